Source: an optimization exercise on an open RTL-to-GDS flow (aim: small area). Production flows keep margins and buffers that such runs may drop.
At most, simulation tests tie the RTL to the original design; equivalence was not proved.
Order is by start time. A run may have started before the one above it ended, and the first run may already hold edits.
Not every run is shown, and edits may drop behaviour that the tests do not exercise.
The RTL of runs 3 to 6 was laid out without a check of its function.
The clock cells of runs 7 and 8 come from the design's own scripts or RTL, not from TritonCTS.
The clock port is modelled as an ideal driver, which makes a skipped or thinned clock tree look cheaper than it is; a real chip needs a root buffer or a tree.
Power is estimated from default activity; no workload was simulated.

==> design/flow/design.v <==
module	beep(clk,rst_n,key,beep_out);
	input	clk,rst_n;
	input	[3:0]key;
	output	reg	beep_out;
	reg	[15:0]cnt;
	reg	[15:0]frep;
	always@(posedge clk,negedge	rst_n)
		begin
			if(!rst_n)
				cnt<=16'd0;
			else
				if(cnt==frep)
					cnt<=16'd0;
				else
					cnt<=cnt+1'b1;
		end
	always@(posedge	clk,negedge	rst_n)
		begin
			if(!rst_n)
				beep_out<=1'b1;
			else
				begin
					if(cnt==frep)
						beep_out<=~beep_out;
					else
						beep_out<=beep_out;
				end
		end
	always@(*)
   begin
	 case(key)
	   4'b1110:frep=16'd47774; 
		4'b1101:frep=16'd42568; 
		4'b1011:frep=16'd37919; 
		4'b0111:frep=16'd35791; 
	 default:frep=16'b0;
	 endcase
	end
endmodule
module	counter(key,clk,rst_n,data);
	input	clk,rst_n;
	input	[3:0]key;
	output	reg[23:0]data;
	parameter	T1s=200;
	localparam	CW=$clog2(T1s);
	reg	[CW-1:0]cnt;
	reg	[3:0]miao_l,miao_h,fen_l,fen_h,shi_l,shi_h;
	reg	stop;
	always@(posedge	clk,negedge	rst_n)
		begin
			if(!rst_n)
				stop<=1'b0;
			else
				begin
					if(key[0]==1'b0)
						stop<=~stop;
					else
						stop<=stop;
				end
		end
	always@(posedge clk,negedge rst_n)
		begin
			if(!rst_n)
				begin
					cnt<={CW{1'b0}};
				end
			else
				begin
					if(stop)
						cnt<=cnt;
					else
						begin
							if(cnt==T1s-1'b1)
								begin
									cnt<={CW{1'b0}};
								end
							else
								begin
									cnt<=cnt+1'b1;
								end
						end
				end
		end
	wire	flag;
	assign	flag=(cnt==T1s-1'b1)?1'b1:1'b0;
	always@(posedge	clk,negedge	rst_n)
		begin
			if(!rst_n)
			begin
				data[3:0]<=4'd0;
				miao_l<=4'd0;
			end
			else
				begin
					if(miao_l==4'd10)
						miao_l<=4'd0;
					else
						begin
							if(flag||(key[2]==1'b0))
								miao_l<=miao_l+1'b1;
							else
								data[3:0]<=miao_l;
						end
				end
		end
	always@(posedge	clk,negedge	rst_n)
		begin
			if(!rst_n)
				begin
					data[7:4]<=4'd0;
					miao_h<=4'd0;
				end
			else
				begin
					if(miao_h==4'd6)
						miao_h<=4'd0;
					else
						begin
							if(miao_l==4'd10)
								miao_h<=miao_h+1'b1;
							else
								data[7:4]<=miao_h;
						end
				end
		end
	always@(posedge	clk,negedge	rst_n)
		begin
			if(!rst_n)
				begin
					data[11:8]<=4'd0;
					fen_l<=4'd0;
				end
			else
				begin
					if(fen_l==4'd10)
						fen_l<=4'd0;
					else
						begin
							if(miao_h==4'd6||key[3]==1'b0)
								fen_l<=fen_l+1'b1;
							else
								data[11:8]<=fen_l;
						end
				end
		end
	always@(posedge	clk,negedge	rst_n)
		begin
			if(!rst_n)
				begin
					data[15:12]<=4'd0;
					fen_h<=4'd0;
				end
			else
				begin
					if(fen_h==4'd6)
						fen_h<=4'd0;
					else
						begin
							if(fen_l==4'd10)
								fen_h<=fen_h+1'b1;
							else
								data[15:12]<=fen_h;
						end
				end
		end
	always@(posedge	clk,negedge	rst_n)
		begin
			if(!rst_n)
				begin
					data[19:16]<=4'd0;
					shi_l<=4'd0;
				end
			else
				begin
					if((shi_h==1'b0||shi_h==1'b1)&&shi_l==10||(shi_h==2'd2&&shi_l==3'd4))
						shi_l<=4'd0;
					else
						begin
							if(fen_h==4'd6||key[1]==1'b0)
								shi_l<=shi_l+1'b1;
							else
								data[19:16]<=shi_l;
						end
				end
		end
	always@(posedge	clk,negedge	rst_n)
		begin
			if(!rst_n)
				begin
					data[23:20]<=4'd0;
					shi_h<=4'd0;
				end
			else
				begin
					if(shi_h==2'd2&&shi_l==3'd4)
						shi_h<=4'd0;
					else
						if((shi_h==1'b0||shi_h==1'b1)&&shi_l==10||(shi_h==2'd2&&shi_l==3'd4))
							shi_h<=shi_h+1'b1;
						else
							data[23:20]<=shi_h;
				end
		end
endmodule
module	display(data,clk,rst_n,sel,seg);
	input	[23:0]data;
	input	clk,rst_n;
	output	reg[2:0]sel;
	output	reg[7:0]seg;
	parameter	T1ms=5;
	localparam	CW=$clog2(T1ms);
	reg	[CW-1:0]cnt;
	always@(posedge	clk,negedge	rst_n)
		begin
			if(!rst_n)
				cnt<={CW{1'b0}};
			else
				begin
					if(cnt==T1ms-1'b1)
						cnt<={CW{1'b0}};
					else
						cnt<=cnt+1'b1;
				end
		end
	wire	flag;
	assign	flag=(cnt==T1ms-1'b1)?1'b1:1'b0;
	reg	[2:0]state;
	reg	[3:0]show_data;
	always@(posedge	clk,negedge	rst_n)
		begin
			if(!rst_n)
				begin
					sel<=3'd7;
					state<=3'd0;
				end
			else
				begin
					case(state)
						3'd0	:begin
									if(flag)
										state<=3'd1;
									else
										begin
											show_data<=data[23:20];
											sel<=3'd0;
											state<=3'd0;
										end
								end
						3'd1	:begin
									if(flag)
										state<=3'd2;
									else
										begin
											show_data<=data[19:16];
											sel<=3'd1;
											state<=3'd1;
										end
								end
						3'd2	:begin
									if(flag)
										state<=3'd3;
									else
										begin
											show_data<=data[15:12];
											sel<=3'd2;
											state<=3'd2;
										end
								end
						3'd3	:begin
									if(flag)
										state<=3'd4;
									else
										begin
											show_data<=data[11:8];
											sel<=3'd3;
											state<=3'd3;
										end
								end
						3'd4	:begin
									if(flag)
										state<=3'd5;
									else
										begin
											show_data<=data[7:4];
											sel<=3'd4;
											state<=3'd4;
										end
								end
						3'd5	:begin
									if(flag)
										state<=3'd0;
									else
										begin
											show_data<=data[3:0];
											sel<=3'd5;
											state<=3'd5;
										end
								end
						default	:state<=3'd0;
					endcase
				end
		end
	always@(*)
	  begin
	      if(!rst_n)
			  begin
			    seg=8'b1111_1111;
			  end
			else
			  begin
			    case(show_data)
				     0: seg=8'b1100_0000;
                 1: seg=8'b1111_1001;
					  2: seg=8'b1010_0100;
					  3: seg=8'b1011_0000;
					  4: seg=8'b1001_1001;
					  5: seg=8'b1001_0010;
					  6: seg=8'b1000_0010;
					  7: seg=8'b1111_1000;
					  8: seg=8'b1000_0000;
					  9: seg=8'b1001_0000;
					  default :seg=8'b0000_0000;
				 endcase
			  end
	  end
endmodule
module	key_module(clk,rst_n,key,key_out);
	input	clk,rst_n;
	input	[3:0]key;
	output	reg[3:0]	key_out;
	parameter	T20ms=40;
	localparam	CW=$clog2(T20ms+1);
	reg	[CW-1:0]cnt;
	localparam	key_in=4'b1111;
	reg	key_press;
	always@(posedge	clk,negedge	rst_n)
		begin
			if(!rst_n)
				key_press<=1'b0;
			else
				if(key_in^key)
					key_press<=1'b1;
				else
					key_press<=1'b0;
		end
	always@(posedge	clk,negedge	rst_n)
		begin
			if(!rst_n)
				begin
					cnt<={CW{1'b0}};
					key_out<=4'b1111;
				end
			else
				begin
					if(cnt==T20ms)
					begin
						cnt<={CW{1'b0}};
						if(key_press)
							key_out<=key;
						else
							key_out<=4'b1111;
					end
					else
						begin
							cnt<=cnt+1'b1;
							key_out<=4'b1111;
						end
				end
		end
endmodule
module	shizhong(clk,key,rst_n,seg,sel,beep_out);
	input	clk,rst_n;
	input	[3:0]key;
	output	[7:0]seg;
	output	[2:0]sel;
	output	beep_out;
	wire	[3:0]key_l;
	wire	[23:0]data;
	counter	counter(
		.clk(clk),
		.rst_n(rst_n),
		.key(key_l),
		.data(data)
	);
	display	display(
		.data(data),
		.clk(clk),
		.rst_n(rst_n),
		.sel(sel),
		.seg(seg)
	);
	key_module	key_module(
		.clk(clk),
		.rst_n(rst_n),
		.key(key),
		.key_out(key_l)
	);
	beep	beep(
		.clk(clk),
		.rst_n(rst_n),
		.key(key),
		.beep_out(beep_out)
	);
endmodule
==> design/flow/run.sh <==
#!/bin/bash
# synth_recipe.tcl (not shown) runs the flow's synth.tcl, then flattens the netlist and writes it again
# the make line also repeats each setting of config.mk as NAME=value (left out here)
make -C /OpenROAD-flow-scripts/flow DESIGN_CONFIG=/design/flow/config.mk WORK_HOME=/design/flow/orfs CLKGATE_MAP_FILE= SYNTH_SCRIPT=/design/flow/synth_recipe.tcl finish
==> design/flow/config.mk <==
export PLATFORM = sky130hd
export DESIGN_NAME = shizhong
export DESIGN_NICKNAME = shizhong
export VERILOG_FILES = /design/flow/design.v
export SDC_FILE = /design/flow/constraint.sdc
export NUM_CORES = 4
export LEC_CHECK = 0
export CAP_MARGIN = 20
export CORE_MARGIN = 2
export CORE_UTILIZATION = 40
export SLEW_MARGIN = 20
==> design/flow/constraint.sdc <==
create_clock -name core_clock -period 10.0 [get_ports {clk}]
set_input_delay 2.0000 -clock core_clock [delete_from_list [all_inputs] [get_ports {clk}]]
set_output_delay 2.0000 -clock core_clock [all_outputs]
set_load 0.01 [all_outputs]
==> results of run 1 <==
## sequential cells by signal, summed over array words and instances, names as in the netlist, 3 cells and up, named ones only
register and count:
counter.shi_l 4, display.show_data 4, display.state 3, counter.miao_h 4
counter.fen_h 4, counter.cnt 8, display.sel 3, counter.fen_l 4
counter.miao_l 4, key_module.key_out 4, key_module.cnt 6, counter.shi_h 4
display.cnt 3, counter.data 24, beep.cnt 16
## worst max-delay path by stage
stage	startpoint	end	slack, ns	cells after the start
4_1_cts	rst_n	seg[3]	4.12	4
3_5_place_dp	rst_n	seg[3]	4.13	4
2_1_floorplan	rst_n	seg[0]	5.91	1
3_3_place_gp	rst_n	seg[0]	4.19	4
6_report	rst_n	seg[3]	4.23	4
5_1_grt	rst_n	seg[7]	3.95	4
## routing by layer
| metal | global-route usage, % | wire, um | vias up |
|---|---|---|---|
| met5 | 0 | 0 | - |
| met4 | 4.67 | 133 | 0 |
| met3 | 3.18 | 189 | 9 |
| met2 | 21.7 | 4510 | 21 |
| met1 | 21.9 | 5210 | 1866 |
| li1 | - | - | 1938 |
## cell usage after synthesis (7+ instances only)
cell type	number	area (um^2)
xnor2_1	25	219
mux2_2	18	203
o21ai_0	36	180
clkbuf_1	13	48.8
dfxtp_1	8	160
dfstp_2	8	210
nor3_1	7	35.0
nand2b_1	25	156
a21oi_1	25	125
nand2_1	40	150
nand3_1	17	85.1
mux2i_1	9	90.1
nor2_1	57	214
dfrtp_1	86	2150
ha_1	18	225
xor2_1	16	140
a21o_1	9	67.6
inv_1	28	105
## layout by cell type (no fill, tap or decap), drive strengths merged, types with 7 or more instances in the layout
master	netlist	routed
a21o	9	9
a21oi	25	25
a31oi	7	7
clkbuf	13	13
clkdlybuf4s50	0	16
dfrtp	86	86
dfstp	8	8
dfxtp	8	8
ha	18	18
inv	28	28
mux2	18	18
mux2i	9	9
nand2	40	40
nand2b	25	25
nand3	17	17
nor2	57	57
nor3	7	7
o21ai	38	38
xnor2	25	25
xor2	16	16
## per-stage QoR
stage | cells | worst slack, ns | power (W) | hold WS, ns | utilization [%]
finish | 747 | 4.23 | 0.000865 | 0.433 | 44.4
global route | 747 | 3.95 | 0.000911 | 0.462 | 44.4
CTS | 747 | 4.12 | 0.000878 | 0.436 | 44.3
detailed placement | 731 | 4.13 | 0.000555 | 0.422 | 42.4
global placement | 731 | 4.19 | 0.000552 | 0.423 | 42.4
floorplan | 558 | 5.91 | 0.000528 | 0.390 | -
## power breakdown
group | internal [W] | switching [W] | total [W] | leakage, nW
registers | 0.000449 | 0.0000185 | 0.000468 | 1.30
clock network | 0.000175 | 0.000144 | 0.000318 | 0.133
logic | 0.0000382 | 0.0000402 | 0.0000784 | 1.23
total | 0.000662 | 0.000202 | 0.000865 | 2.67
## cell families (layout without fill, tap and decap cells)
family                   after synthesis  in the layout  share of synthesized area [%]
AND/OR/NAND/NOR                      190            190                           17.5
AO/OA/AOI/OAI                        120            120                           13.9
flip-flops                           106            106                           47.6
buffers and inverters                 55             64                           4.76
XOR/XNOR                              41             41                           6.47
multiplexers                          28             28                           5.68
adder cells (fa/ha/maj)               18             18                           4.06
## critical path: stages
cell,delay (ns)
buf_4,0.38
buf_4,0.72
nand2b_1,0.11
clkdlybuf4s50_1,0.50
## cell type report
type,count,area share [%]
timing repair buffer,20,3.12
inverter,28,1.73
tap,180,3.70
sequential,106,43.4
clock inverter,3,0.247
clock buffer,13,4.11
multi-input combinational,397,43.7
==> impl_metrics.py, run 1 <==
metrics = {
    "global_routing": {
        "grt_max_degree": 68,
        "grt_pass1_wl_um": 17700,
        "grt_usage_pct": 14.8,
        "gr-total-overflow": 0,
        "antenna_found_initial": 0,
        "grt_pass1_vias": 3675,
    },
    "setup_path": {
        "worstPathRequired_ns": 8.00,
        "reg2reg_slack_ns": 7.20,
        "crit_type": "in2out",
        "worstReg2RegStart": "display.state[1]",
        "crit_fanout": 67,
        "worst_setup_path_end_kind": "output pin",
        "r2r_cells": 8,
        "worstPathArrival_ns": 3.77,
        "cp-start-kind": "input pin",
    },
    "placement": {
        "gp_congestion": 0.841,
        "io_buffers": 17,
        "placed_area_um2": 5810,
        "dp_hpwl_um": 6950,
    },
    "yosys": {
        "ys_seq_area_share_pct": 47.6,
        "synth.distinct_cells": 67,
        "synth_seq_cells": 106,
        "syn-instance-count": 558,
        "avgSynthCellArea_um2": 9.95,
        "async_flop_share_pct": 88.7,
        "syn-num-nets": 582,
        "synth_flop_cell": "dfrtp_1",
        "yosys_warnings": 4,
        "syn_area_um2": 5550,
        "synth_edf_count": 4,
    },
    "layout": {
        "final_area_um2": 6090,
        "num-fill-cells": 1304,
        "syn_to_final_growth_pct": 9.67,
        "nets": 586,
        "diodes": 0,
        "multi_input_area_um2": 2660,
        "drive_gt1_share_pct": 10.2,
        "seqCellArea_um2": 2640,
    },
    "drt": {
        "num_vias": 3834,
        "wl_um": 10000,
        "remaining_drc_errors": 0,
        "ant_nets": 0,
        "viasPerCell": 5.13,
        "wl_per_cell_um": 13.4,
        "drtIter0Drc": 311,
        "dr.pass1.iters": 4,
    },
    "power_and_ir_drop": {
        "leakagePower_nw": 2.67,
        "ir_drop_mv": 0.0740,
        "p_per_area_nw_per_um2": 142,
    },
    "cts": {
        "htree_levels": 3,
        "clk_latency_ns": 0.34,
        "ctsRootBufferMaster": "clkbuf_16",
        "hold_buffers": 0,
        "ctsResizeCount": 0,
        "clock_tree.buffer_depth": 2,
        "clkTransAtPathRegs_ns": 0.06,
        "cts_tree": "done",
        "numCtsBuffers": 9,
        "cts_sinks": 106,
        "postCtsSetupBuffers": 0,
    },
    "floorplanning": {
        "start_util_pct": 40.5,
        "die_area_um2": 14800,
        "ios": 18,
        "core_um2": 13700,
        "die_y_um": 122,
        "rows": 43,
        "die_w_um": 122,
    },
    "timing": {
        "max_freq_mhz": 173,
        "setup_viol": 0,
        "fin_tns_setup_ns": 0,
        "slew_headroom_pct": 39.0,
        "period_needed_ns": 5.77,
        "worst_pin_slew_ns": 0.908,
        "post-route-period-util_pct": 57.7,
        "rsz0062_at_grt": "false",
        "skew_ns": 0.00968,
        "report.final.slew_viol_count": 0,
        "hold_viol_final": 0,
    },
    "hold_path": {
        "min-delay-start": "counter.shi_h[3]",
        "hold_path_end": "counter.shi_h[3]",
        "holdCritPathClass": "reg2reg",
        "min_delay_path_depth": 0,
    },
    "status": {
        "status": "no timing/DRC/antenna violations",
    },
    "flow_run": {
        "max-cap-violations": 0,
    },
}
==> inputs of run 2 (changes only) <==
==> design/flow/design.v (replaced) <==
module beep(clk, rst_n, key, beep_out);
	input clk, rst_n;
	input [3:0] key;
	output reg beep_out;
	localparam [15:0] X  = 16'hd020;   
	localparam [15:0] T0 = 16'hdc20;   
	localparam [15:0] T1 = 16'hd164;   
	localparam [15:0] T2 = 16'hd133;   
	localparam [15:0] T3 = 16'h9130;   
	reg [15:0] s;
	reg [15:0] lim;
	always @(*)
		case (key)
			4'b1110: lim = T0;
			4'b1101: lim = T1;
			4'b1011: lim = T2;
			4'b0111: lim = T3;
			default: lim = X;
		endcase
	wire eq = (s == lim);
	wire f = s[15] ^ s[13] ^ s[11] ^ s[0] ^ ~|s[14:0];
	always @(posedge clk or negedge rst_n)
		if (!rst_n) begin
			s <= X;
			beep_out <= 1'b1;
		end else begin
			s <= eq ? X : {s[14:0], f};
			beep_out <= beep_out ^ eq;
		end
endmodule
module counter(clk, rst_n, kl, dhh, dhl, dfh, dfl, dmh, dml);
	input clk, rst_n;
	input [3:0] kl;
	output reg [1:0] dhh;
	output reg [3:0] dhl;
	output reg [2:0] dfh;
	output reg [3:0] dfl;
	output reg [2:0] dmh;
	output reg [3:0] dml;
	reg stop;
	reg [7:0] tc;    
	reg [3:0] ml, fl, hl;
	reg [2:0] mh, fh;
	reg [1:0] hh;
	wire flag   = tc[7] & tc[6] & tc[2] & tc[1] & tc[0];
	wire ovf_ml = ml[3] & ml[1];
	wire ovf_mh = mh[2] & mh[1];
	wire ovf_fl = fl[3] & fl[1];
	wire ovf_fh = fh[2] & fh[1];
	wire ovf_h  = hh[1] ? hl[2] : (hl[3] & hl[1]);
	wire st_ml  = flag | kl[2];
	wire st_mh  = ovf_ml;
	wire st_fl  = ovf_mh | kl[3];
	wire st_fh  = ovf_fl;
	wire st_hl  = ovf_fh | kl[1];
	always @(posedge clk or negedge rst_n)
		if (!rst_n) begin
			stop <= 1'b0;
			tc <= 8'd0;
			ml <= 4'd0; mh <= 3'd0; fl <= 4'd0; fh <= 3'd0; hl <= 4'd0; hh <= 2'd0;
			dhh <= 2'd0;
		end else begin
			stop <= stop ^ kl[0];
			if (!stop) tc <= flag ? 8'd0 : tc + 8'd1;
			if (ovf_ml) ml <= 4'd0; else if (st_ml) ml <= ml + 4'd1;
			if (ovf_mh) mh <= 3'd0; else if (st_mh) mh <= mh + 3'd1;
			if (ovf_fl) fl <= 4'd0; else if (st_fl) fl <= fl + 4'd1;
			if (ovf_fh) fh <= 3'd0; else if (st_fh) fh <= fh + 3'd1;
			if (ovf_h)  hl <= 4'd0; else if (st_hl) hl <= hl + 4'd1;
			if (ovf_h)  hh <= hh[1] ? 2'd0 : hh + 2'd1;
			else dhh <= hh;
		end
	always @(posedge clk) begin
		if (!ovf_ml && !st_ml) dml <= ml;
		if (!ovf_mh && !st_mh) dmh <= mh;
		if (!ovf_fl && !st_fl) dfl <= fl;
		if (!ovf_fh && !st_fh) dfh <= fh;
		if (!ovf_h  && !st_hl) dhl <= hl;
	end
endmodule
module display(clk, rst_n, dhh, dhl, dfh, dfl, dmh, dml, sel, seg);
	input clk, rst_n;
	input [1:0] dhh;
	input [3:0] dhl;
	input [2:0] dfh;
	input [3:0] dfl;
	input [2:0] dmh;
	input [3:0] dml;
	output reg [2:0] sel;
	output reg [7:0] seg;
	reg [2:0] dc;    
	reg [3:0] sd;    
	wire dc4 = dc[2];
	wire dc0 = ~(dc[2] | dc[1] | dc[0]);
	wire s5 = sel[2] & ~sel[1] & sel[0];
	wire [2:0] sel_n = dc0 ? (s5 ? 3'd0 : sel + 3'd1) : sel;
	reg [3:0] dsel;
	always @(*)
		case (sel_n)
			3'd0: dsel = {2'b00, dhh};
			3'd1: dsel = dhl;
			3'd2: dsel = {1'b0, dfh};
			3'd3: dsel = dfl;
			3'd4: dsel = {1'b0, dmh};
			default: dsel = dml;
		endcase
	always @(posedge clk or negedge rst_n)
		if (!rst_n) begin
			dc <= 3'd0;
			sel <= 3'd7;
		end else begin
			dc <= dc4 ? 3'd0 : dc + 3'd1;
			sel <= sel_n;
		end
	always @(posedge clk)
		if (!dc4) sd <= dsel;
	wire [3:0] v = sd;
	wire [6:0] s;
	assign s[0] = (v[2]&~v[1]&~v[0]) | (~v[3]&~v[2]&~v[1]&v[0]);
	assign s[1] = v[2] & (v[1] ^ v[0]);
	assign s[2] = ~v[2] & v[1] & ~v[0];
	assign s[3] = (v[2]&~v[1]&~v[0]) | (v[2]&v[1]&v[0]) | (~v[3]&~v[2]&~v[1]&v[0]);
	assign s[4] = v[0] | (v[2]&~v[1]);
	assign s[5] = (v[1]&v[0]) | (~v[2]&v[1]) | (~v[3]&~v[2]&v[0]);
	assign s[6] = (v[2]&v[1]&v[0]) | (~v[3]&~v[2]&~v[1]);
	always @(*)
		seg = {1'b1, s | {7{~rst_n}}};
endmodule
module key_module(clk, rst_n, key, kl);
	input clk, rst_n;
	input [3:0] key;
	output reg [3:0] kl;
	reg [5:0] kc;    
	reg kp;          
	wire k40 = kc[5] & kc[3];
	always @(posedge clk)
		kp <= ~&key;
	always @(posedge clk or negedge rst_n)
		if (!rst_n) begin
			kc <= 6'd0;
			kl <= 4'd0;
		end else begin
			kc <= k40 ? 6'd0 : kc + 6'd1;
			kl <= {4{k40 & kp}} & ~key;
		end
endmodule
module shizhong(clk, key, rst_n, seg, sel, beep_out);
	input clk, rst_n;
	input [3:0] key;
	output [7:0] seg;
	output [2:0] sel;
	output beep_out;
	wire [3:0] kl;
	wire [1:0] dhh;
	wire [3:0] dhl, dfl, dml;
	wire [2:0] dfh, dmh;
	key_module key_module(.clk(clk), .rst_n(rst_n), .key(key), .kl(kl));
	counter counter(.clk(clk), .rst_n(rst_n), .kl(kl),
		.dhh(dhh), .dhl(dhl), .dfh(dfh), .dfl(dfl), .dmh(dmh), .dml(dml));
	display display(.clk(clk), .rst_n(rst_n),
		.dhh(dhh), .dhl(dhl), .dfh(dfh), .dfl(dfl), .dmh(dmh), .dml(dml),
		.sel(sel), .seg(seg));
	beep beep(.clk(clk), .rst_n(rst_n), .key(key), .beep_out(beep_out));
endmodule
==> run 2 against run 1 <==
- still clean
- design area decreased by 26%
- critical path depth grew 1
- register-to-register slack improved by 0.08 ns
- via count shrank 34%
- area after synthesis fell by 28%
- first-iteration DRC count fell by 63%
==> impl_metrics.py, run 2 <==
metrics = {
    "yosys": {
        "synth_most_common_cell": "dfrtp_1",
        "avgSynthCellArea_um2": 11.2,
        "synth.distinct_cells": 56,
        "async_flop_share_pct": 73.6,
        "yosysTopAreaCell": "dfrtp_1",
        "synth_top_area_share_pct": 35.1,
        "syn_area_um2": 3990,
        "synthTopCellsByCount": "dfrtp_1, nor2_1, edfxtp_1, a21oi_1, nand2_1",
        "syn-instance-count": 355,
        "synth_edf_count": 22,
        "yosys_warnings": 4,
        "synth_flop_cell": "dfrtp_1",
        "synth_seq_cells": 87,
        "syn-num-nets": 371,
        "synth_area_leaders": "dfrtp_1, edfxtp_1, dfstp_2, xnor2_1, ha_1",
        "ys_seq_area_share_pct": 57.5,
    },
    "floorplanning": {
        "die_w_um": 104,
        "die_area_um2": 10800,
        "start_util_pct": 41.0,
        "die_y_um": 104,
        "core_um2": 9730,
        "ios": 18,
        "rows": 36,
    },
    "layout": {
        "top_register": "beep.s",
        "largest_reg_flops": 16,
        "layout_common_cells": "dfrtp_1, nor2_1, edfxtp_1, a21oi_1, nand2_1",
        "layout_top_registers": "beep.s (16), counter.tc (8), key_module.kc (6)",
        "layout_commonest_cell": "dfrtp_1",
        "nets": 384,
        "syn_to_final_growth_pct": 12.3,
        "final_area_um2": 4480,
        "drive_gt1_share_pct": 9.65,
        "diodes": 0,
    },
    "hold_path": {
        "holdCritPathClass": "reg2reg",
        "min-delay-start": "beep.s[3]",
    },
    "drt": {
        "wl_met1_um": 3220,
        "drtIter0Drc": 114,
        "met3_length_um": 265,
        "topRoutingLayerUsed": "met4",
        "ant_nets": 0,
        "dr_wl_met2_um": 2950,
        "dr.pass1.iters": 4,
        "wl_um": 6540,
        "num_vias": 2547,
        "remaining_drc_errors": 0,
        "wl_per_cell_um": 12.9,
        "viasPerCell": 5.03,
    },
    "timing": {
        "rsz0062_at_grt": "false",
        "worst_pin_slew_ns": 0.846,
        "max_freq_mhz": 177,
        "setup_viol": 0,
        "slew_headroom_pct": 43.6,
        "period_needed_ns": 5.65,
        "fin_tns_setup_ns": 0,
        "skew_ns": 0.00899,
        "post-route-period-util_pct": 56.5,
        "report.final.slew_viol_count": 0,
        "hold_viol_final": 0,
    },
    "cts": {
        "clk_latency_ns": 0.35,
        "htree_levels": 3,
        "ctsRootBufferMaster": "clkbuf_8",
        "ctsResizeCount": 0,
        "clkTransAtPathRegs_ns": 0.08,
        "hold_buffers": 0,
        "cts_tree": "done",
        "postCtsSetupBuffers": 0,
        "clock_tree.buffer_depth": 2,
        "cts_sinks": 87,
        "numCtsBuffers": 9,
    },
    "setup_path": {
        "worstPathRequired_ns": 8.00,
        "cp-start-kind": "input pin",
        "crit_family": "buffers and inverters",
        "cp.buffers_inverters": 3,
        "worst_setup_path_end_kind": "output pin",
        "cp-endpoint": "seg[3]",
        "crit_fanout": 70,
        "crit_path_start": "rst_n",
        "worstPathArrival_ns": 3.65,
        "r2r_cells": 5,
        "reg2reg_slack_ns": 7.28,
        "path_cells": "buf_2 > buf_4 > o21ai_0 > nand2b_1 > clkdlybuf4s50_1",
        "cp.depth": 5,
        "critical_path.max_stage_delay_ns": 0.64,
        "rr_endpoint": "display.sd[2]",
        "crit_type": "in2out",
        "slowest_stage": "buf_4",
        "worstReg2RegStart": "display.sel[0]",
    },
    "power_and_ir_drop": {
        "p_per_area_nw_per_um2": 161,
        "leakagePower_nw": 1.97,
        "ir_drop_mv": 0.0716,
    },
    "global_routing": {
        "grt_pass1_wl_um": 11600,
        "gr-total-overflow": 0,
        "antenna_found_initial": 0,
        "grt_pass1_vias": 2493,
        "grt_usage_pct": 13.2,
        "grt_max_degree": 71,
    },
    "placement": {
        "placed_area_um2": 4240,
        "gp_congestion": 0.790,
        "dp_hpwl_um": 4490,
        "io_buffers": 16,
    },
    "flow_run": {
        "max-cap-violations": 0,
    },
    "status": {
        "status": "no timing/DRC/antenna violations",
    },
}
[run 2: cell count changes after synthesis, sizes merged, moves of 11 or more]
cell    before  now
nor2b        6   17
o21ai       38   11
nand2b      25    3
dfrtp       86   56
nor2        57   33
mux2        18    4
nand2       40   21
inv         28   11
edfxtp       4   22
[run 2: per-stage QoR]
stage	setup slack, ns	std cells	hold slack [ns]	power (W)	utilization (%)
floorplan	5.63	355	0.420	0.000434	-
global placement	4.30	490	0.365	0.000451	43.6
detailed placement	4.26	490	0.366	0.000454	43.6
CTS	4.26	506	0.386	0.000730	46.0
global route	4.14	506	0.408	0.000756	46.0
finish	4.35	506	0.383	0.000721	46.0
[run 2: kinds of logic after synthesis]
group / Yosys count / synth area share [%]
XOR/XNOR: 23 / 5.05
flip-flops: 87 / 57.5
adder cells (fa/ha/maj): 10 / 3.14
other: 1 / 0.0940
AND/OR/NAND/NOR: 134 / 18.3
buffers and inverters: 26 / 2.95
AO/OA/AOI/OAI: 63 / 10.1
multiplexers: 11 / 2.89
[run 2: worst reg2reg max path, stage by stage, from the launching register on]
cell and delay, ns:
dfstp_2 0.70, ha_1 0.28, nor4b_1 0.61, o22ai_1 0.16, nor2_1 0.33, mux2_2 0.39
[run 2: layer usage]
metal | global-route usage, % | up-vias
met5 | 0 | -
met4 | 5.60 | 0
met3 | 3.40 | 12
met2 | 20.7 | 43
met1 | 17.6 | 1209
li1 | - | 1283
[run 2: final cells by class]
class | count | area [um^2]
multi-input cells | 242 | 1580
well taps | 133 | 166
clock buffers | 13 | 191
clock inverters | 3 | 45.0
fillers | 936 | 5250
inverters | 11 | 41.3
flip-flops and latches | 87 | 2290
repair buffers | 17 | 163
[run 2: worst min-delay path by stage]
stage,endpoint,slack (ns),cells after the start
CTS,beep.s[8],0.39,0
floorplan,counter.stop,0.42,1
detailed placement,beep.s[8],0.37,0
global placement,beep.s[8],0.36,0
finish,beep.s[4],0.38,0
global route,beep.s[10],0.41,0
[run 2: report_power, final]
| part | internal [W] | leakage, nW | switching (W) | total [W] |
|---|---|---|---|---|
| Clock | 0.000153 | 0.120 | 0.000122 | 0.000276 |
| Sequential | 0.000382 | 1.08 | 0.0000166 | 0.000398 |
| Combinational | 0.0000241 | 0.762 | 0.0000229 | 0.0000470 |
==> inputs of run 3 (changes only) <==
--- a/design/flow/design.v
+++ b/design/flow/design.v
@@ -29,18 +29,16 @@
 		end
 endmodule
-module counter(clk, rst_n, kl, dhh, dhl, dfh, dfl, dmh, dml);
+module counter(clk, rst_n, kl, dml, mh, lmh, fl, lfl, fh, lfh, hl, lhl, hh, lhh);
 	input clk, rst_n;
 	input [3:0] kl;
-	output reg [1:0] dhh;
-	output reg [3:0] dhl;
-	output reg [2:0] dfh;
-	output reg [3:0] dfl;
-	output reg [2:0] dmh;
 	output reg [3:0] dml;
+	output reg [2:0] mh, fh;
+	output reg [3:0] fl, hl;
+	output reg [1:0] hh;
+	output reg lmh, lfh, lhh;
+	output reg [1:0] lfl, lhl;
 	reg stop;
 	reg [7:0] tc;    
-	reg [3:0] ml, fl, hl;
-	reg [2:0] mh, fh;
-	reg [1:0] hh;
+	reg [3:0] ml;
 	wire flag   = tc[7] & tc[6] & tc[2] & tc[1] & tc[0];
 	wire ovf_ml = ml[3] & ml[1];
@@ -59,5 +57,5 @@
 			tc <= 8'd0;
 			ml <= 4'd0; mh <= 3'd0; fl <= 4'd0; fh <= 3'd0; hl <= 4'd0; hh <= 2'd0;
-			dhh <= 2'd0;
+			lhh <= 1'b0;
 		end else begin
 			stop <= stop ^ kl[0];
@@ -69,40 +67,41 @@
 			if (ovf_h)  hl <= 4'd0; else if (st_hl) hl <= hl + 4'd1;
 			if (ovf_h)  hh <= hh[1] ? 2'd0 : hh + 2'd1;
-			else dhh <= hh;
+			lhh <= ovf_h;
 		end
 	always @(posedge clk) begin
 		if (!ovf_ml && !st_ml) dml <= ml;
-		if (!ovf_mh && !st_mh) dmh <= mh;
-		if (!ovf_fl && !st_fl) dfl <= fl;
-		if (!ovf_fh && !st_fh) dfh <= fh;
-		if (!ovf_h  && !st_hl) dhl <= hl;
+		lmh <= ovf_mh | st_mh;
+		lfh <= ovf_fh | st_fh;
+		lfl <= (ovf_fl | st_fl) ? lfl + 2'd1 : 2'd0;
+		lhl <= (ovf_h  | st_hl) ? lhl + 2'd1 : 2'd0;
 	end
 endmodule
-module display(clk, rst_n, dhh, dhl, dfh, dfl, dmh, dml, sel, seg);
+module display(clk, rst_n, dml, mh, lmh, fl, lfl, fh, lfh, hl, lhl, hh, lhh, sel, seg);
 	input clk, rst_n;
-	input [1:0] dhh;
-	input [3:0] dhl;
-	input [2:0] dfh;
-	input [3:0] dfl;
-	input [2:0] dmh;
-	input [3:0] dml;
+	input [3:0] dml, fl, hl;
+	input [2:0] mh, fh;
+	input [1:0] hh, lfl, lhl;
+	input lmh, lfh, lhh;
 	output reg [2:0] sel;
-	output reg [7:0] seg;
-	reg [2:0] dc;    
+	output [7:0] seg;
+	reg [2:0] dc;
 	reg [3:0] sd;    
-	wire dc4 = dc[2];
-	wire dc0 = ~(dc[2] | dc[1] | dc[0]);
+	wire dc4 = dc[2] & ~dc[1];
+	wire dc0 = ~dc[2] & ~dc[0];
 	wire s5 = sel[2] & ~sel[1] & sel[0];
 	wire [2:0] sel_n = dc0 ? (s5 ? 3'd0 : sel + 3'd1) : sel;
-	reg [3:0] dsel;
+	reg [3:0] c, m;
+	reg [1:0] lag;
 	always @(*)
 		case (sel_n)
-			3'd0: dsel = {2'b00, dhh};
-			3'd1: dsel = dhl;
-			3'd2: dsel = {1'b0, dfh};
-			3'd3: dsel = dfl;
-			3'd4: dsel = {1'b0, dmh};
-			default: dsel = dml;
+			3'd0: begin c = {2'b00, hh}; lag = {1'b0, lhh}; m = 4'd3; end
+			3'd1: begin c = hl; lag = lhl; m = (hh == 2'd0) ? 4'd5 : 4'd11; end
+			3'd2: begin c = {1'b0, fh}; lag = {1'b0, lfh}; m = 4'd6; end
+			3'd3: begin c = fl; lag = lfl; m = 4'd11; end
+			3'd4: begin c = {1'b0, mh}; lag = {1'b0, lmh}; m = 4'd6; end
+			default: begin c = dml; lag = 2'd0; m = 4'd10; end
 		endcase
+	wire [4:0] diff = {1'b0, c} - {3'b000, lag};
+	wire [3:0] val = diff[4] ? diff[3:0] + m : diff[3:0];
 	always @(posedge clk or negedge rst_n)
 		if (!rst_n) begin
@@ -110,9 +109,9 @@
 			sel <= 3'd7;
 		end else begin
-			dc <= dc4 ? 3'd0 : dc + 3'd1;
+			dc <= {dc[1], dc[0], ~(dc[2] | dc[1])};
 			sel <= sel_n;
 		end
 	always @(posedge clk)
-		if (!dc4) sd <= dsel;
+		if (!dc4) sd <= val;
 	wire [3:0] v = sd;
 	wire [6:0] s;
@@ -124,6 +123,5 @@
 	assign s[5] = (v[1]&v[0]) | (~v[2]&v[1]) | (~v[3]&~v[2]&v[0]);
 	assign s[6] = (v[2]&v[1]&v[0]) | (~v[3]&~v[2]&~v[1]);
-	always @(*)
-		seg = {1'b1, s | {7{~rst_n}}};
+	assign seg = {1'b1, s | {7{~rst_n}}};
 endmodule
 module key_module(clk, rst_n, key, kl);
@@ -131,15 +129,15 @@
 	input [3:0] key;
 	output reg [3:0] kl;
-	reg [5:0] kc;    
+	reg [5:0] kc;
 	reg kp;          
-	wire k40 = kc[5] & kc[3];
+	wire k40 = kc[4] & kc[3] & ~kc[1] & ~kc[0];
 	always @(posedge clk)
 		kp <= ~&key;
 	always @(posedge clk or negedge rst_n)
 		if (!rst_n) begin
-			kc <= 6'd0;
+			kc <= 6'h02;
 			kl <= 4'd0;
 		end else begin
-			kc <= k40 ? 6'd0 : kc + 6'd1;
+			kc <= k40 ? 6'h02 : {kc[4:0], kc[5] ^ kc[0]};
 			kl <= {4{k40 & kp}} & ~key;
 		end
@@ -152,13 +150,15 @@
 	output beep_out;
 	wire [3:0] kl;
-	wire [1:0] dhh;
-	wire [3:0] dhl, dfl, dml;
-	wire [2:0] dfh, dmh;
+	wire [3:0] dml, fl, hl;
+	wire [2:0] mh, fh;
+	wire [1:0] hh, lfl, lhl;
+	wire lmh, lfh, lhh;
 	key_module key_module(.clk(clk), .rst_n(rst_n), .key(key), .kl(kl));
-	counter counter(.clk(clk), .rst_n(rst_n), .kl(kl),
-		.dhh(dhh), .dhl(dhl), .dfh(dfh), .dfl(dfl), .dmh(dmh), .dml(dml));
-	display display(.clk(clk), .rst_n(rst_n),
-		.dhh(dhh), .dhl(dhl), .dfh(dfh), .dfl(dfl), .dmh(dmh), .dml(dml),
-		.sel(sel), .seg(seg));
+	counter counter(.clk(clk), .rst_n(rst_n), .kl(kl), .dml(dml),
+		.mh(mh), .lmh(lmh), .fl(fl), .lfl(lfl), .fh(fh), .lfh(lfh),
+		.hl(hl), .lhl(lhl), .hh(hh), .lhh(lhh));
+	display display(.clk(clk), .rst_n(rst_n), .dml(dml),
+		.mh(mh), .lmh(lmh), .fl(fl), .lfl(lfl), .fh(fh), .lfh(lfh),
+		.hl(hl), .lhl(lhl), .hh(hh), .lhh(lhh), .sel(sel), .seg(seg));
 	beep beep(.clk(clk), .rst_n(rst_n), .key(key), .beep_out(beep_out));
 endmodule
==> design/flow/flow/run.sh (new file) <==
#!/bin/bash
# Standard layout, unchanged; full tool output goes to standard.log.
bash standard.sh > standard.log 2>&1
==> design/flow/standard.sh (new file) <==
#!/bin/bash
# synth_recipe.tcl (not shown) runs the flow's synth.tcl, then flattens the netlist and writes it again
# the make line also repeats each setting of config.mk as NAME=value (left out here)
make -C /OpenROAD-flow-scripts/flow DESIGN_CONFIG=/design/flow/config.mk WORK_HOME=/design/flow/orfs CLKGATE_MAP_FILE= SYNTH_SCRIPT=/design/flow/synth_recipe.tcl "${@:-finish}"
--- a/design/flow/config.mk
+++ b/design/flow/config.mk
@@ -6,4 +6,5 @@
 export NUM_CORES = 4
 export LEC_CHECK = 0
+export ABC_AREA = 1
 export CAP_MARGIN = 20
 export CORE_MARGIN = 2
removed: design/flow/run.sh
==> run 3 against run 2 <==
- still clean on timing, DRC and antenna
- clock skew decreased by 0.0017 ns
- sequential power increased by 3%
- sequential share of layout area decreased by 6.2 points
==> impl_metrics.py, run 3 <==
metrics = {
    "timing": {
        "fin_tns_setup_ns": 0,
        "hold_viol_final": 0,
        "setup_viol": 0,
        "skew_ns": 0.00733,
        "rsz0062_at_grt": "false",
        "max_freq_mhz": 180,
        "worst_pin_slew_ns": 0.846,
        "report.final.slew_viol_count": 0,
        "hold-worst-slack_ns": 0.371,
        "period_needed_ns": 5.55,
        "slew_headroom_pct": 43.6,
        "post-route-period-util_pct": 55.5,
    },
    "placement": {
        "gp_congestion": 0.826,
        "io_buffers": 16,
        "dp_hpwl_um": 5340,
        "dp_cells": 597,
    },
    "global_routing": {
        "gr-total-overflow": 0,
        "antenna_found_initial": 0,
        "grt_max_degree": 71,
        "grt_pass1_wl_um": 12300,
        "grt_usage_pct": 15.0,
        "grt_pass1_vias": 2678,
    },
    "yosys": {
        "muxShareOfSynthArea_pct": 0,
        "synth_edf_count": 8,
        "synth_area_leaders": "dfrtp_1, inv_1, nand2_1, edfxtp_1, dfstp_2",
        "syn_area_um2": 3900,
        "synth_top_family_by_area": "simple AND/OR/NAND/NOR gates",
        "ys_seq_area_share_pct": 50.5,
        "yosys.area_share.simple_pct": 25.5,
        "synthTopCellsByCount": "inv_1, nand2_1, dfrtp_1, nor2_1, nand3_1",
        "synth_fa_ha_area_share_pct": 5.20,
        "synth.distinct_cells": 41,
        "synth_flop_cell": "dfrtp_1",
        "syn-instance-count": 453,
        "synth_xor_area_share_pct": 2.47,
        "avgSynthCellArea_um2": 8.61,
        "synth_top_area_share_pct": 34.7,
        "synth_seq_cells": 78,
        "async_flop_share_pct": 80.8,
        "yosysTopAreaCell": "dfrtp_1",
        "syn-num-nets": 474,
        "synth_compound_area_share_pct": 7.25,
        "yosys_warnings": 4,
        "synth_most_common_cell": "inv_1",
    },
    "layout": {
        "top_register": "beep.s",
        "diodes": 0,
        "final_util_pct": 45.6,
        "layout_top_registers": "beep.s (16), counter.tc (8), key_module.kc (6)",
        "drive_gt1_share_pct": 11.7,
        "syn_to_final_growth_pct": 12.3,
        "final_cells": 613,
        "layout_common_cells": "inv_1, nand2_1, dfrtp_1, nor2_1, nand3_1",
        "layout_commonest_cell": "inv_1",
        "nets": 496,
        "largest_reg_flops": 16,
    },
    "drt": {
        "ant_nets": 0,
        "drtIter0Drc": 120,
        "wl_per_cell_um": 11.7,
        "remaining_drc_errors": 0,
        "wl_um": 7190,
        "viasPerCell": 4.68,
        "num_vias": 2869,
        "dr.pass1.iters": 4,
    },
    "setup_path": {
        "r2r_cells": 25,
        "crit_fanout": 70,
        "worst_setup_path_end_kind": "output pin",
        "reg2reg_slack_ns": 5.96,
        "worstReg2RegStart": "display.sel[0]",
        "crit_type": "in2out",
        "cp-start-kind": "input pin",
        "rr_endpoint": "display.sd[3]",
        "worstPathRequired_ns": 8.00,
        "worstPathArrival_ns": 3.55,
    },
    "hold_path": {
        "min-delay-start": "beep.s[3]",
        "hold_path_end": "beep.s[4]",
        "holdCritPathClass": "reg2reg",
        "min_delay_path_depth": 0,
    },
    "floorplanning": {
        "rows": 36,
        "core_um2": 9590,
        "die_area_um2": 10600,
        "ios": 18,
        "die_w_um": 103,
        "start_util_pct": 40.6,
        "die_y_um": 103,
    },
    "cts": {
        "clock_tree.buffer_depth": 2,
        "clk_latency_ns": 0.35,
        "htree_levels": 3,
        "clkTransAtPathRegs_ns": 0.08,
        "ctsRootBufferMaster": "clkbuf_8",
        "postCtsSetupBuffers": 0,
        "numCtsBuffers": 9,
        "hold_buffers": 0,
        "ctsResizeCount": 0,
        "cts_tree": "done",
        "cts_sinks": 78,
    },
    "flow_run": {
        "max-cap-violations": 0,
    },
    "power_and_ir_drop": {
        "leakagePower_nw": 2.23,
        "ir_drop_mv": 0.0986,
        "p_per_area_nw_per_um2": 170,
    },
    "status": {
        "status": "no timing/DRC/antenna violations",
    },
}
run 3: cell count changes after synthesis, moves of 6 or more:
cell	previous run	this run
inv_1	11	78
nand2_1	21	77
nor2_1	33	51
nor2b_1	17	0
nand3_1	13	29
edfxtp_1	22	8
xnor2_1	15	5
nand2_2	0	9
a21o_1	7	0
mux2i_1	7	0
o21ai_0	10	17
clkbuf_1	10	4
dfxtp_1	1	7
run 3: through the flow:
| step | setup slack (ns) | instance area (um^2) | total power, W |
|---|---|---|---|
| 3_5_place_dp | 4.36 | 4190 | 0.000530 |
| 5_1_grt | 4.15 | 4380 | 0.000792 |
| 4_1_cts | 4.36 | 4380 | 0.000752 |
| 2_1_floorplan | 5.80 | 3900 | 0.000497 |
| 3_3_place_gp | 4.39 | 4190 | 0.000526 |
| 6_report | 4.45 | 4380 | 0.000744 |
run 3: layout make-up:
| type | count | area, um^2 |
|---|---|---|
| Clock buffer | 12 | 155 |
| Sequential cell | 78 | 1970 |
| Tap cell | 133 | 166 |
| Multi-Input combinational cell | 286 | 1580 |
| Timing Repair Buffer | 17 | 163 |
| Clock inverter | 4 | 27.5 |
| Inverter | 83 | 317 |
| Fill cell | 961 | 5220 |
run 3: worst max-delay path by stage:
stage               slack [ns]  start      to  cells past startpoint
floorplan                 5.80  rst_n  seg[5]                      1
global placement          4.39  rst_n  seg[5]                      4
detailed placement        4.36  rst_n  seg[5]                      4
CTS                       4.36  rst_n  seg[5]                      4
global route              4.15  rst_n  seg[5]                      4
finish                    4.45  rst_n  seg[5]                      4
run 3: kinds of logic after synthesis:
family / count (synthesis)
adder cells (fa/ha/maj): 15
flip-flops: 78
XOR/XNOR: 11
AND/OR/NAND/NOR: 209
other: 1
AO/OA/AOI/OAI: 50
buffers and inverters: 89
run 3: power by group:
part	leakage (nW)	switching, W	internal (W)
clock	0.0933	0.000117	0.000105
sequential	0.941	0.0000341	0.000375
combinational	1.19	0.0000637	0.0000496
run 3: routing by layer:
layer | routed length (um) | track usage (%) | share of wire, % | vias to the layer above
met5 | 0 | 0 | 0 | -
met4 | 104 | 5.23 | 1.4 | 0
met3 | 192 | 3.46 | 2.7 | 7
met2 | 3300 | 23.1 | 46 | 37
met1 | 3600 | 20.9 | 50 | 1346
li1 | - | - | - | 1479
run 3: critical path, cell delays in order:
cell	delay (ns)
buf_2	0.07
buf_4	0.65
o311ai_0	0.28
clkdlybuf4s50_1	0.54
==> inputs of run 4 (changes only) <==
--- a/design/flow/design.v
+++ b/design/flow/design.v
@@ -91,17 +91,26 @@
 	wire s5 = sel[2] & ~sel[1] & sel[0];
 	wire [2:0] sel_n = dc0 ? (s5 ? 3'd0 : sel + 3'd1) : sel;
-	reg [3:0] c, m;
+	reg [3:0] c;
 	reg [1:0] lag;
 	always @(*)
 		case (sel_n)
-			3'd0: begin c = {2'b00, hh}; lag = {1'b0, lhh}; m = 4'd3; end
-			3'd1: begin c = hl; lag = lhl; m = (hh == 2'd0) ? 4'd5 : 4'd11; end
-			3'd2: begin c = {1'b0, fh}; lag = {1'b0, lfh}; m = 4'd6; end
-			3'd3: begin c = fl; lag = lfl; m = 4'd11; end
-			3'd4: begin c = {1'b0, mh}; lag = {1'b0, lmh}; m = 4'd6; end
-			default: begin c = dml; lag = 2'd0; m = 4'd10; end
+			3'd0: begin c = {2'b00, hh}; lag = {1'b0, lhh}; end
+			3'd1: begin c = hl; lag = lhl; end
+			3'd2: begin c = {1'b0, fh}; lag = {1'b0, lfh}; end
+			3'd3: begin c = fl; lag = lfl; end
+			3'd4: begin c = {1'b0, mh}; lag = {1'b0, lmh}; end
+			default: begin c = dml; lag = 2'd0; end
 		endcase
 	wire [4:0] diff = {1'b0, c} - {3'b000, lag};
-	wire [3:0] val = diff[4] ? diff[3:0] + m : diff[3:0];
+	wire [3:0] r = diff[3:0];
+	reg [3:0] w;
+	always @(*)
+		case (sel_n)
+			3'd0: w = 4'd2;
+			3'd1: w = (hh == 2'd0) ? {3'b001, ~r[0]} : {3'b100, ~r[0]};
+			3'd3: w = {3'b100, ~r[0]};
+			default: w = 4'd5;
+		endcase
+	wire [3:0] val = diff[4] ? w : r;
 	always @(posedge clk or negedge rst_n)
 		if (!rst_n) begin
==> design/flow/run.sh (new file) <==
#!/bin/bash
# synth_recipe.tcl (not shown) runs the flow's synth.tcl, then flattens the netlist and writes it again
# the make line also repeats each setting of config.mk as NAME=value (left out here)
make -C /OpenROAD-flow-scripts/flow DESIGN_CONFIG=/design/flow/config.mk WORK_HOME=/design/flow/orfs CLKGATE_MAP_FILE= SYNTH_SCRIPT=/design/flow/synth_recipe.tcl finish
--- a/design/flow/config.mk
+++ b/design/flow/config.mk
@@ -10,3 +10,4 @@
 export CORE_MARGIN = 2
 export CORE_UTILIZATION = 40
+export CTS_BUF_LIST = sky130_fd_sc_hd__clkbuf_8
 export SLEW_MARGIN = 20
removed: design/flow/flow/run.sh
removed: design/flow/standard.sh
==> run 4 against run 3 <==
- wire length is 7.6% lower
- clock-buffer cell count is 1 lower
- largest cell class unchanged
- critical endpoint unchanged
- sequential power is 15% lower
- die area is 2.7% lower
==> impl_metrics.py, run 4 <==
metrics = {
    "status": {
        "status": "no timing/DRC/antenna violations",
    },
    "yosys": {
        "ys_seq_area_share_pct": 51.9,
        "avgSynthCellArea_um2": 8.51,
        "synth_flop_cell": "dfrtp_1",
        "synth.distinct_cells": 42,
        "yosys_warnings": 4,
        "syn-instance-count": 445,
        "synth_area_leaders": "dfrtp_1, nand2_1, inv_1, edfxtp_1, nor2_1",
        "synth_edf_count": 8,
        "synthTopCellsByCount": "nand2_1, inv_1, nor2_1, dfrtp_1, nand3_1",
        "synth_seq_cells": 78,
        "synth_top_area_share_pct": 35.7,
        "synth_most_common_cell": "nand2_1",
        "syn_area_um2": 3790,
        "yosysTopAreaCell": "dfrtp_1",
        "syn-num-nets": 462,
        "async_flop_share_pct": 80.8,
    },
    "layout": {
        "drive_gt1_share_pct": 10.8,
        "final_area_um2": 4250,
        "final_util_pct": 46.3,
        "layout_common_cells": "nand2_1, inv_1, nor2_1, dfrtp_1, nand3_1",
        "nets": 483,
        "final_cells": 582,
        "syn_to_final_growth_pct": 12.3,
        "largest_reg_flops": 16,
        "layout_commonest_cell": "nand2_1",
        "top_register": "beep.s",
        "layout_top_registers": "beep.s (16), counter.tc (8), key_module.kc (6)",
        "diodes": 0,
        "num-fill-cells": 890,
    },
    "global_routing": {
        "gr-total-overflow": 0,
        "grt_pass1_wl_um": 11700,
        "grt_max_degree": 64,
        "antenna_found_initial": 0,
        "grt_usage_pct": 14.6,
        "grt_pass1_vias": 2588,
    },
    "hold_path": {
        "hold_path_end": "beep.s[8]",
        "min-delay-start": "beep.s[7]",
        "holdCritPathClass": "reg2reg",
        "min_delay_path_depth": 0,
    },
    "cts": {
        "hold_buffers": 0,
        "ctsResizeCount": 0,
        "cts_tree": "done",
        "ctsRootBufferMaster": "clkbuf_8",
        "cts_sinks": 78,
        "numCtsBuffers": 9,
        "clock_tree.buffer_depth": 2,
        "postCtsSetupBuffers": 0,
        "htree_levels": 3,
        "clk_latency_ns": 0.34,
        "clkTransAtPathRegs_ns": 0.08,
    },
    "setup_path": {
        "slowest_stage": "clkdlybuf4s50_1",
        "crit_type": "in2out",
        "crit_fanout": 8,
        "worst_setup_path_end_kind": "output pin",
        "cp-start-kind": "input pin",
        "worstReg2RegStart": "display.sel[0]",
        "worstPathArrival_ns": 2.90,
        "worstPathRequired_ns": 8.00,
        "rr_endpoint": "display.sd[2]",
        "critical_path.max_stage_delay_ns": 0.60,
        "r2r_cells": 16,
        "path_cells": "buf_2 > o311ai_0 > clkdlybuf4s50_1",
        "reg2reg_slack_ns": 7.08,
    },
    "drt": {
        "num_vias": 2769,
        "viasPerCell": 4.76,
        "topRoutingLayerUsed": "met4",
        "ant_nets": 0,
        "wl_met1_um": 3340,
        "met3_length_um": 207,
        "wl_per_cell_um": 11.4,
        "dr_wl_met2_um": 3000,
        "wl_um": 6640,
        "remaining_drc_errors": 0,
        "drtIter0Drc": 110,
        "dr.pass1.iters": 4,
    },
    "power_and_ir_drop": {
        "ir_drop_mv": 0.0665,
        "leakagePower_nw": 2.10,
        "total_power_w": 0.000628,
        "p_per_area_nw_per_um2": 148,
    },
    "placement": {
        "dp_cells": 566,
        "io_buffers": 16,
        "placed_area_um2": 4050,
        "gp_congestion": 0.899,
        "dp_hpwl_um": 4930,
    },
    "floorplanning": {
        "die_y_um": 101,
        "start_util_pct": 41.2,
        "die_w_um": 101,
        "core_um2": 9200,
        "die_area_um2": 10300,
        "ios": 18,
        "rows": 35,
    },
    "timing": {
        "skew_ns": 0.00946,
        "max_freq_mhz": 204,
        "report.final.slew_viol_count": 0,
        "hold_viol_final": 0,
        "slew_headroom_pct": 48.0,
        "worst_pin_slew_ns": 0.780,
        "post-route-period-util_pct": 49.0,
        "setup_viol": 0,
        "period_needed_ns": 4.90,
        "rsz0062_at_grt": "false",
        "fin_tns_setup_ns": 0,
    },
    "flow_run": {
        "max-cap-violations": 0,
    },
}
run 4: cell types whose count changed after synthesis, moves of 4 or more:
cell | before | now
nand2_2 | 9 | 13
inv_1 | 78 | 73
nor2_1 | 51 | 64
a21oi_1 | 21 | 14
run 4: metrics by stage:
step / hold slack [ns] / setup WS, ns
2_1_floorplan: 0.368 / 5.80
3_3_place_gp: 0.363 / 5.10
3_5_place_dp: 0.368 / 5.08
4_1_cts: 0.380 / 5.08
5_1_grt: 0.391 / 5.04
6_report: 0.382 / 5.10
run 4: worst max-delay path by stage:
| stage | startpoint | endpoint | slack [ns] | depth (start not counted) |
|---|---|---|---|---|
| floorplan | rst_n | seg[5] | 5.80 | 1 |
| global placement | rst_n | seg[5] | 5.10 | 3 |
| detailed placement | rst_n | seg[5] | 5.08 | 3 |
| CTS | rst_n | seg[5] | 5.08 | 3 |
| global route | rst_n | seg[5] | 5.04 | 3 |
| finish | rst_n | seg[5] | 5.10 | 3 |
run 4: kinds of logic (layout without fill, tap and decap cells):
logic type,after synthesis,count (layout),synth area share [%]
other,1,1,0.0990
xor gates and xnor gates,12,12,2.77
buffers and inverters,82,108,8.45
DFF,78,78,51.9
AOI/OAI and AO/OA,42,42,6.18
and+or+nand+nor,219,219,26.7
adders and majority gates,11,11,3.83
run 4: final cells by class:
class                      count  area, um^2  share of cell area [%]
sequential                    78        1970                    46.3
multi-input combinational    285        1500                    35.3
inverter                      75         283                    6.65
timing repair buffer          17         163                    3.82
clock buffer                  11         151                    3.56
tap                          111         139                    3.26
clock inverter                 5        50.0                    1.18
run 4: layer usage:
layer | vias to the layer above | global-route usage, %
met3 | 6 | 3.31
met2 | 40 | 22.4
li1 | 1456 | -
met1 | 1267 | 20.2
met4 | 0 | 6.13
met5 | - | 0
run 4: critical path, delay by kind of cell:
kind / cells / cell delay (ns)
compound gates: 1 / 0.12
buf+inv: 2 / 0.77
run 4: report_power, final:
part	internal [W]	switching, W
Combinational	0.0000201	0.0000255
Sequential	0.000335	0.0000119
Clock	0.000127	0.000109
Total	0.000482	0.000146
==> inputs of run 5 (changes only) <==
--- a/design/flow/config.mk
+++ b/design/flow/config.mk
@@ -10,4 +10,4 @@
 export CORE_MARGIN = 2
 export CORE_UTILIZATION = 40
-export CTS_BUF_LIST = sky130_fd_sc_hd__clkbuf_8
+export CTS_BUF_LIST = sky130_fd_sc_hd__clkbuf_4 sky130_fd_sc_hd__clkbuf_8
 export SLEW_MARGIN = 20
==> run 5 against run 4 <==
- still clean
- synthesized cell count stayed put
- first-iteration DRC count is 30% lower
- core utilization is 0.082 points higher
- clock power is 3% higher
- hold slack hardly changed
- flip-flop and latch count stayed put
- clock skew hardly changed
==> impl_metrics.py, run 5 <==
metrics = {
    "setup_path": {
        "worstPathRequired_ns": 8.00,
        "crit_type": "in2out",
        "cp-start-kind": "input pin",
        "worstPathArrival_ns": 2.90,
        "worst_setup_path_end_kind": "output pin",
        "crit_fanout": 8,
    },
    "cts": {
        "cts_tree": "done",
        "clkTransAtPathRegs_ns": 0.08,
        "ctsResizeCount": 0,
        "postCtsSetupBuffers": 0,
        "clk_latency_ns": 0.35,
        "ctsRootBufferMaster": "clkbuf_8",
        "clock_tree.buffer_depth": 2,
        "htree_levels": 3,
        "numCtsBuffers": 9,
        "cts_sinks": 78,
        "hold_buffers": 0,
    },
    "power_and_ir_drop": {
        "leakagePower_nw": 2.10,
        "p_per_area_nw_per_um2": 149,
        "ir_drop_mv": 0.0663,
    },
    "drt": {
        "viasPerCell": 4.76,
        "dr.pass1.iters": 4,
        "num_vias": 2772,
        "wl_um": 6670,
        "drtIter0Drc": 77,
        "ant_nets": 0,
        "remaining_drc_errors": 0,
        "wl_per_cell_um": 11.5,
    },
    "floorplanning": {
        "start_util_pct": 41.2,
        "rows": 35,
        "ios": 18,
        "die_w_um": 101,
        "core_um2": 9200,
        "die_y_um": 101,
        "die_area_um2": 10300,
    },
    "timing": {
        "skew_ns": 0.00984,
        "report.final.slew_viol_count": 0,
        "hold_viol_final": 0,
        "rsz0062_at_grt": "false",
        "slew_headroom_pct": 49.1,
        "timing.final.ws_setup_ns": 5.10,
        "hold-worst-slack_ns": 0.382,
        "period_needed_ns": 4.90,
        "setup_viol": 0,
        "max_freq_mhz": 204,
        "post-route-period-util_pct": 49.0,
        "fin_tns_setup_ns": 0,
        "worst_pin_slew_ns": 0.764,
    },
    "global_routing": {
        "busiest_layer": "met2",
        "antenna_found_initial": 0,
        "grt_pass1_vias": 2596,
        "met1_usage_pct": 20.4,
        "gr-total-overflow": 0,
        "grt_pass1_wl_um": 11800,
        "gr-usage-met2_pct": 22.2,
        "met3_usage_pct": 3.31,
        "grt_max_degree": 64,
        "grt_usage_pct": 14.7,
    },
    "yosys": {
        "avgSynthCellArea_um2": 8.51,
        "yosys_warnings": 4,
        "synth_top_area_share_pct": 35.7,
        "async_flop_share_pct": 80.8,
        "syn-num-nets": 462,
        "syn-instance-count": 445,
        "synth_most_common_cell": "nand2_1",
        "synth_seq_cells": 78,
        "synth_edf_count": 8,
        "yosysTopAreaCell": "dfrtp_1",
        "synth.distinct_cells": 42,
        "syn_area_um2": 3790,
        "synth_flop_cell": "dfrtp_1",
        "ys_seq_area_share_pct": 51.9,
        "synthTopCellsByCount": "nand2_1, inv_1, nor2_1, dfrtp_1, nand3_1",
        "synth_area_leaders": "dfrtp_1, nand2_1, inv_1, edfxtp_1, nor2_1",
    },
    "placement": {
        "dp_cells": 566,
        "dp_worst_setup_slack_ns": 5.08,
        "io_buffers": 16,
        "dp_hpwl_um": 4930,
        "gp_congestion": 0.899,
    },
    "layout": {
        "drive_gt1_share_pct": 11.3,
        "seqCellArea_um2": 1970,
        "layout_top_registers": "beep.s (16), counter.tc (8), key_module.kc (6)",
        "diodes": 0,
        "layout_common_cells": "nand2_1, inv_1, nor2_1, dfrtp_1, nand3_1",
        "final_cells": 582,
        "multi_input_area_um2": 1500,
        "nets": 483,
        "num-fill-cells": 890,
        "largest_reg_flops": 16,
        "syn_to_final_growth_pct": 12.5,
        "top_register": "beep.s",
        "final_util_pct": 46.3,
        "layout_commonest_cell": "nand2_1",
    },
    "status": {
        "status": "no timing/DRC/antenna violations",
    },
    "flow_run": {
        "max-cap-violations": 0,
    },
    "hold_path": {
        "holdCritPathClass": "reg2reg",
    },
}
run 5: per-stage QoR:
stage	area, um^2	power [W]
5_1_grt	4260	0.000668
2_1_floorplan	3790	0.000381
4_1_cts	4260	0.000643
3_3_place_gp	4050	0.000396
6_report	4260	0.000635
3_5_place_dp	4050	0.000400
run 5: cells by family after synthesis:
kind of cell               synth area share [%]
AOI/OAI and AO/OA                          6.18
buffers and inverters                      8.45
other                                    0.0990
and+or+nand+nor                            26.7
DFF                                        51.9
xor gates and xnor gates                   2.77
adders and majority gates                  3.83
run 5: final timing paths:
kind | start | end | slack, ns | depth (start not counted)
max | rst_n | seg[5] | 5.10 | 3
min | beep.s[7] | beep.s[8] | 0.38 | 0
max reg2reg | display.sel[0] | display.sd[2] | 7.08 | 16
min reg2reg | beep.s[7] | beep.s[8] | 0.38 | 0
max in group asynchronous | rst_n | beep.s[0] | 7.48 | 2
min in group asynchronous | rst_n | counter.tc[3] | 2.01 | 2
run 5: routing by layer:
layer | up-vias | wire length (um)
li1 | 1457 | -
met1 | 1276 | 3390
met2 | 33 | 3040
met3 | 6 | 168
met4 | 0 | 70
met5 | - | 0
run 5: cell type report:
class | instances | share of cell area (%)
inverter | 75 | 6.64
multi-input combinational | 285 | 35.2
timing repair buffer | 17 | 3.82
sequential | 78 | 46.2
tap | 111 | 3.26
clock buffer | 13 | 3.90
clock inverter | 3 | 0.998
run 5: worst max-delay path: stages:
cell and delay (ns):
buf_2 0.17, o311ai_0 0.12, clkdlybuf4s50_1 0.60
run 5: report_power, final:
group | leakage [nW] | total, W | internal [W] | switching (W)
Combinational | 1.08 | 0.0000457 | 0.0000201 | 0.0000256
Clock | 0.106 | 0.000243 | 0.000134 | 0.000109
Sequential | 0.915 | 0.000347 | 0.000335 | 0.0000119
==> inputs of run 6 (changes only) <==
--- a/design/flow/design.v
+++ b/design/flow/design.v
@@ -52,4 +52,24 @@
 	wire st_fh  = ovf_fl;
 	wire st_hl  = ovf_fh | kl[1];
+	wire en = ~stop;
+	wire [7:0] tc_n;
+	wire [7:0] cy = {en & (&tc[6:0]), en & (&tc[5:0]), en & (&tc[4:0]), en & (&tc[3:0]),
+			en & (&tc[2:0]), en & (&tc[1:0]), en & tc[0], en};
+	wire clr = en & flag;
+	assign tc_n[2:0] = tc[2:0] ^ cy[2:0];
+	assign tc_n[3] = tc[3] ^ (cy[3] & ~(tc[7] & tc[6]));
+	assign tc_n[5:4] = tc[5:4] ^ cy[5:4];
+	assign tc_n[7:6] = (tc[7:6] ^ cy[7:6]) & {2{~clr}};
+	function [3:0] dec_n(input [3:0] q, input st);
+		dec_n = {(q[3] & ~q[1]) | (st & q[0] & q[1] & q[2]),
+			q[2] ^ (st & q[0] & q[1]),
+			(q[1] & ~q[3]) ^ (st & q[0]),
+			(q[0] ^ st) & ~(q[3] & q[1])};
+	endfunction
+	function [2:0] sex_n(input [2:0] q, input st);
+		sex_n = {(q[2] & ~q[1]) | (st & q[0] & q[1]),
+			(q[1] & ~q[2]) ^ (st & q[0]),
+			q[0] ^ st};
+	endfunction
 	always @(posedge clk or negedge rst_n)
 		if (!rst_n) begin
@@ -60,11 +80,11 @@
 		end else begin
 			stop <= stop ^ kl[0];
-			if (!stop) tc <= flag ? 8'd0 : tc + 8'd1;
-			if (ovf_ml) ml <= 4'd0; else if (st_ml) ml <= ml + 4'd1;
-			if (ovf_mh) mh <= 3'd0; else if (st_mh) mh <= mh + 3'd1;
-			if (ovf_fl) fl <= 4'd0; else if (st_fl) fl <= fl + 4'd1;
-			if (ovf_fh) fh <= 3'd0; else if (st_fh) fh <= fh + 3'd1;
+			tc <= tc_n;
+			ml <= dec_n(ml, st_ml);
+			mh <= sex_n(mh, st_mh);
+			fl <= dec_n(fl, st_fl);
+			fh <= sex_n(fh, st_fh);
 			if (ovf_h)  hl <= 4'd0; else if (st_hl) hl <= hl + 4'd1;
-			if (ovf_h)  hh <= hh[1] ? 2'd0 : hh + 2'd1;
+			if (ovf_h)  hh <= {hh[0], ~hh[0] & ~hh[1]};
 			lhh <= ovf_h;
 		end
==> design/flow/flow/run.sh (new file) <==
#!/bin/bash
# Layout flow: the standard flow (standard.sh, same make targets and
# settings) with these changes:
#  - synthesis maps the logic with an area-oriented ABC script (area.abc)
#    instead of ORFS's, which buffers and upsizes for speed; the flip-flops
#    are mapped before ABC runs, exactly as in the standard synthesis;
#  - input and output ports are buffered with buf_1 cells;
#  - the clock tree is built from small clock buffers, without dummy loads.
# Each tool's full output is in orfs/logs/; make's output is in flow.log.
set -euo pipefail
W=$(pwd)
cat flow/abc_override.tcl synth_recipe.tcl > my_synth.tcl
sed -e "s|SYNTH_SCRIPT=[^ ]*synth_recipe.tcl|SYNTH_SCRIPT=$W/my_synth.tcl|" standard.sh > my_standard.sh
grep -q "SYNTH_SCRIPT=$W/my_synth.tcl" my_standard.sh
export MY_ABC_SCRIPT=$W/flow/area.abc
export BUFFER_PORTS_ARGS="-buffer_cell sky130_fd_sc_hd__buf_1"
export CTS_ARGS="-sink_clustering_enable -repair_clock_nets -dont_use_dummy_load -buf_list sky130_fd_sc_hd__clkbuf_8 -root_buf sky130_fd_sc_hd__clkbuf_8 -sink_clustering_size 25"
bash my_standard.sh > flow.log 2>&1
==> design/flow/flow/abc_override.tcl (new file) <==
# Prepended to synth_recipe.tcl: run ABC's technology mapping with the area
# script in MY_ABC_SCRIPT instead of ORFS's. Everything else in the
# synthesis, flip-flop mapping included, is unchanged.
proc abc {args} {
  set i [lsearch -exact $args -script]
  if { $i >= 0 } {
    set args [lreplace $args [expr {$i + 1}] [expr {$i + 1}] $::env(MY_ABC_SCRIPT)]
  }
  yosys abc {*}$args
}
==> design/flow/flow/area.abc (new file) <==
strash
&get -n
&fraig -x
&put
scorr
dc2
strash
&get -n
&dch -f
&nf -a
&put
==> design/flow/standard.sh (new file) <==
#!/bin/bash
# synth_recipe.tcl (not shown) runs the flow's synth.tcl, then flattens the netlist and writes it again
# the make line also repeats each setting of config.mk as NAME=value (left out here)
make -C /OpenROAD-flow-scripts/flow DESIGN_CONFIG=/design/flow/config.mk WORK_HOME=/design/flow/orfs CLKGATE_MAP_FILE= SYNTH_SCRIPT=/design/flow/synth_recipe.tcl "${@:-finish}"
--- a/design/flow/config.mk
+++ b/design/flow/config.mk
@@ -10,4 +10,3 @@
 export CORE_MARGIN = 2
 export CORE_UTILIZATION = 40
-export CTS_BUF_LIST = sky130_fd_sc_hd__clkbuf_4 sky130_fd_sc_hd__clkbuf_8
 export SLEW_MARGIN = 20
removed: design/flow/run.sh
==> run 6 against run 5 <==
- still clean
- design area decreased by 13%
- combinational power increased by 81%
- via count decreased by 19%
- die area decreased by 9.8%
- register-to-register slack got worse by 1.1 ns
- clock-buffer cell count decreased by 4
- sequential power increased by 21%
- highest routed layer unchanged
==> impl_metrics.py, run 6 <==
metrics = {
    "placement": {
        "dp_hpwl_um": 4310,
        "io_buffers": 16,
        "gp_congestion": 0.825,
    },
    "hold_path": {
        "min_delay_path_depth": 0,
        "holdCritPathClass": "reg2reg",
        "hold_path_end": "display.dc[2]",
        "min-delay-start": "display.dc[1]",
    },
    "setup_path": {
        "cp-start-kind": "input pin",
        "cp.buffers_inverters": 3,
        "rr_endpoint": "display.sd[1]",
        "worst_setup_path_end_kind": "output pin",
        "crit_fanout": 68,
        "crit_family": "buffers and inverters",
        "worstPathRequired_ns": 8.00,
        "cp.depth": 7,
        "worstPathArrival_ns": 3.46,
        "reg2reg_slack_ns": 5.98,
        "worstReg2RegStart": "display.sel[0]",
        "r2r_cells": 10,
        "slowest_stage": "buf_4",
        "path_cells": "buf_2 > buf_4 > o21ai_0 > nor2_1 > a21oi_1 > a31o_1 > buf_1",
        "critical_path.max_stage_delay_ns": 0.62,
        "crit_type": "in2out",
    },
    "drt": {
        "ant_nets": 0,
        "remaining_drc_errors": 0,
        "num_vias": 2249,
        "wl_um": 6130,
        "dr.pass1.iters": 4,
        "drtIter0Drc": 53,
        "viasPerCell": 5.23,
        "wl_per_cell_um": 14.3,
    },
    "global_routing": {
        "met3_usage_pct": 3.68,
        "busiest_layer": "met2",
        "gr-total-overflow": 0,
        "grt_max_degree": 69,
        "antenna_found_initial": 0,
        "gr-usage-met2_pct": 23.6,
        "grt_pass1_wl_um": 10700,
        "met1_usage_pct": 19.8,
        "grt_pass1_vias": 2275,
        "grt_usage_pct": 15.1,
    },
    "cts": {
        "numCtsBuffers": 9,
        "clock_tree.buffer_depth": 2,
        "cts_tree": "done",
        "ctsRootBufferMaster": "clkbuf_8",
        "clk_latency_ns": 0.35,
        "htree_levels": 3,
        "postCtsSetupBuffers": 0,
        "clkTransAtPathRegs_ns": 0.07,
        "ctsResizeCount": 0,
        "cts_sinks": 78,
        "hold_buffers": 0,
    },
    "yosys": {
        "synth_edf_count": 8,
        "ys_seq_area_share_pct": 57.9,
        "syn-instance-count": 303,
        "synth.distinct_cells": 50,
        "syn_area_um2": 3400,
        "synth_area_leaders": "dfrtp_1, edfxtp_1, dfstp_2, ha_1, dfxtp_1",
        "avgSynthCellArea_um2": 11.2,
        "yosys_warnings": 4,
        "syn-num-nets": 322,
        "synth_seq_cells": 78,
        "synth_most_common_cell": "dfrtp_1",
        "async_flop_share_pct": 80.8,
        "synthTopCellsByCount": "dfrtp_1, nor2_1, nand2_1, a21oi_1, nor2b_1",
        "synth_flop_cell": "dfrtp_1",
        "yosysTopAreaCell": "dfrtp_1",
        "synth_top_area_share_pct": 39.7,
    },
    "timing": {
        "rsz0062_at_grt": "false",
        "slew_headroom_pct": 45.0,
        "report.final.slew_viol_count": 0,
        "fin_tns_setup_ns": 0,
        "skew_ns": 0.0277,
        "hold-worst-slack_ns": 0.396,
        "max_freq_mhz": 183,
        "period_needed_ns": 5.46,
        "hold_viol_final": 0,
        "post-route-period-util_pct": 54.6,
        "worst_pin_slew_ns": 0.824,
        "setup_viol": 0,
    },
    "flow_run": {
        "max-cap-violations": 0,
    },
    "power_and_ir_drop": {
        "p_per_area_nw_per_um2": 183,
        "seqPwrFrac_pct": 61.8,
        "leakagePower_nw": 1.66,
        "comb_power_share_pct": 12.2,
        "clkPwrFrac_pct": 26.0,
        "switching_share_pct": 27.1,
        "net-switching-power_w": 0.000184,
        "internal-power_w": 0.000495,
        "ir_drop_mv": 0.0992,
    },
    "floorplanning": {
        "ios": 18,
        "die_y_um": 96.2,
        "core_um2": 8220,
        "rows": 33,
        "die_area_um2": 9260,
        "die_w_um": 96.2,
        "start_util_pct": 41.4,
    },
    "layout": {
        "drive_gt1_share_pct": 6.77,
        "layout_top_registers": "beep.s (16), counter.tc (8), key_module.kc (6)",
        "diodes": 0,
        "largest_reg_flops": 16,
        "top_register": "beep.s",
        "layout_common_cells": "dfrtp_1, nor2_1, nand2_1",
        "nets": 346,
        "layout_commonest_cell": "dfrtp_1",
        "syn_to_final_growth_pct": 9.27,
    },
    "status": {
        "status": "no timing/DRC/antenna violations",
    },
}
==> run 6: cell families after synthesis <==
logic type	count (synthesis)	synth area share, %
fa+ha+maj	13	5.00
buf+inv	19	2.21
flops	78	57.9
mux	4	1.25
compound gates	58	12.1
xor+xnor	18	4.63
simple gates	112	16.9
other cells	1	0.110
==> run 6: worst max-delay path by stage <==
stage	start	to	slack, ns
after floorplan	rst_n	seg[3]	5.44
after global placement	rst_n	seg[3]	4.49
after detailed placement	rst_n	seg[3]	4.45
after CTS	rst_n	seg[3]	4.45
after global routing	rst_n	seg[3]	4.28
final	rst_n	seg[3]	4.54
==> run 6: per-stage QoR <==
stage | cell area, um^2 | worst slack (ns) | instances | util, % | power (W)
6_report | 3720 | 4.54 | 430 | 45.2 | 0.000679
5_1_grt | 3720 | 4.28 | 430 | 45.2 | 0.000717
4_1_cts | 3720 | 4.45 | 430 | 45.2 | 0.000686
3_5_place_dp | 3590 | 4.45 | 421 | 43.7 | 0.000507
3_3_place_gp | 3590 | 4.49 | 421 | 43.7 | 0.000503
2_1_floorplan | 3400 | 5.44 | 303 | - | 0.000477
==> run 6: power groups by stage <==
| stage | combinational [W] | sequential [W] | clock (W) |
|---|---|---|---|
| 3_5_place_dp | 0.0000823 | 0.000424 | 0 |
| 2_1_floorplan | 0.0000679 | 0.000409 | 0 |
| 6_report | 0.0000829 | 0.000420 | 0.000177 |
| 5_1_grt | 0.0000951 | 0.000427 | 0.000195 |
| 4_1_cts | 0.0000846 | 0.000419 | 0.000182 |
| 3_3_place_gp | 0.0000804 | 0.000422 | 0 |
==> run 6: metal layers <==
layer,up-vias,share of wire [%],wire length (um)
met5,-,0,0
met4,0,1.8,109
met3,12,2.9,175
met2,29,47,2860
met1,1100,49,2990
li1,1108,-,-
==> run 6: layout make-up <==
cell class / instances / area, um^2
inverters: 14 / 52.6
multi-input cells: 206 / 1370
clock buffers: 9 / 124
repair buffers: 18 / 76.3
flip-flops and latches: 78 / 1970
well taps: 105 / 131
fillers: 787 / 4500
==> inputs of run 7 (changes only) <==
--- a/design/flow/design.v
+++ b/design/flow/design.v
@@ -20,12 +20,11 @@
 	wire eq = (s == lim);
 	wire f = s[15] ^ s[13] ^ s[11] ^ s[0] ^ ~|s[14:0];
+	always @(posedge clk)
+		s <= (eq | ~rst_n) ? X : {s[14:0], f};
 	always @(posedge clk or negedge rst_n)
-		if (!rst_n) begin
-			s <= X;
+		if (!rst_n)
 			beep_out <= 1'b1;
-		end else begin
-			s <= eq ? X : {s[14:0], f};
+		else
 			beep_out <= beep_out ^ eq;
-		end
 endmodule
 module counter(clk, rst_n, kl, dml, mh, lmh, fl, lfl, fh, lfh, hl, lhl, hh, lhh);
@@ -61,15 +60,18 @@
 	assign tc_n[5:4] = tc[5:4] ^ cy[5:4];
 	assign tc_n[7:6] = (tc[7:6] ^ cy[7:6]) & {2{~clr}};
-	function [3:0] dec_n(input [3:0] q, input st);
-		dec_n = {(q[3] & ~q[1]) | (st & q[0] & q[1] & q[2]),
-			q[2] ^ (st & q[0] & q[1]),
-			(q[1] & ~q[3]) ^ (st & q[0]),
-			(q[0] ^ st) & ~(q[3] & q[1])};
-	endfunction
-	function [2:0] sex_n(input [2:0] q, input st);
-		sex_n = {(q[2] & ~q[1]) | (st & q[0] & q[1]),
-			(q[1] & ~q[2]) ^ (st & q[0]),
-			q[0] ^ st};
-	endfunction
+	wire [3:0] ml_n = {(ml[3] & ~ml[1]) | (st_ml & ml[0] & ml[1] & ml[2]),
+			ml[2] ^ (st_ml & ml[0] & ml[1]),
+			(ml[1] & ~ml[3]) ^ (st_ml & ml[0]),
+			(ml[0] ^ st_ml) & ~(ml[3] & ml[1])};
+	wire [3:0] fl_n = {(fl[3] & ~fl[1]) | (st_fl & fl[0] & fl[1] & fl[2]),
+			fl[2] ^ (st_fl & fl[0] & fl[1]),
+			(fl[1] & ~fl[3]) ^ (st_fl & fl[0]),
+			(fl[0] ^ st_fl) & ~(fl[3] & fl[1])};
+	wire [2:0] mh_n = {(mh[2] ^ (st_mh & mh[0] & mh[1])) & ~(mh[2] & mh[1]),
+			(mh[1] & ~mh[2]) ^ (st_mh & mh[0]),
+			mh[0] ^ st_mh};
+	wire [2:0] fh_n = {(fh[2] ^ (st_fh & fh[0] & fh[1])) & ~(fh[2] & fh[1]),
+			(fh[1] & ~fh[2]) ^ (st_fh & fh[0]),
+			fh[0] ^ st_fh};
 	always @(posedge clk or negedge rst_n)
 		if (!rst_n) begin
@@ -81,8 +83,8 @@
 			stop <= stop ^ kl[0];
 			tc <= tc_n;
-			ml <= dec_n(ml, st_ml);
-			mh <= sex_n(mh, st_mh);
-			fl <= dec_n(fl, st_fl);
-			fh <= sex_n(fh, st_fh);
+			ml <= ml_n;
+			mh <= mh_n;
+			fl <= fl_n;
+			fh <= fh_n;
 			if (ovf_h)  hl <= 4'd0; else if (st_hl) hl <= hl + 4'd1;
 			if (ovf_h)  hh <= {hh[0], ~hh[0] & ~hh[1]};
@@ -161,14 +163,9 @@
 	reg kp;          
 	wire k40 = kc[4] & kc[3] & ~kc[1] & ~kc[0];
-	always @(posedge clk)
+	always @(posedge clk) begin
 		kp <= ~&key;
-	always @(posedge clk or negedge rst_n)
-		if (!rst_n) begin
-			kc <= 6'h02;
-			kl <= 4'd0;
-		end else begin
-			kc <= k40 ? 6'h02 : {kc[4:0], kc[5] ^ kc[0]};
-			kl <= {4{k40 & kp}} & ~key;
-		end
+		kc <= (k40 | ~rst_n) ? 6'h02 : {kc[4:0], kc[5] ^ kc[0]};
+		kl <= {4{k40 & kp & rst_n}} & ~key;
+	end
 endmodule
 module shizhong(clk, key, rst_n, seg, sel, beep_out);
==> design/flow/flow/run.sh (replaced) <==
#!/bin/bash
# Layout flow: the standard flow (standard.sh, same make targets and
# settings) with these changes:
#  - synthesis maps the logic with an area-oriented ABC script (area.abc)
#    instead of ORFS's, which buffers and upsizes for speed; the flip-flops
#    are mapped before ABC runs, exactly as in the standard synthesis. The
#    standard synthesis is run first and its flip-flops (names and cell types)
#    are compared with ours; if they differ the standard synthesis is used;
#  - input and output ports are buffered with buf_1 cells;
#  - the clock tree is built by manual_cts.tcl: 9 clkbuf_4 cells, each driving
#    one cluster of flip-flops, fed by one clkbuf_4 on the clock port.
# Each tool's full output is in orfs/logs/ (std_logs/ for the standard
# synthesis); make's output is in std_synth.log and flow.log.
set -euo pipefail
W=$(pwd)
NL=orfs/results/sky130hd/shizhong/base/1_2_yosys.v

bash standard.sh synth > std_synth.log 2>&1
python3 flow/regnames.py $NL > std_regs.txt
cp $NL std_1_2_yosys.v
mv orfs/logs std_logs
rm -rf orfs

cat flow/abc_override.tcl synth_recipe.tcl > my_synth.tcl
sed -e "s|SYNTH_SCRIPT=[^ ]*synth_recipe.tcl|SYNTH_SCRIPT=$W/my_synth.tcl|" standard.sh > my_standard.sh
grep -q "SYNTH_SCRIPT=$W/my_synth.tcl" my_standard.sh
export MY_ABC_SCRIPT=$W/flow/area.abc
bash my_standard.sh synth > flow.log 2>&1
python3 flow/regnames.py $NL > my_regs.txt
if ! cmp -s std_regs.txt my_regs.txt || [ ! -s my_regs.txt ]; then
  echo "flip-flops differ from the standard synthesis; using it" | tee -a flow.log
  rm -rf orfs
  cp standard.sh my_standard.sh
fi

export BUFFER_PORTS_ARGS="-buffer_cell sky130_fd_sc_hd__buf_1"
export PRE_CTS_TCL=$W/flow/manual_cts.tcl
export MANUAL_CTS_LEAVES=9
export MANUAL_CTS_ROOTS=1
export MANUAL_CTS_LEAF_BUF=sky130_fd_sc_hd__clkbuf_4
export MANUAL_CTS_ROOT_BUF=sky130_fd_sc_hd__clkbuf_4
bash my_standard.sh >> flow.log 2>&1
==> design/flow/flow/manual_cts.tcl (new file) <==
# Clock tree made by hand, in place of clock_tree_synthesis. The flip-flop
# clock pins are split into MANUAL_CTS_LEAVES clusters (k-means on their
# placed locations), each driven by one MANUAL_CTS_LEAF_BUF clock buffer
# placed at the cluster's centre. The leaf buffers are in turn split into
# MANUAL_CTS_ROOTS clusters, each driven by one MANUAL_CTS_ROOT_BUF, and the
# clock port drives the root buffers (or the leaf buffers if there are no roots).

proc mcts_kmeans {pts k} {
  # pts: list of {x y}; returns list of cluster indices
  set n [llength $pts]
  set sorted [lsort -real -index 0 $pts]
  set cx {}; set cy {}
  for {set j 0} {$j < $k} {incr j} {
    set s [lindex $sorted [expr {int(($j + 0.5) * $n / $k)}]]
    lappend cx [lindex $s 0]; lappend cy [lindex $s 1]
  }
  set assign {}
  for {set iter 0} {$iter < 100} {incr iter} {
    set assign {}
    foreach p $pts {
      set best 0; set bd 1e30
      for {set j 0} {$j < $k} {incr j} {
        set dx [expr {[lindex $p 0] - [lindex $cx $j]}]
        set dy [expr {[lindex $p 1] - [lindex $cy $j]}]
        set d [expr {$dx * $dx + $dy * $dy}]
        if {$d < $bd} {set bd $d; set best $j}
      }
      lappend assign $best
    }
    set sx [lrepeat $k 0.0]; set sy [lrepeat $k 0.0]; set sc [lrepeat $k 0]
    foreach p $pts a $assign {
      lset sx $a [expr {[lindex $sx $a] + [lindex $p 0]}]
      lset sy $a [expr {[lindex $sy $a] + [lindex $p 1]}]
      lset sc $a [expr {[lindex $sc $a] + 1}]
    }
    for {set j 0} {$j < $k} {incr j} {
      if {[lindex $sc $j] > 0} {
        lset cx $j [expr {[lindex $sx $j] / [lindex $sc $j]}]
        lset cy $j [expr {[lindex $sy $j] / [lindex $sc $j]}]
      }
    }
  }
  return [list $assign $cx $cy]
}

proc mcts_add_buffers {block master prefix k cx cy drv_net} {
  set nets {}
  for {set j 0} {$j < $k} {incr j} {
    set inst [odb::dbInst_create $block $master "${prefix}_$j"]
    set net [odb::dbNet_create $block "${prefix}_net_$j"]
    $net setSigType CLOCK
    [$inst findITerm A] connect $drv_net
    [$inst findITerm X] connect $net
    $inst setLocation [expr {int([lindex $cx $j])}] [expr {int([lindex $cy $j])}]
    $inst setPlacementStatus PLACED
    lappend nets $net
  }
  return $nets
}

proc manual_clock_tree {args} {
  set nleaf $::env(MANUAL_CTS_LEAVES)
  set nroot $::env(MANUAL_CTS_ROOTS)
  set db [ord::get_db]
  set block [ord::get_db_block]
  set clk [[[$block findBTerm clk] getNet] getName]
  set clk [$block findNet $clk]
  set sinks {}; set pts {}
  foreach it [$clk getITerms] {
    set bb [[$it getInst] getBBox]
    lappend sinks $it
    lappend pts [list [expr {([$bb xMin] + [$bb xMax]) / 2.0}] [expr {([$bb yMin] + [$bb yMax]) / 2.0}]]
  }
  lassign [mcts_kmeans $pts $nleaf] lassign lcx lcy
  # leaf buffers first hang on the clock net; re-hung on roots below
  set leafnets [mcts_add_buffers $block [$db findMaster $::env(MANUAL_CTS_LEAF_BUF)] clkbuf_leaf $nleaf $lcx $lcy $clk]
  foreach it $sinks a $lassign {
    $it disconnect
    $it connect [lindex $leafnets $a]
  }
  if {$nroot > 0} {
    set lpts {}
    foreach x $lcx y $lcy { lappend lpts [list $x $y] }
    lassign [mcts_kmeans $lpts $nroot] rassign rcx rcy
    set rootnets [mcts_add_buffers $block [$db findMaster $::env(MANUAL_CTS_ROOT_BUF)] clkbuf_root $nroot $rcx $rcy $clk]
    for {set j 0} {$j < $nleaf} {incr j} {
      set it [[$block findInst "clkbuf_leaf_$j"] findITerm A]
      $it disconnect
      $it connect [lindex $rootnets [lindex $rassign $j]]
    }
  }
  foreach n [$clk getITerms] { puts "manual clock tree: clock port drives [[$n getInst] getName]" }
  for {set j 0} {$j < $nleaf} {incr j} {
    set net [$block findNet "clkbuf_leaf_net_$j"]
    puts "manual clock tree: clkbuf_leaf_$j drives [llength [$net getITerms]] pins"
  }
}

# Used as PRE_CTS_TCL: ORFS's cts.tcl then calls clock_tree_synthesis, which
# now builds the tree above; its placement legalisation and timing repair
# run as usual.
rename clock_tree_synthesis orfs_clock_tree_synthesis
proc clock_tree_synthesis {args} {
  manual_clock_tree
  set_propagated_clock [all_clocks]
}
==> design/flow/flow/regnames.py (new file) <==
# Prints the flip-flops (instance name and cell type without drive strength)
# of a Yosys netlist, one per line, sorted.
import re, sys
cells = re.findall(r'^\s*(sky130_fd_sc_hd__(?:df|edf|sdf)\w*?)(?:_\d+)?\s+(\S+)\s*\(', open(sys.argv[1]).read(), re.M)
for name, cell in sorted((n, c) for c, n in cells):
    print(name, cell)
--- a/design/flow/config.mk
+++ b/design/flow/config.mk
@@ -9,4 +9,4 @@
 export CAP_MARGIN = 20
 export CORE_MARGIN = 2
-export CORE_UTILIZATION = 40
+export CORE_UTILIZATION = 65
 export SLEW_MARGIN = 20
==> run 7 against run 6 <==
- largest cell class unchanged
- design area down 5.4%
- sequential power is 13% lower
- hold slack gained 0.0071 ns
- setup slack better by 0.22 ns
- final cell count decreased by 5.3%
- combinational power shrank 31%
- clock skew shrank 0.0011 ns
==> impl_metrics.py, run 7 <==
metrics = {
    "power_and_ir_drop": {
        "ir_drop_mv": 0.131,
        "p_per_area_nw_per_um2": 158,
        "total_power_w": 0.000556,
        "leakagePower_nw": 1.52,
    },
    "timing": {
        "slew_headroom_pct": 44.3,
        "period_needed_ns": 5.24,
        "fin_tns_setup_ns": 0,
        "worst_pin_slew_ns": 0.833,
        "hold_viol_final": 0,
        "rsz0062_at_grt": "false",
        "post-route-period-util_pct": 52.4,
        "setup_viol": 0,
        "max_freq_mhz": 191,
        "report.final.slew_viol_count": 0,
        "skew_ns": 0.0267,
    },
    "placement": {
        "io_buffers": 16,
        "dp_hpwl_um": 4190,
        "placed_area_um2": 3440,
        "gp_congestion": 0.827,
    },
    "hold_path": {
        "hold_path_end": "display.dc[2]",
        "min_delay_path_depth": 0,
        "holdCritPathClass": "reg2reg",
        "min-delay-start": "display.dc[1]",
    },
    "floorplanning": {
        "ios": 18,
        "die_area_um2": 5660,
        "rows": 25,
        "die_w_um": 75.2,
        "start_util_pct": 68.5,
        "die_y_um": 75.2,
        "core_um2": 4820,
    },
    "yosys": {
        "ys_seq_area_share_pct": 55.5,
        "async_flop_share_pct": 47.4,
        "synthTopCellsByCount": "dfrtp_1, dfxtp_1, nor2_1, and2_0, nand2_1",
        "yosysTopAreaCell": "dfrtp_1",
        "yosys_warnings": 4,
        "syn-num-nets": 333,
        "synth.distinct_cells": 44,
        "syn-instance-count": 314,
        "synth_seq_cells": 78,
        "syn_area_um2": 3300,
        "synth_flop_cell": "dfxtp_1",
        "synth_top_area_share_pct": 25.0,
        "avgSynthCellArea_um2": 10.5,
        "synth_area_leaders": "dfrtp_1, dfxtp_1, edfxtp_1, and2_0, ha_1",
        "synth_edf_count": 8,
    },
    "layout": {
        "final_util_pct": 73.0,
        "drive_gt1_share_pct": 4.71,
        "layout_common_cells": "dfxtp_1, dfrtp_1, nor2_1, and2_0, nand2_1",
        "layout_top_registers": "beep.s (16), counter.tc (8), key_module.kc (6)",
        "final_area_um2": 3520,
        "largest_reg_flops": 16,
        "syn_to_final_growth_pct": 6.68,
        "top_register": "beep.s",
        "diodes": 0,
        "nets": 361,
    },
    "drt": {
        "ant_nets": 0,
        "num_vias": 2320,
        "remaining_drc_errors": 0,
        "wl_um": 5590,
        "wl_per_cell_um": 13.7,
        "viasPerCell": 5.70,
        "drtIter0Drc": 146,
        "dr.pass1.iters": 4,
    },
    "setup_path": {
        "r2r_cells": 12,
        "crit_type": "in2out",
        "worstReg2RegStart": "display.sel[0]",
        "cp.buffers_inverters": 3,
        "reg2reg_slack_ns": 6.27,
        "worstPathArrival_ns": 3.24,
        "path_cells": "clkbuf_2 > buf_4 > o21ai_0 > nor2_1 > a21oi_1 > a31o_1 > buf_1",
        "slowest_stage": "buf_4",
        "rr_endpoint": "display.sd[0]",
        "crit_family": "buffers and inverters",
        "worstPathRequired_ns": 8.00,
        "worst_setup_path_end_kind": "output pin",
        "cp-start-kind": "input pin",
        "critical_path.max_stage_delay_ns": 0.43,
        "crit_fanout": 46,
    },
    "cts": {
        "clkTransAtPathRegs_ns": 0.08,
        "ctsResizeCount": 0,
        "clk_latency_ns": 0.41,
        "postCtsSetupBuffers": 0,
        "hold_buffers": 0,
    },
    "global_routing": {
        "grt_max_degree": 47,
        "grt_pass1_vias": 2107,
        "gr-total-overflow": 0,
        "antenna_found_initial": 0,
        "grt_pass1_wl_um": 9530,
        "grt_usage_pct": 21.3,
    },
    "flow_run": {
        "max-cap-violations": 0,
    },
    "status": {
        "status": "no timing/DRC/antenna violations",
    },
}
-- run 7: cell types whose count changed in the layout (fill, tap and decap cells not counted), sizes merged, moves of 3 or more --
cell	previous run	this run
dfxtp	7	33
dfrtp	54	33
and2	6	25
nor2b	15	4
a21oi	15	23
dfstp	9	4
or2	6	1
a22oi	4	8
nand2	20	24
a222oi	1	4
o211a	3	0
-- run 7: stage by stage --
step           cells  setup slack [ns]  hold WS [ns]
4_1_cts          407              4.70         0.403
3_5_place_dp     397              4.72         0.385
6_report         407              4.76         0.403
5_1_grt          407              4.56         0.424
2_1_floorplan    314              5.44         0.367
3_3_place_gp     397              4.74         0.371
-- run 7: worst max path at each step --
stage,slack (ns),start,depth (start not counted),to
6_report,4.76,rst_n,7,seg[3]
3_5_place_dp,4.72,rst_n,7,seg[3]
3_3_place_gp,4.74,rst_n,7,seg[3]
2_1_floorplan,5.44,rst_n,4,seg[3]
5_1_grt,4.56,rst_n,7,seg[3]
4_1_cts,4.70,rst_n,7,seg[3]
-- run 7: logic make-up after synthesis --
group	share of synthesized area [%]
AO/OA/AOI/OAI	12.8
XOR/XNOR	4.51
adder cells (fa/ha/maj)	5.16
buffers and inverters	1.82
flip-flops	55.5
other	0.114
AND/OR/NAND/NOR	20.1
-- run 7: where the power goes --
group          switching [W]   total, W  leakage [nW]  internal, W
combinational      0.0000305  0.0000572         0.623    0.0000267
sequential         0.0000199   0.000367         0.846     0.000347
clock              0.0000861   0.000132        0.0460    0.0000463
-- run 7: per-layer routing --
layer,up-vias,track usage [%],share of wire (%)
met4,0,4.68,1.6
met1,1099,33.8,50
li1,1172,-,-
met3,8,2.28,3.4
met5,-,0,0
met2,41,31.9,45
-- run 7: area by class of cell --
cell class,count,area (um^2)
plain buffers,10,75.1
flip-flops and latches,78,1830
well taps,67,83.8
fillers,363,1300
multi-input cells,221,1410
repair buffers,17,68.8
inverters,14,52.6
==> inputs of run 8 (changes only) <==
--- a/design/flow/design.v
+++ b/design/flow/design.v
@@ -74,5 +74,5 @@
 			(fh[1] & ~fh[2]) ^ (st_fh & fh[0]),
 			fh[0] ^ st_fh};
-	always @(posedge clk or negedge rst_n)
+	always @(posedge clk)
 		if (!rst_n) begin
 			stop <= 1'b0;
@@ -135,12 +135,14 @@
 		endcase
 	wire [3:0] val = diff[4] ? w : r;
+	always @(posedge clk)
+		if (!rst_n)
+			dc <= 3'd0;
+		else
+			dc <= {dc[1], dc[0], ~(dc[2] | dc[1])};
 	always @(posedge clk or negedge rst_n)
-		if (!rst_n) begin
-			dc <= 3'd0;
+		if (!rst_n)
 			sel <= 3'd7;
-		end else begin
-			dc <= {dc[1], dc[0], ~(dc[2] | dc[1])};
+		else
 			sel <= sel_n;
-		end
 	always @(posedge clk)
 		if (!dc4) sd <= val;
--- a/design/flow/flow/run.sh
+++ b/design/flow/flow/run.sh
@@ -3,5 +3,6 @@
 # settings) with these changes:
 #  - synthesis maps the logic with an area-oriented ABC script (area.abc)
-#    instead of ORFS's, which buffers and upsizes for speed; the flip-flops
+#    instead of ORFS's, which buffers and upsizes for speed, and leaves
+#    adders to ABC (no full/half-adder cells, no alumacc); the flip-flops
 #    are mapped before ABC runs, exactly as in the standard synthesis. The
 #    standard synthesis is run first and its flip-flops (names and cell types)
@@ -23,5 +24,5 @@
 
 cat flow/abc_override.tcl synth_recipe.tcl > my_synth.tcl
-sed -e "s|SYNTH_SCRIPT=[^ ]*synth_recipe.tcl|SYNTH_SCRIPT=$W/my_synth.tcl|" standard.sh > my_standard.sh
+sed -e "s|SYNTH_SCRIPT=[^ ]*synth_recipe.tcl|SYNTH_SCRIPT=$W/my_synth.tcl ADDER_MAP_FILE= SYNTH_OPERATIONS_ARGS=-noalumacc|" standard.sh > my_standard.sh
 grep -q "SYNTH_SCRIPT=$W/my_synth.tcl" my_standard.sh
 export MY_ABC_SCRIPT=$W/flow/area.abc
==> run 8 against run 7 <==
- die area is 4.6% lower
- final cell count increased by 1.7%
- first-iteration DRC count stayed put
- sequential power fell by 4%
- area after synthesis fell by 4.8%
- core utilization is 1.7 points lower
- register-to-register slack worse by 0.25 ns
- combinational power is 94% higher
- total power grew 7.9%
- largest power group unchanged
==> impl_metrics.py, run 8 <==
metrics = {
    "yosys": {
        "synth_fa_ha_area_share_pct": 0.319,
        "synth_xor_area_share_pct": 3.63,
        "synthTopCellsByCount": "dfxtp_1, nor2_1, a21oi_1, and2_0",
        "muxShareOfSynthArea_pct": 0.996,
        "synth_most_common_cell": "dfxtp_1",
        "ys_seq_area_share_pct": 53.1,
        "synth_top_family_by_area": "simple AND/OR/NAND/NOR gates",
        "yosys_warnings": 4,
        "synth_edf_count": 8,
        "yosysTopAreaCell": "dfxtp_1",
        "synth_top_area_share_pct": 42.1,
        "avgSynthCellArea_um2": 9.43,
        "yosys.area_share.simple_pct": 25.8,
        "synth_seq_cells": 78,
        "async_flop_share_pct": 5.13,
        "synth_flop_cell": "dfxtp_1",
        "synth_compound_area_share_pct": 14.9,
        "syn-num-nets": 339,
        "synth.distinct_cells": 45,
        "synth_area_leaders": "dfxtp_1, edfxtp_1, and2_0, a21oi_1, nor2_1",
        "syn-instance-count": 333,
        "syn_area_um2": 3140,
    },
    "layout": {
        "syn_to_final_growth_pct": 6.70,
        "multi_input_area_um2": 1440,
        "final_util_pct": 71.4,
        "num-fill-cells": 374,
        "layout_commonest_cell": "dfxtp_1",
        "layout_top_registers": "beep.s (16), counter.tc (8), key_module.kc (6)",
        "seqCellArea_um2": 1670,
        "layout_common_cells": "dfxtp_1, nor2_1, a21oi_1, and2_0",
        "nets": 368,
        "top_register": "beep.s",
        "diodes": 0,
        "largest_reg_flops": 16,
        "drive_gt1_share_pct": 4.44,
    },
    "setup_path": {
        "worstPathArrival_ns": 3.06,
        "cp.buffers_inverters": 3,
        "crit_type": "in2out",
        "crit_family": "buffers and inverters",
        "cp-start-kind": "input pin",
        "path_cells": "buf_1 > buf_4 > o21ai_0 > nor2_1 > a21oi_1 > o21bai_1 > buf_1",
        "worst_setup_path_end_kind": "output pin",
        "slowest_stage": "buf_4",
        "crit_fanout": 41,
        "worstPathRequired_ns": 8.00,
        "critical_path.max_stage_delay_ns": 0.33,
        "crit_path_frequent_cell": "buf_1",
    },
    "global_routing": {
        "antenna_found_initial": 0,
        "grt_pass1_wl_um": 9550,
        "gr-total-overflow": 0,
        "grt_pass1_vias": 2209,
        "grt_max_degree": 42,
        "grt_usage_pct": 21.7,
    },
    "power_and_ir_drop": {
        "internal-power_w": 0.000425,
        "comb_power_share_pct": 18.6,
        "switching_share_pct": 29.2,
        "ir_drop_mv": 0.120,
        "seqPwrFrac_pct": 59.0,
        "net-switching-power_w": 0.000175,
        "clkPwrFrac_pct": 22.4,
        "total_power_w": 0.000600,
        "leakagePower_nw": 1.25,
        "p_per_area_nw_per_um2": 179,
    },
    "cts": {
        "clk_latency_ns": 0.44,
        "ctsResizeCount": 0,
        "clkTransAtPathRegs_ns": 0.10,
        "hold_buffers": 0,
        "postCtsSetupBuffers": 0,
    },
    "floorplanning": {
        "start_util_pct": 66.9,
        "core_um2": 4690,
        "die_y_um": 73.5,
        "die_area_um2": 5400,
        "rows": 25,
        "ios": 18,
        "die_w_um": 73.5,
    },
    "timing": {
        "rsz0062_at_grt": "false",
        "max_freq_mhz": 198,
        "fin_tns_setup_ns": 0,
        "report.final.slew_viol_count": 0,
        "period_needed_ns": 5.06,
        "slew_headroom_pct": 31.8,
        "post-route-period-util_pct": 50.6,
        "setup_viol": 0,
        "skew_ns": 0.0429,
        "worst_pin_slew_ns": 1.01,
        "hold_viol_final": 0,
    },
    "drt": {
        "drtIter0Drc": 146,
        "viasPerCell": 5.92,
        "wl_um": 5660,
        "num_vias": 2449,
        "dr.pass1.iters": 6,
        "remaining_drc_errors": 0,
        "ant_nets": 0,
        "wl_per_cell_um": 13.7,
    },
    "placement": {
        "io_buffers": 16,
        "dp_hpwl_um": 4030,
        "gp_congestion": 0.914,
    },
    "hold_path": {
        "holdCritPathClass": "reg2reg",
    },
    "status": {
        "status": "no timing/DRC/antenna violations",
    },
    "flow_run": {
        "max-cap-violations": 0,
    },
}
run 8: path summary, 6_finish.rpt:
path / from / end / slack, ns / cells after the start
hold / removal: key_module.kl[0] / counter.stop / 0.43 / 1
max in group asynchronous: rst_n / beep.beep_out / 8.12 / 2
min in group asynchronous: rst_n / display.sel[0] / 1.85 / 2
hold reg to reg: key_module.kl[0] / counter.stop / 0.43 / 1
setup / recovery: rst_n / seg[3] / 4.94 / 7
setup reg to reg: display.sel[0] / display.sd[1] / 6.02 / 9
run 8: power groups by stage:
stage	clock network [W]	logic [W]	registers (W)
floorplan	0	0.0000759	0.000361
global placement	0	0.000108	0.000360
detailed placement	0	0.000110	0.000361
CTS	0.000139	0.000110	0.000354
global route	0.000152	0.000126	0.000357
finish	0.000135	0.000111	0.000354
run 8: cell type report:
type                       count  share of cell area (%)
sequential                    78                    49.8
multi-input combinational    246                    42.8
timing repair buffer          18                    2.24
buffer                        10                    2.24
tap                           54                    2.02
inverter                       8                   0.897
run 8: metrics by stage:
| step | worst slack, ns | hold WS [ns] | cells | cell area (um^2) |
|---|---|---|---|---|
| 6_report | 4.94 | 0.430 | 414 | 3350 |
| 5_1_grt | 4.81 | 0.464 | 414 | 3350 |
| 4_1_cts | 4.92 | 0.434 | 414 | 3350 |
| 3_5_place_dp | 4.93 | 0.421 | 404 | 3270 |
| 3_3_place_gp | 4.95 | 0.418 | 404 | 3270 |
| 2_1_floorplan | 5.44 | 0.404 | 333 | 3140 |
run 8: per-layer routing:
metal | routed length [um] | GRT usage [%] | vias up
li1 | - | - | 1252
met1 | 2560 | 28.0 | 1116
met2 | 2670 | 37.4 | 69
met3 | 317 | 3.70 | 12
met4 | 112 | 6.06 | 0
met5 | 0 | 0 | -
run 8: cell families after synthesis:
group	after synthesis
other	1
AO/OA/AOI/OAI	76
buffers and inverters	9
flip-flops	78
multiplexers	3
adder cells (fa/ha/maj)	1
AND/OR/NAND/NOR	152
XOR/XNOR	13

-- port drivers added, routing unchanged --
How much do the figures lean on ideal ports? The routed layouts below were timed once more, with nothing changed but the port constraints.
Step 1, drivers: a clkbuf_16 drives clk and a buf_2 each remaining input, both assumed.
Step 2, shift: input delay + t, output delay - t, t = (earliest + latest rising clock arrival at the registers) / 2. This alone moves slack from input paths to output paths.
a / b / c = ideal / step 1 / step 2; a / b = the first two.
run	t, ns	slack for setup (ns)	worst hold slack (ns)	worst setup path after step 2	worst register clock-pin slew, ns
run 1	0.378	4.232 / 4.206 / 4.206	0.433 / 0.433 / 0.433	input to output	0.07 / 0.07
run 2	0.377	4.354 / 4.329 / 4.329	0.383 / 0.383 / 0.383	input to output	0.09 / 0.09
run 3	0.379	4.447 / 4.427 / 4.427	0.371 / 0.371 / 0.371	input to output	0.08 / 0.08
run 4	0.369	5.102 / 5.083 / 5.083	0.382 / 0.382 / 0.382	input to output	0.08 / 0.08
run 5	0.372	5.102 / 5.083 / 5.083	0.382 / 0.382 / 0.382	input to output	0.08 / 0.08
run 6	0.364	4.544 / 4.523 / 4.523	0.396 / 0.396 / 0.396	input to output	0.09 / 0.09
run 7	0.424	4.762 / 4.735 / 4.735	0.403 / 0.403 / 0.403	input to output	0.10 / 0.10
run 8	0.449	4.944 / 4.920 / 4.920	0.430 / 0.430 / 0.430	input to output	0.12 / 0.12
After both steps setup and hold are still met in every run listed. The setup slack of run 7, which loses most, moves by -0.027 ns with the drivers and by -0.027 ns with both steps.
